Background: an optimization exercise with open tools, aiming at a short achievable clock period and few clock cycles. Do not read the settings as production practice.
At most, simulation tests tie the RTL to the original design; equivalence was not proved.
Runs are listed by start time; runs that overlapped did not see each other's results, and the first one shown may already differ from the original design.
Not every run is shown, and edits may drop behaviour that the tests do not exercise.
No functional check of the RTL was part of run 1.
No activity file was given, so power comes from the tool's default toggle rates.

==> design/flow/design.v <==
`timescale 1ns/1ns
module MIPS(input clk, rst,
	output [31:0] imem_addr, input [31:0] imem_data,
	output [31:0] dmem_addr, output [31:0] dmem_wdata, output dmem_we, input [31:0] dmem_rdata);
	wire Is_SV, MemtoReg, Reg_Write, Mem_Read, Mem_Write ,  Branch, ALUsrc, ld;
	wire [1:0] regDst, writeDst, Jump;
	wire [2:0] ALUOp;
	wire [3:0] ALUOperation;
	wire [5:0] func, opcode;
	Data_path DP(clk , rst  , MemtoReg , Reg_Write , Mem_Read, Mem_Write , Branch , ALUsrc ,  ld , regDst ,   writeDst , Jump , ALUOperation, func, opcode,
		imem_addr, imem_data, dmem_addr, dmem_wdata, dmem_we, dmem_rdata);
	controller CU(opcode , MemtoReg , Reg_Write , Mem_Read ,Mem_Write ,  Branch , ALUsrc , ld , regDst ,  writeDst , Jump , ALUOp);
	ALU_control ALU_CU(func , ALUOp , ALUOperation);
endmodule
`timescale 1ns/1ns
module Data_path (input clk , reset , MemtoReg , Reg_Write , Mem_Read, Mem_Write  , Branch , ALUsrc ,  ld ,input [1:0] regDst ,   writeDst , Jump , input[3:0] ALUOperation, output [5:0]func, opcode,
  output [31:0] imem_addr, input [31:0] imem_data, output [31:0] dmem_addr, output [31:0] dmem_wdata, output dmem_we, input [31:0] dmem_rdata);
  wire [31:0] adrToPC, PC_out, PC_inc_out, Extend_data, instruction, WritetoReg_data,
  high_out, low_out, write_data, Read_data1, Read_data2, Operand_data2, branch_data
  , Mem_read_value , shifted_ext , adr_inc_out , concated;
  wire [63:0] ALU_result;
  wire Zero;
  wire [4:0] write_reg;
  wire [27:0] shifted_inst;
  PC CUT_PC(clk , reset, adrToPC , PC_out);
  PC_inc CUT_PCinc(PC_out, PC_inc_out);
  Sign_extend CUT_SE(instruction[15:0] , Extend_data);
  assign imem_addr = PC_out;
  assign instruction = imem_data;
  Mux4to1_32bit CUT_mux4_32( WritetoReg_data , PC_inc_out, high_out , low_out , writeDst , write_data);
  Mux3to1_5bit CUT_mux3_5( instruction[20:16] , instruction[15:11], 5'b11111, regDst , write_reg);
  Register_file CUT_RF(clk , reset ,  instruction[25:21] , instruction[20:16] , write_reg , write_data , Reg_Write , Read_data1 ,Read_data2);
  Mux2to1_32bit CUT_mux2_32( Read_data2 ,Extend_data , ALUsrc , Operand_data2);
  Shl2_32 CUT_shl2(Extend_data , shifted_ext);
  address_inc CUT_inc_adr( PC_inc_out, shifted_ext , adr_inc_out);
  assign can_branch = Zero & Branch;
  Mux2to1_32bit CUT3_mux2_32( PC_inc_out , adr_inc_out ,can_branch , branch_data);
  Shl2_26 CUT2_shl2( instruction[25:0] , shifted_inst);
  assign concated = {PC_inc_out[31:28], shifted_inst};
  Mux3to1_32bit CUT2_mux3_32( branch_data , concated, Read_data1 , Jump, adrToPC);
  ALU_32bit CUT_ALU(Read_data1, Operand_data2 , ALUOperation , ALU_result, Zero);
  REG32 High(reset, clk, ld, ALU_result[63:32], high_out);
  REG32 Low(reset, clk, ld, ALU_result[31:0], low_out);
  assign dmem_addr = ALU_result[31:0];
  assign dmem_wdata = Read_data2;
  assign dmem_we = Mem_Write;
  assign Mem_read_value = dmem_rdata;
  Mux2to1_32bit CUT2_mux2_32( ALU_result[31:0] , Mem_read_value ,MemtoReg , WritetoReg_data);
  assign func = instruction[5:0];
  assign opcode = instruction[31:26];
 endmodule
module controller (input [5:0] opcode , output reg MemtoReg , Reg_Write , Mem_Read , Mem_Write ,  Branch , ALUsrc , ld ,output reg [1:0] regDst ,  writeDst , Jump , output reg  [2:0] ALUOp);
	parameter [5:0] R_TYPE = 6'b000000;
	parameter [5:0] ADD_IMEDIATE = 6'b000001;  
	parameter [5:0] SLT_IMEDIATE = 6'b000010;  
	parameter [5:0] LOAD_WORD = 6'b000011;  
	parameter [5:0] SAVE_WORD = 6'b000100;  
	parameter [5:0] BRANCH_EQUAL = 6'b000101;  
	parameter [5:0] JUMP = 6'b000110;  
	parameter [5:0] JUMP_REG = 6'b000111;  
	parameter [5:0] JUMP_AND_LINK = 6'b001000;  
	always @ (*)
	begin 
		{MemtoReg , Reg_Write , Mem_Read , Branch , ALUsrc , ld, regDst , writeDst , Mem_Write ,  Jump , ALUOp} = 16'b0;
		Mem_Write = 1'b0;
		case (opcode)
		R_TYPE: begin  
			{regDst, Reg_Write, ALUsrc, MemtoReg, writeDst, Jump} = 9'b011000000;
			ALUOp = 3'b101;
		end
		ADD_IMEDIATE: begin  
			{regDst, Reg_Write, ALUsrc, MemtoReg, writeDst, Jump} = 9'b001100000;
			ALUOp = 3'b000;
		end
		SLT_IMEDIATE: begin  
			{regDst, Reg_Write, ALUsrc, MemtoReg, writeDst, Jump} = 9'b001100000;
			ALUOp = 3'b011;
		end	
		LOAD_WORD: begin  
			{regDst, MemtoReg, Reg_Write, Mem_Read, ALUsrc, writeDst, Jump} = 10'b0011110000;
			ALUOp = 3'b000;
			end	
		SAVE_WORD:begin  
			{ALUsrc, Mem_Write ,Jump} = 4'b1100;
			ALUOp = 3'b000;
			end
		BRANCH_EQUAL:begin  
			{Branch, Jump} = 3'b100;
			ALUOp = 3'b001;
		end
		JUMP:begin  
			{Jump} = 2'b01;
			end	
		JUMP_AND_LINK:begin  
			{Reg_Write, regDst, writeDst, Jump} = 7'b1100101;
			end
		JUMP_REG:begin  
			{Jump} = 2'b10;
			end		
		endcase
	end
endmodule 
module ALU_control(input [5:0] func , input [2:0] ALUop , output reg [3:0] ALUoperation);  
always @ (*)
	begin 
	  ALUoperation = 4'b0000;
	  case(ALUop)
	    0: ALUoperation = 4'b0000;  
	    1: ALUoperation = 4'b0111;  
	    2: ALUoperation = 4'b1000;  
	    3: ALUoperation = 4'b0110;  
	    4: ALUoperation = 4'b0010;  
	    5: case(func)
	         0: ALUoperation = 4'b0000;  
	         1: ALUoperation = 4'b0001;  
	         2: ALUoperation = 4'b0011;  
	         3: ALUoperation = 4'b0100;  
	         4: ALUoperation = 4'b0101;  
	         5: ALUoperation = 4'b0110;  
	         default: ALUoperation = 4'b0000;
	         endcase
	    default: ALUoperation = 4'b0000;
	     endcase
  end
endmodule
module ALU_32bit( input [31:0] In1 ,In2 , input [3:0] ALU_Sel ,output [63:0] Out, output Zero);
  reg [63:0] ALU_Result;
  reg temp_zero;
  always @(*)
  begin
      ALU_Result = 64'b0;
      temp_zero = 1'b0;
      case(ALU_Sel)
      4'b0000:  
       ALU_Result = In1 + In2; 
      4'b0001:  
       ALU_Result = In1 - In2;
      4'b0011:  
       ALU_Result = In1 & In2;
      4'b0100:  
       ALU_Result = In1 | In2;
      4'b0101:  
       ALU_Result = In1 ^ In2;
      4'b0110:  
       ALU_Result = ( In1 < In2 ) ? 32'd1 : 32'd0;
      4'b0111:  
       temp_zero = ( In1 == In2 ) ? 1'd1 : 1'd0  ;
      4'b1000:  
       temp_zero =  ( In1 == In2 ) ? 1'd0 : 1'd1;
        default: ALU_Result = 64'b0 ; 
      endcase
  end
  assign Out = ALU_Result;
  assign Zero = temp_zero;
endmodule
`timescale 1ns/1ns
module Register_file ( input clk, reset , input [4:0] Read_reg1 , Read_reg2 , write_reg ,  input [31:0] write_data , input reg_write ,output [31:0] Read_data1 ,Read_data2 );
	reg [31:0] Reg_data [0:31];
 	wire [31:0] test;
	assign test = Reg_data[9];
	integer i;
	assign Read_data1 = Reg_data[Read_reg1];
	assign Read_data2 = Reg_data[Read_reg2];
	always @ (posedge clk)
	begin 
		if ( reset )
			begin
				for ( i=0 ; i < 32 ; i = i+1)
					Reg_data [i] <= 0;
			end
		else 
			begin 
				if ( reg_write )
					if ( write_reg != 5'b0 )
						Reg_data[write_reg] <= write_data;
					else
					  Reg_data[write_reg] <= Reg_data[write_reg];
			end
	end
endmodule
`timescale 1ns/1ns
module REG32(input rst, clk, ld, input [31:0]data, output reg [31:0]out);
  always @(posedge clk) begin
      if(rst) out<=32'b0;
      else if(ld==1) out<=data;
      else out<=out;
  end
endmodule
`timescale 1ns/1ns
module PC(input clk , reset,  input [31:0] PC , 	output reg [31:0] PC_out);
	always @(posedge clk) begin
		if (reset)
			PC_out <=32'b0;
		else 
			PC_out <= PC;
	end
endmodule
module PC_inc ( input [31:0] PC , output [31:0] PC_inc_out);
	assign PC_inc_out = PC + 4;
endmodule
module address_inc( input [31:0] In1 , In2 , output [31:0] adr_inc_out);
	assign adr_inc_out = In1 + In2;
endmodule	
module Mux2to1_32bit( input [31:0] In1 , In2 ,input Sel , output [31:0]Out);
	assign Out = (Sel == 1'b0) ? In1 : 
	             (Sel == 1'b1) ? In2 : 32'bx;
endmodule
module Mux3to1_5bit( input [4:0] In1 , In2, In3 , input [1:0]Sel , output [4:0]Out);
	assign Out = (Sel == 2'b00) ? In1 : 
	             (Sel == 2'b01) ? In2 : 
	             (Sel == 2'b10) ? In3 : 5'bx;
endmodule
module Mux3to1_32bit( input [31:0] In1 , In2, In3 , input [1:0]Sel , output [31:0]Out);
	assign Out = (Sel == 2'b00) ? In1 : 
	             (Sel == 2'b01) ? In2 : 
	             (Sel == 2'b10) ? In3 : 32'bx;
endmodule
module Mux4to1_32bit( input [31:0] In1 , In2, In3 , In4 , input [1:0]Sel , output [31:0]Out);
	assign Out = (Sel == 2'b00) ? In1 : 
	             (Sel == 2'b01) ? In2 : 
	             (Sel == 2'b10) ? In3 : 
	             (Sel == 2'b11) ? In4 : 32'bx;
endmodule
module Sign_extend ( input [15:0] In , output reg [31:0] Out);
	integer i;
	always @ (*)
	begin 
		for ( i=16 ; i<32 ; i = i+1 )
		begin 
			Out [i] = In[15];
			Out [i-16] = In[i-16];
		end
	end
endmodule
module Shl2_32(input [31:0] In , 	output [31:0] Out);
    assign Out = {In[29:0], 2'b00};
endmodule
module Shl2_26(input [25:0] In , 	output [27:0] Out);
    assign Out = {In, 2'b00};
endmodule
==> design/flow/run.sh <==
#!/bin/bash
# synth_recipe.tcl (not shown) runs the flow's synth.tcl, then flattens the netlist and writes it again
# the make line also repeats each setting of config.mk as NAME=value (left out here)
make -C /OpenROAD-flow-scripts/flow DESIGN_CONFIG=/design/flow/config.mk WORK_HOME=/design/flow/orfs CLKGATE_MAP_FILE= SYNTH_SCRIPT=/design/flow/synth_recipe.tcl finish
==> design/flow/config.mk <==
export PLATFORM = sky130hd
export DESIGN_NAME = MIPS
export DESIGN_NICKNAME = MIPS
export VERILOG_FILES = /design/flow/design.v
export SDC_FILE = /design/flow/constraint.sdc
export NUM_CORES = 4
export LEC_CHECK = 0
export CAP_MARGIN = 20
export CORE_MARGIN = 2
export CORE_UTILIZATION = 40
export SLEW_MARGIN = 20
==> design/flow/constraint.sdc <==
create_clock -name core_clock -period 10.5 [get_ports {clk}]
set_input_delay 2.1000 -clock core_clock [delete_from_list [all_inputs] [get_ports {clk}]]
set_output_delay 2.1000 -clock core_clock [all_outputs]
set_load 0.01 [all_outputs]
==> results.sh, run 1 <==
export IMPL_setup_viol=0
export IMPL_grt_setup_unrepaired="no"
export IMPL_fmax_mhz=97.7
export IMPL_via_count=47234
export IMPL_gp_congestion=0.996
export IMPL_use_met1=0.409
export IMPL_start_util=0.403
export IMPL_die_area_sq_um=158000
export IMPL_grt_usage=0.321
export IMPL_synth_top_area_cell="edfxtp_1"
export IMPL_synthArstFlopShare=0
export IMPL_final_hold_violation_count=0
export IMPL_io_pins=163
export IMPL_worst_ep_required_time_ns=8.40
export IMPL_cts_tree="done"
export IMPL_ys_flop_type="edfxtp_1"
export IMPL_syn_avg_cell_area_sq_um=12.7
export IMPL_period_share=0.975
export IMPL_path_class="in -> out"
export IMPL_clock_sinks=1056
export IMPL_setup_tns_ns=0
export IMPL_power_leakage_nw=25.6
export IMPL_crit_path_start_kind="input port"
export IMPL_fin_nets=5243
export IMPL_swShare=0.338
export IMPL_ctsRootBufferMaster="clkbuf_16"
export IMPL_drt_wl_total_mm=256
export IMPL_min_from="DP.CUT_PC.PC_out[1]"
export IMPL_slew_violations=0
export IMPL_die_w_microns=398
export IMPL_power_frac_clock=0.317
export IMPL_num_rows=144
export IMPL_clock_latency_ns=0.75
export IMPL_ant_nets=0
export IMPL_grt_pass1_wl_mm=356
export IMPL_firstDrtPassIters=6
export IMPL_cap_violations=0
export IMPL_fillers=13831
export IMPL_clk_path_buf_depth=3
export IMPL_finalPower_mw=12.2
export IMPL_worst_setup_path_end_kind="primary output"
export IMPL_fin_crit_ns=10.24
export IMPL_synth_top_area_frac=0.496
export IMPL_drtIter0Drc=7387
export IMPL_slew_headroom=0.234
export IMPL_ys_seq_area_frac=0.507
export IMPL_p_comb_frac=0.286
export IMPL_avgViaCountPerCell=6.58
export IMPL_gr_max_usage_layer="met2"
export IMPL_numCtsBuffers=108
export IMPL_synth_warnings=8
export IMPL_dp_hpwl_mm=162
export IMPL_switching_power_mw=4.12
export IMPL_p_seq_frac=0.398
export IMPL_core_area_sq_um=154000
export IMPL_synth_cells=4894
export IMPL_internal_power_mw=8.07
export IMPL_syn_to_final_growth_pct=13.9
export IMPL_placed_cell_area_sq_um=67200
export IMPL_setup_slack_ns=0.263
export IMPL_design_area_sq_um=70600
export IMPL_io_buffer_count=162
export IMPL_grt_pass1_vias=46258
export IMPL_synth_edf_count=1024
export IMPL_skew_ns=0.0351
export IMPL_grt_overflow=0
export IMPL_cts_hold_buf=0
export IMPL_wl_per_cell_microns=35.7
export IMPL_met2_usage=0.500
export IMPL_die_h_microns=398
export IMPL_met3_usage=0.0855
export IMPL_reg2reg_depth=22
export IMPL_synth_seq_cells=1056
export IMPL_drc_errors=0
export IMPL_cts_max_level=3
export IMPL_drive_gt1_frac=0.236
export IMPL_synth_common_cells="nor2_1, edfxtp_1, mux4_2"
export IMPL_stdcell_count=7180
export IMPL_status="finished clean"
export IMPL_hp_class="reg -> reg"
export IMPL_netlist_area_sq_um=61900
export IMPL_antenna_found_initial=7
export IMPL_synth_cell_type_count=97
export IMPL_synthTopCellsByArea="edfxtp_1, mux4_2, nor2_1"
export IMPL_power_density_nw_per_um2=173
export IMPL_grt_max_degree=99
export IMPL_min_delay_path_depth=2
export IMPL_worstSetupStartpoint="imem_data[21]"
export IMPL_rr_startpoint="DP.CUT_RF.Reg_data[19][7]"
export IMPL_post_synth_top_count_cell="nor2_1"
export IMPL_post_place_ws_ns=0.217
export IMPL_peakVddDrop_uv=127
export IMPL_worstPathMaxFanout=43
export IMPL_worst_pin_slew_ns=1.14
export IMPL_placed_cells=6984
export IMPL_clk_pin_slew_ns=0.06
export IMPL_arrival_ns=8.14
-- routing by layer --
layer,vias up,wire length (microns)
met5,-,128
met1,23962,90200
met3,799,33700
met4,10,16200
li1,18857,-
met2,3606,116000
-- worst paths after layout --
kind                            slack, ns                         to
worst max register to register       3.65  DP.CUT_RF.Reg_data[5][27]
worst min-delay path                 0.57        DP.CUT_PC.PC_out[1]
worst max-delay path                 0.26              dmem_addr[17]
worst min register to register       0.57        DP.CUT_PC.PC_out[1]
-- logic make-up after synthesis --
group                      count (synthesis)  synth area share
and+or+nand+nor                         1632             0.111
DFF                                     1056             0.507
other                                      1         0.0000605
buffers and inverters                    549            0.0363
AOI/OAI and AO/OA                        702            0.0757
muxes                                    765             0.235
xor gates and xnor gates                  62           0.00877
adders and majority gates                127            0.0260
-- flip-flops by register name, indices dropped and copies added (netlist names) --
| name | cells |
|---|---|
| DP.CUT_PC.PC_out | 32 |
| DP.CUT_RF.Reg_data | 1024 |
-- power by group through the flow --
stage,registers (mW),logic [mW],clock network [mW]
6_report,4.85,3.48,3.86
5_1_grt,4.86,3.61,4.01
4_1_cts,4.85,3.39,3.87
3_5_place_dp,4.93,3.37,0
3_3_place_gp,4.92,3.38,0
2_1_floorplan,4.90,1.95,0
-- area by class of cell --
cell class	count	area (sq um)	area share
clock inverters	58	515	0.00730
flip-flops and latches	1056	31400	0.445
clock buffers	137	2880	0.0407
well taps	2044	2560	0.0362
inverters	121	454	0.00643
diodes	1	2.50	0.0000355
multi-input cells	3320	28800	0.408
repair buffers	443	4020	0.0570
-- critical path, stage by stage --
cell             delay (ns)
buf_8                  0.42
mux4_2                 0.56
mux4_2                 0.51
mux2i_1                0.61
buf_4                  0.25
inv_1                  0.06
ha_1                   0.41
nor2_1                 0.17
buf_4                  0.14
inv_1                  0.10
nor3_1                 0.21
nor2_1                 0.10
nor4_1                 0.37
a211oi_1               0.15
buf_4                  0.19
o221ai_1               0.25
buf_4                  0.17
a21oi_1                0.08
mux2_2                 0.28
o21ai_1                0.30
clkdlybuf4s50_1        0.61
-- through the flow --
stage	hold WS, ns	utilization
2_1_floorplan	0.543	-
3_3_place_gp	0.546	0.437
3_5_place_dp	0.557	0.437
4_1_cts	0.565	0.459
5_1_grt	0.652	0.459
6_report	0.572	0.459
-- placed cells by master (no fill, tap or decap), types with 12 or more instances in the layout --
cell type / count
xor2_1: 28
nand2b_2: 28
clkbuf_1: 26
nor3_1: 35
o21ai_0: 119
buf_4: 261
o21a_1: 17
a31oi_1: 16
clkbuf_16: 111
o211ai_1: 19
clkinv_2: 20
o21bai_1: 37
and3_1: 12
edfxtp_1: 1024
clkinv_1: 22
nand4_1: 19
a22oi_1: 96
a21o_1: 30
a221oi_1: 17
nand2b_1: 24
conb_1: 32
mux2i_1: 170
mux4_2: 548
nor2_1: 1137
xnor2_1: 34
ha_1: 124
nand2_1: 156
a21oi_1: 192
dfxtp_1: 32
nand3_1: 47
nor2_2: 24
nand2_2: 31
nor4_1: 16
buf_12: 23
inv_1: 121
mux2_2: 46
clkdlybuf4s50_1: 151
or2_2: 26
or3_1: 18
-- timing repair --
action / CTS / global route
endpoints found under the setup margin: 0 / 5
buffers inserted: 0 / 0
gates resized for setup: 0 / 3
==> inputs of run 2 (changes only) <==
==> design/flow/design.v (replaced) <==
`timescale 1ns/1ns
module MIPS(input clk, rst,
	output [31:0] imem_addr, input [31:0] imem_data,
	output [31:0] dmem_addr, output [31:0] dmem_wdata, output dmem_we, input [31:0] dmem_rdata);
	localparam [5:0] OP_R = 6'd0, OP_ADDI = 6'd1, OP_SLTI = 6'd2, OP_LW = 6'd3, OP_SW = 6'd4,
	                 OP_BEQ = 6'd5, OP_J = 6'd6, OP_JR = 6'd7, OP_JAL = 6'd8;
	reg  [31:0] pc;
	reg  [31:0] regs [1:31];
	reg         x_valid;
	reg  [5:0]  x_op, x_func;
	reg  [4:0]  x_dst;
	reg         x_we, x_lw, x_sw, x_beq, x_jr, x_jal, x_useimm, x_sub, x_slt;
	reg  [2:0]  x_logic;           
	reg  [15:0] x_imm;
	reg  [31:0] x_pc4, x_a, x_b;
	reg         x_fma, x_fmb, x_fwa, x_fwb;   
	reg         m_we, m_lw, m_sw;
	reg  [4:0]  m_dst;
	reg  [31:0] m_res, m_sdata;
	reg         w_we;
	reg  [4:0]  w_dst;
	reg  [31:0] w_data;
	wire [5:0]  f_op = imem_data[31:26];
	wire [4:0]  f_rs = imem_data[25:21];
	wire [4:0]  f_rt = imem_data[20:16];
	wire [4:0]  f_rd = imem_data[15:11];
	wire [5:0]  f_func = imem_data[5:0];
	wire [31:0] f_pc4 = pc + 32'd4;
	wire f_isR    = f_op == OP_R;
	wire f_uses_rs = f_isR | f_op == OP_ADDI | f_op == OP_SLTI | f_op == OP_LW | f_op == OP_SW | f_op == OP_BEQ | f_op == OP_JR;
	wire f_uses_rt = f_isR | f_op == OP_SW | f_op == OP_BEQ;
	wire f_jump   = f_op == OP_J | f_op == OP_JAL;
	wire [31:0] f_a = (f_rs == 5'd0) ? 32'd0 : regs[f_rs];
	wire [31:0] f_b = (f_rt == 5'd0) ? 32'd0 : regs[f_rt];
	reg  [4:0]  f_dst;
	reg         f_we;
	always @(*) begin
		f_dst = 5'd0; f_we = 1'b0;
		case (f_op)
			OP_R:                  begin f_dst = f_rd;  f_we = 1'b1; end
			OP_ADDI, OP_SLTI, OP_LW: begin f_dst = f_rt;  f_we = 1'b1; end
			OP_JAL:                begin f_dst = 5'd31; f_we = 1'b1; end
			default: ;
		endcase
		if (f_dst == 5'd0) f_we = 1'b0;
	end
	wire stall = x_valid & x_lw &
	             ((f_uses_rs & f_rs == x_dst) | (f_uses_rt & f_rt == x_dst));
	wire [31:0] xa = x_fma ? m_res : x_fwa ? w_data : x_a;
	wire [31:0] xb = x_fmb ? m_res : x_fwb ? w_data : x_b;
	wire [31:0] x_sext = {{16{x_imm[15]}}, x_imm};
	wire [31:0] opb = x_useimm ? x_sext : xb;
	wire [31:0] sum = xa + (x_sub ? ~opb : opb) + {31'd0, x_sub};
	wire        ltu = xa < opb;
	reg  [31:0] x_res;
	always @(*) begin
		if (x_jal)             x_res = x_pc4;
		else if (x_slt)        x_res = {31'd0, ltu};
		else if (x_logic[0])   x_res = xa & opb;
		else if (x_logic[1])   x_res = xa | opb;
		else if (x_logic[2])   x_res = xa ^ opb;
		else                   x_res = sum;
	end
	wire        x_eq = xa == xb;
	wire [31:0] x_btarget = x_pc4 + {x_sext[29:0], 2'b00};
	wire        redirect = x_valid & ((x_beq & x_eq) | x_jr);
	wire [31:0] redirect_pc = x_jr ? xa : x_btarget;
	wire [31:0] f_jtarget = {f_pc4[31:28], imem_data[25:0], 2'b00};
	always @(posedge clk) begin
		if (rst)           pc <= 32'd0;
		else if (redirect) pc <= redirect_pc;
		else if (stall)    pc <= pc;
		else if (f_jump)   pc <= f_jtarget;
		else               pc <= f_pc4;
	end
	always @(posedge clk) begin
		if (rst | redirect | stall) x_valid <= 1'b0;
		else                        x_valid <= 1'b1;
		x_op   <= f_op;
		x_func <= f_func;
		x_dst  <= f_dst;
		x_we   <= f_we & ~(rst | redirect | stall);
		x_lw   <= f_op == OP_LW;
		x_sw   <= f_op == OP_SW;
		x_beq  <= f_op == OP_BEQ;
		x_jr   <= f_op == OP_JR;
		x_jal  <= f_op == OP_JAL;
		x_useimm <= f_op == OP_ADDI | f_op == OP_SLTI | f_op == OP_LW | f_op == OP_SW;
		x_sub  <= f_isR & f_func == 6'd1;
		x_slt  <= (f_isR & f_func == 6'd5) | f_op == OP_SLTI;
		x_logic <= {f_isR & f_func == 6'd4, f_isR & f_func == 6'd3, f_isR & f_func == 6'd2};
		x_imm  <= imem_data[15:0];
		x_pc4  <= f_pc4;
		x_a    <= f_a;
		x_b    <= f_b;
		x_fma  <= x_we & f_rs == x_dst;
		x_fmb  <= x_we & f_rt == x_dst;
		x_fwa  <= m_we & f_rs == m_dst;
		x_fwb  <= m_we & f_rt == m_dst;
	end
	always @(posedge clk) begin
		m_we    <= x_we & x_valid & ~rst;
		m_lw    <= x_lw & x_valid;
		m_sw    <= x_sw & x_valid & ~rst;
		m_dst   <= x_dst;
		m_res   <= x_res;
		m_sdata <= xb;
	end
	assign imem_addr  = pc;
	assign dmem_addr  = m_res;
	assign dmem_wdata = m_sdata;
	assign dmem_we    = m_sw;
	wire [31:0] m_wdata = m_lw ? dmem_rdata : m_res;
	integer i;
	always @(posedge clk) begin
		if (rst) begin
			for (i = 1; i < 32; i = i + 1) regs[i] <= 32'd0;
		end else if (m_we) begin
			regs[m_dst] <= m_wdata;
		end
	end
	always @(posedge clk) begin
		w_we   <= m_we & ~rst;
		w_dst  <= m_dst;
		w_data <= m_wdata;
	end
endmodule
==> run 2 against run 1 <==
  * Clock-buffer cell count up 65
  * Register-to-register slack better by 1.3 ns
  * Final area grew 11%
  * Synthesized cell count is 7.0% higher
  * Critical endpoint is now m_res[28]
  * Largest cell class unchanged
  * Highest routed layer unchanged
==> results.sh, run 2 <==
export IMPL_synth_cell_type_count=84
export IMPL_worstSetupStartpoint="x_fwb"
export IMPL_fin_worst_hold_slack_ns=0.399
export IMPL_slowest_stage="dfxtp_2"
export IMPL_setup_slack_ns=5.00
export IMPL_min_delay_path_depth=0
export IMPL_path_class="reg -> reg"
export IMPL_fillers=15136
export IMPL_rr_endpoint="m_res[28]"
export IMPL_ys_seq_area_frac=0.525
export IMPL_min_from="pc[0]"
export IMPL_die_w_microns=419
export IMPL_synthTopCellsByArea="edfxtp_1, mux4_2, dfxtp_1"
export IMPL_min_to="x_pc4[0]"
export IMPL_synth_top_area_cell="edfxtp_1"
export IMPL_grt_overflow=0
export IMPL_start_util=0.402
export IMPL_die_h_microns=419
export IMPL_cts_setup_buffers=0
export IMPL_ctsRootBufferMaster="clkbuf_16"
export IMPL_die_area_sq_um=176000
export IMPL_worst_setup_path_end_kind="flip-flop"
export IMPL_core_area_sq_um=171000
export IMPL_drt_wl_total_mm=245
export IMPL_power_leakage_nw=28.9
export IMPL_dp_hpwl_mm=156
export IMPL_peakVddDrop_uv=145
export IMPL_stdcell_count=7670
export IMPL_fin_nets=5492
export IMPL_cts_max_level=4
export IMPL_cts_hold_buf=0
export IMPL_clk_pin_slew_ns=0.07
export IMPL_layout_common_cells="nor2_1, edfxtp_1, mux4_2, dfxtp_1, ha_1"
export IMPL_synth_top_area_frac=0.446
export IMPL_worst_pin_slew_ns=1.17
export IMPL_ys_flop_type="edfxtp_1"
export IMPL_worstPathMaxFanout=32
export IMPL_finalPower_mw=14.5
export IMPL_drc_errors=0
export IMPL_status="finished clean"
export IMPL_setup_tns_ns=0
export IMPL_synth_cells=5235
export IMPL_skew_ns=0.0405
export IMPL_antenna_found_initial=19
export IMPL_placed_cells=7380
export IMPL_drive_gt1_frac=0.215
export IMPL_fin_crit_ns=5.50
export IMPL_avgViaCountPerCell=6.15
export IMPL_clock_latency_ns=0.81
export IMPL_final_hold_violation_count=0
export IMPL_post_synth_top_count_cell="nor2_1"
export IMPL_rr_startpoint="x_fwb"
export IMPL_clk_path_buf_depth=3
export IMPL_crit_path_start_kind="flip-flop"
export IMPL_worst_ep_required_time_ns=11.18
export IMPL_crit_path_frequent_cell="o21ai_0"
export IMPL_grt_max_degree=149
export IMPL_drtIter0Drc=6386
export IMPL_cap_violations=0
export IMPL_cts_tree="done"
export IMPL_synth_edf_count=1024
export IMPL_slew_headroom=0.218
export IMPL_grt_pass1_wl_mm=344
export IMPL_mostFrequentLayoutCell="nor2_1"
export IMPL_placed_cell_area_sq_um=73300
export IMPL_grt_pass1_vias=45959
export IMPL_grt_setup_unrepaired="no"
export IMPL_setup_viol=0
export IMPL_max_stage_delay_ns=0.97
export IMPL_crit_chain="mux2i_1 -> o21ai_0 -> mux2i_1 -> xnor2_1 -> ha_1 -> o211ai_1 -> o21ai_0 -> a21oi_1 -> o31ai_1 -> buf_4 -> a31o_2 -> a221o_1 -> a311o_1 -> xnor2_1 -> o21ai_0 -> a21o_1"
export IMPL_power_density_nw_per_um2=186
export IMPL_synth_common_cells="nor2_1, edfxtp_1, mux4_2"
export IMPL_synth_warnings=1
export IMPL_largest_register_ffs=1024
export IMPL_ant_nets=0
export IMPL_design_area_sq_um=78300
export IMPL_fmax_mhz=182
export IMPL_utilization=0.457
export IMPL_regMostFlops="regs"
export IMPL_clock_sinks=1294
export IMPL_grt_usage=0.278
export IMPL_synthArstFlopShare=0
export IMPL_hp_class="reg -> reg"
export IMPL_netlist_area_sq_um=68900
export IMPL_io_buffer_count=162
export IMPL_cts_resized=0
export IMPL_firstDrtPassIters=6
export IMPL_io_pins=163
export IMPL_arrival_ns=6.18
export IMPL_via_count=47175
export IMPL_num_rows=152
export IMPL_numCtsBuffers=148
export IMPL_syn_avg_cell_area_sq_um=13.2
export IMPL_synth_seq_cells=1294
export IMPL_reg2reg_slack_ns=5.00
export IMPL_syn_to_final_growth_pct=13.7
export IMPL_gp_congestion=0.961
export IMPL_period_share=0.524
export IMPL_wl_per_cell_microns=32.0
export IMPL_post_place_ws_ns=4.65
export IMPL_slew_violations=0
export IMPL_reg2reg_depth=16
-- run 2: cell types whose count changed in the layout (fill, tap and decap cells not counted), moves of 67 or more --
cell	delta
dfxtp_1	+230
buf_4	-145
a22oi_1	-92
mux4_2	+92
a21oi_1	-68
ha_1	+67
-- run 2: kinds of logic after synthesis --
| logic type | after synthesis | synth area share |
|---|---|---|
| fa+ha+maj | 193 | 0.0353 |
| mux | 860 | 0.242 |
| buf+inv | 616 | 0.0350 |
| flops | 1294 | 0.525 |
| simple gates | 1641 | 0.0983 |
| xor+xnor | 154 | 0.0196 |
| compound gates | 477 | 0.0448 |
-- run 2: how the worst max path moves through the flow --
stage	endpoint	cells after the start
finish	m_res[28]	16
global route	m_res[21]	14
CTS	m_res[28]	16
detailed placement	x_b[6]	7
global placement	x_b[27]	7
floorplan	x_a[24]	7
-- run 2: power breakdown --
part,switching (mW),internal (mW)
clock network,2.23,2.89
registers,0.363,5.86
logic,2.03,1.16
total,4.63,9.91
-- run 2: layout make-up --
class | instances | area, sq um | area share
Sequential cell | 1294 | 36200 | 0.462
Multi-Input combinational cell | 3325 | 30900 | 0.395
Clock buffer | 202 | 4100 | 0.0523
Timing Repair Buffer | 298 | 2980 | 0.0380
Tap cell | 2310 | 2890 | 0.0369
Clock inverter | 73 | 647 | 0.00826
Inverter | 166 | 623 | 0.00795
Antenna cell | 2 | 5.00 | 0.0000639
-- run 2: routing by layer --
| metal | GRT usage | vias to the layer above | share of wire |
|---|---|---|---|
| met3 | 0.0737 | 525 | 0.12 |
| met5 | 0 | - | 0.00015 |
| li1 | - | 19527 | - |
| met2 | 0.428 | 2856 | 0.46 |
| met1 | 0.364 | 24261 | 0.37 |
| met4 | 0.137 | 6 | 0.054 |
-- run 2: critical path, delay by kind of cell, from the launching register on --
family | cells | cell delay [ns]
buf+inv | 1 | 0.18
fa+ha+maj | 1 | 0.39
mux | 2 | 0.55
flops | 1 | 0.97
compound gates | 10 | 2.87
xor+xnor | 2 | 0.41
Testbench counts for the RTL of run 2, summed over its fixed seeds: cycles 73,646.
==> inputs of run 3 (changes only) <==
==> design/flow/design.v (replaced) <==
`timescale 1ns/1ns
module ks_add #(parameter W = 32) (input [W-1:0] a, b, input cin, output [W-1:0] s, output cout);
	reg [W-1:0] g, p, ng, np, c;
	integer d, i;
	always @(*) begin
		g = a & b;
		p = a ^ b;
		for (d = 1; d < W; d = d * 2) begin
			ng = g; np = p;
			for (i = d; i < W; i = i + 1) begin
				ng[i] = g[i] | (p[i] & g[i-d]);
				np[i] = p[i] & p[i-d];
			end
			g = ng; p = np;
		end
		c[0] = cin;
		for (i = 1; i < W; i = i + 1) c[i] = g[i-1] | (p[i-1] & cin);
	end
	assign s = a ^ b ^ c;
	assign cout = g[W-1] | (p[W-1] & cin);
endmodule
module rf_read(input [991:0] r, input [31:1] oh, output reg [31:0] q);
	integer k;
	always @(*) begin
		q = 32'd0;
		for (k = 1; k < 32; k = k + 1)
			q = q | (r[32*(k-1) +: 32] & {32{oh[k]}});
	end
endmodule
module br_target(input [31:0] pc4, input [15:0] imm, output [31:0] t);
	wire [15:0] lo;
	wire        c;
	ks_add #(16) u_lo (.a(pc4[17:2]), .b(imm), .cin(1'b0), .s(lo), .cout(c));
	wire [13:0] hi   = pc4[31:18];
	wire [13:0] hi_p = hi + 14'd1;
	wire [13:0] hi_m = hi - 14'd1;
	wire        s0 = c == imm[15];
	wire        sp = c & ~imm[15];
	wire        sm = ~c & imm[15];
	assign t = {({14{s0}} & hi) | ({14{sp}} & hi_p) | ({14{sm}} & hi_m), lo, pc4[1:0]};
endmodule
module alu(input [31:0] a, b, link, input s_add, s_sub, s_and, s_or, s_xor, s_slt, s_link,
	output [31:0] res, output [31:0] sum);
	wire [31:0] dif;
	wire        c;
	ks_add #(32) u_add (.a(a), .b(b),  .cin(1'b0), .s(sum), .cout());
	ks_add #(32) u_sub (.a(a), .b(~b), .cin(1'b1), .s(dif), .cout(c));
	assign res = ({32{s_add}} & sum) | ({32{s_sub}} & dif) |
	             ({32{s_and}} & (a & b)) | ({32{s_or}} & (a | b)) |
	             ({32{s_xor}} & (a ^ b)) | {31'd0, s_slt & ~c} |
	             ({32{s_link}} & link);
endmodule
module MIPS(input clk, rst,
	output [31:0] imem_addr, input [31:0] imem_data,
	output [31:0] dmem_addr, output [31:0] dmem_wdata, output dmem_we, input [31:0] dmem_rdata);
	localparam [5:0] OP_R = 6'd0, OP_ADDI = 6'd1, OP_SLTI = 6'd2, OP_LW = 6'd3, OP_SW = 6'd4,
	                 OP_BEQ = 6'd5, OP_J = 6'd6, OP_JR = 6'd7, OP_JAL = 6'd8;
	reg  [31:0] pc;
	reg  [31:0] ras;               
	reg  [31:0] regs [1:31];
	reg         d_valid;
	reg  [31:0] d_ir, d_pc4, d_pred;
	reg  [31:1] d_rsoh, d_rtoh;    
	reg         x_valid;
	reg  [4:0]  x_dst;
	reg         x_we, x_lw, x_sw, x_beq, x_jr;
	reg  [15:0] x_imm;
	reg  [31:0] x_pc4, x_pred;
	reg  [31:0] x_a, x_b, x_o;     
	reg         x_rAdd, x_rSub, x_rAnd, x_rOr, x_rXor, x_rSlt, x_rLink;
	reg         m_we, m_lw;
	reg  [4:0]  m_dst;
	reg  [31:0] m_res;
	reg  [31:0] m_addr, m_sdata;   
	reg         m_sw;
	wire [31:0] r_add, x_res;
	alu u_alu (.a(x_a), .b(x_o), .link(x_pc4), .s_add(x_rAdd), .s_sub(x_rSub), .s_and(x_rAnd),
		.s_or(x_rOr), .s_xor(x_rXor), .s_slt(x_rSlt), .s_link(x_rLink), .res(x_res), .sum(r_add));
	wire        x_eq   = x_a == x_b;
	wire        x_jrok = x_a == x_pred;
	wire [31:0] x_btarget;
	ks_add #(30) u_xbt (.a(x_pc4[31:2]), .b({{14{x_imm[15]}}, x_imm}), .cin(1'b0), .s(x_btarget[31:2]), .cout());
	assign x_btarget[1:0] = x_pc4[1:0];
	wire        xr = x_valid & ((x_beq & x_eq) | (x_jr & ~x_jrok));
	wire [31:0] xr_pc = ({32{x_jr}} & x_a) | ({32{~x_jr}} & x_btarget);
	wire [31:0] m_wdata = ({32{m_lw}} & dmem_rdata) | ({32{~m_lw}} & m_res);
	wire [5:0]  d_op   = d_ir[31:26];
	wire [4:0]  d_rs   = d_ir[25:21];
	wire [4:0]  d_rt   = d_ir[20:16];
	wire [4:0]  d_rd   = d_ir[15:11];
	wire [5:0]  d_func = d_ir[5:0];
	wire [15:0] d_imm  = d_ir[15:0];
	wire d_isR    = d_op == OP_R;
	wire d_isBeq  = d_op == OP_BEQ;
	wire d_bsame  = d_isBeq & (d_rs == d_rt);       
	wire d_useimm = d_op == OP_ADDI | d_op == OP_SLTI | d_op == OP_LW | d_op == OP_SW;
	wire d_uses_rs = d_isR | d_useimm | (d_isBeq & ~d_bsame) | d_op == OP_JR;
	wire d_uses_rt = d_isR | d_op == OP_SW | (d_isBeq & ~d_bsame);
	wire d_isJal  = d_op == OP_JAL;
	reg  [4:0]  d_dst;
	reg         d_we;
	always @(*) begin
		d_dst = 5'd0; d_we = 1'b0;
		case (d_op)
			OP_R:                    begin d_dst = d_rd;  d_we = 1'b1; end
			OP_ADDI, OP_SLTI, OP_LW: begin d_dst = d_rt;  d_we = 1'b1; end
			OP_JAL:                  begin d_dst = 5'd31; d_we = 1'b1; end
			default: ;
		endcase
		if (d_dst == 5'd0) d_we = 1'b0;
	end
	wire [991:0] rflat;
	genvar gi;
	generate for (gi = 1; gi < 32; gi = gi + 1) begin : g_rf
		assign rflat[32*(gi-1) +: 32] = regs[gi];
	end endgenerate
	wire [31:0] d_a, d_b;
	rf_read u_rfa (.r(rflat), .oh(d_rsoh), .q(d_a));
	rf_read u_rfb (.r(rflat), .oh(d_rtoh), .q(d_b));
	wire xwe = x_we & x_valid;
	wire a_fx = xwe & d_rs == x_dst;
	wire a_fm = ~a_fx & m_we & d_rs == m_dst;
	wire a_fr = ~a_fx & ~a_fm;
	wire b_fx = xwe & d_rt == x_dst;
	wire b_fm = ~b_fx & m_we & d_rt == m_dst;
	wire b_fr = ~b_fx & ~b_fm;
	wire a_fl = a_fm & m_lw, a_fa = a_fm & ~m_lw;
	wire b_fl = b_fm & m_lw, b_fa = b_fm & ~m_lw;
	wire [31:0] d_av = ({32{a_fx}} & x_res) | ({32{a_fa}} & m_res) | ({32{a_fl}} & dmem_rdata) |
	                   ({32{a_fr}} & d_a);
	wire [31:0] d_bv = ({32{b_fx}} & x_res) | ({32{b_fa}} & m_res) | ({32{b_fl}} & dmem_rdata) |
	                   ({32{b_fr}} & d_b);
	wire [31:0] d_ov = ({32{~d_useimm & b_fx}} & x_res) | ({32{~d_useimm & b_fa}} & m_res) |
	                   ({32{~d_useimm & b_fl}} & dmem_rdata) | ({32{~d_useimm & b_fr}} & d_b) |
	                   ({32{d_useimm}} & {{16{d_imm[15]}}, d_imm});
	wire stall = d_valid & ~xr & xwe & x_lw &
	             ((d_uses_rs & d_rs == x_dst) | (d_uses_rt & d_rt == x_dst));
	wire dr = d_valid & ~xr & d_bsame;
	wire [31:0] dr_pc;
	br_target u_dbt (.pc4(d_pc4), .imm(d_imm), .t(dr_pc));
	wire [5:0]  f_op   = imem_data[31:26];
	wire        f_jump = f_op == OP_J | f_op == OP_JAL;
	wire        f_isJr = f_op == OP_JR;
	wire [31:0] f_pc4  = pc + 32'd4;
	wire [31:0] f_jtarget = {f_pc4[31:28], imem_data[25:0], 2'b00};
	wire        f_go = ~xr & ~dr & ~stall;
	wire [31:0] early_pc = xr ? xr_pc : dr ? dr_pc : pc;
	wire s_e = ~f_go;
	wire s_j = f_go & f_jump;
	wire s_r = f_go & f_isJr;
	wire s_n = f_go & ~f_jump & ~f_isJr;
	wire [31:0] f_next = ({32{s_e}} & early_pc) | ({32{s_j}} & f_jtarget) |
	                     ({32{s_r}} & ras) | ({32{s_n}} & f_pc4);
	always @(posedge clk) begin
		if (rst) pc <= 32'd0;
		else     pc <= f_next;
	end
	always @(posedge clk) begin
		if (rst)                    ras <= 32'd0;
		else if (d_valid & d_isJal) ras <= d_pc4;
	end
	integer k;
	always @(posedge clk) begin
		if (rst | xr | dr) d_valid <= 1'b0;
		else if (~stall)   d_valid <= 1'b1;
		if (~stall) begin
			d_ir   <= imem_data;
			d_pc4  <= f_pc4;
			d_pred <= ras;
			for (k = 1; k < 32; k = k + 1) begin
				d_rsoh[k] <= imem_data[25:21] == k[4:0];
				d_rtoh[k] <= imem_data[20:16] == k[4:0];
			end
		end
	end
	always @(posedge clk) begin
		x_valid <= d_valid & ~rst & ~xr & ~stall;
		x_dst  <= d_dst;
		x_we   <= d_we;
		x_lw   <= d_op == OP_LW;
		x_sw   <= d_op == OP_SW;
		x_beq  <= d_isBeq & ~d_bsame;
		x_jr   <= d_op == OP_JR;
		x_imm  <= d_imm;
		x_pc4  <= d_pc4;
		x_pred <= d_pred;
		x_a    <= d_av;
		x_b    <= d_bv;
		x_o    <= d_ov;
		x_rSub <= d_isR & d_func == 6'd1;
		x_rAnd <= d_isR & d_func == 6'd2;
		x_rOr  <= d_isR & d_func == 6'd3;
		x_rXor <= d_isR & d_func == 6'd4;
		x_rSlt <= (d_isR & d_func == 6'd5) | d_op == OP_SLTI;
		x_rLink <= d_isJal;
		x_rAdd <= ~((d_isR & (d_func == 6'd1 | d_func == 6'd2 | d_func == 6'd3 | d_func == 6'd4 |
		                      d_func == 6'd5)) | d_op == OP_SLTI | d_isJal);
	end
	always @(posedge clk) begin
		m_we    <= xwe & ~rst;
		m_lw    <= x_lw;
		m_dst   <= x_dst;
		m_res   <= x_res;
		m_sw    <= x_sw & x_valid & ~rst;
		m_addr  <= r_add;
		m_sdata <= x_b;
	end
	assign imem_addr  = pc;
	assign dmem_addr  = m_addr;
	assign dmem_wdata = m_sdata;
	assign dmem_we    = m_sw;
	reg rst_q;
	always @(posedge clk) rst_q <= rst;
	integer i;
	always @(posedge clk) begin
		if (rst_q) begin
			for (i = 1; i < 32; i = i + 1) regs[i] <= 32'd0;
		end else if (m_we) begin
			regs[m_dst] <= m_wdata;
		end
	end
endmodule
==> design/flow/flow/run.sh (new file) <==
#!/bin/bash
# Layout flow: the standard flow (its synthesis unchanged), with
# repair_timing aiming for setup slack beyond the design's clock period and
# the port buffers made from buf cells that the resizer can size.
set -o pipefail
bash standard.sh SETUP_SLACK_MARGIN=7.3 "BUFFER_PORTS_ARGS=-buffer_cell sky130_fd_sc_hd__buf_8" finish > standard.log 2>&1
==> design/flow/standard.sh (new file) <==
#!/bin/bash
# synth_recipe.tcl (not shown) runs the flow's synth.tcl, then flattens the netlist and writes it again
# the make line also repeats each setting of config.mk as NAME=value (left out here)
make -C /OpenROAD-flow-scripts/flow DESIGN_CONFIG=/design/flow/config.mk WORK_HOME=/design/flow/orfs CLKGATE_MAP_FILE= SYNTH_SCRIPT=/design/flow/synth_recipe.tcl "${@:-finish}"
--- a/design/flow/config.mk
+++ b/design/flow/config.mk
@@ -7,5 +7,7 @@
 export LEC_CHECK = 0
+export ABC_CLOCK_PERIOD_IN_PS = 1000
 export CAP_MARGIN = 20
 export CORE_MARGIN = 2
-export CORE_UTILIZATION = 40
+export CORE_UTILIZATION = 30
 export SLEW_MARGIN = 20
+export SYNTH_HIERARCHICAL = 1
removed: design/flow/run.sh
==> run 3 against run 2 <==
  * Largest cell class unchanged
  * Clock power rose by 9.8%
  * Register-to-register slack improved by 2.1 ns
  * Largest power group unchanged
  * Still clean
  * Highest routed layer unchanged
  * Clock skew fell by 0.0011 ns
  * Sequential share of layout area rose by 1.6 points
  * Total power rose by 14%
  * Critical endpoint is now dmem_wdata[31]
  * Maximum frequency rose by 58%
==> results.sh, run 3 <==
export IMPL_finalPower_mw=16.6
export IMPL_layout_common_cells="edfxtp_1, nor2_1, a22oi_1, nand2_1, buf_4"
export IMPL_setup_viol=0
export IMPL_grt_usage=0.246
export IMPL_arrival_ns=1.38
export IMPL_skew_ns=0.0394
export IMPL_period_share=0.331
export IMPL_die_h_microns=498
export IMPL_drt_wl_total_mm=323
export IMPL_crit_family="flip-flops"
export IMPL_grt_pass1_wl_mm=440
export IMPL_max_stage_delay_ns=0.43
export IMPL_clock_latency_ns=0.83
export IMPL_fmax_mhz=288
export IMPL_cts_tree="done"
export IMPL_fin_crit_ns=3.48
export IMPL_fin_nets=7032
export IMPL_numCtsBuffers=156
export IMPL_slew_violations=0
export IMPL_power_leakage_nw=32.4
export IMPL_grt_pass1_vias=57446
export IMPL_die_w_microns=498
export IMPL_path_class="reg -> out"
export IMPL_antenna_found_initial=48
export IMPL_setup_tns_ns=0
export IMPL_reg2reg_depth=7
export IMPL_crit_path_start_kind="flip-flop"
export IMPL_syn_to_final_growth_pct=20.4
export IMPL_mostFrequentLayoutCell="edfxtp_1"
export IMPL_grt_setup_unrepaired="yes"
export IMPL_regMostFlops="regs"
export IMPL_syn_avg_cell_area_sq_um=11.1
export IMPL_via_count=61481
export IMPL_slew_headroom=0.256
export IMPL_power_density_nw_per_um2=188
export IMPL_crit_cells=1
export IMPL_clk_pin_slew_ns=0.07
export IMPL_grt_overflow=0
export IMPL_wl_per_cell_microns=31.9
export IMPL_drc_errors=0
export IMPL_peakVddDrop_uv=191
export IMPL_avgViaCountPerCell=6.07
export IMPL_multi_input_area_sq_um=30900
export IMPL_min_delay_path_depth=0
export IMPL_start_util=0.302
export IMPL_die_area_sq_um=248000
export IMPL_firstDrtPassIters=8
export IMPL_dp_hpwl_mm=203
export IMPL_num_rows=181
export IMPL_hp_class="reg -> reg"
export IMPL_io_pins=163
export IMPL_gp_congestion=0.943
export IMPL_clk_path_buf_depth=3
export IMPL_largest_register_ffs=992
export IMPL_io_buffer_count=162
export IMPL_slowest_stage="dfxtp_4"
export IMPL_worstPathMaxFanout=1
export IMPL_placed_cells=9648
export IMPL_ctsRootBufferMaster="clkbuf_16"
export IMPL_worst_ep_required_time_ns=8.40
export IMPL_ff_latch_area_sq_um=42200
export IMPL_ant_nets=0
export IMPL_worst_setup_path_end_kind="primary output"
export IMPL_grt_max_degree=70
export IMPL_drive_gt1_frac=0.196
export IMPL_synth_cells=6636
export IMPL_cap_violations=0
export IMPL_stdcell_count=10127
export IMPL_drtIter0Drc=10895
export IMPL_crit_chain="buf_8"
export IMPL_cts_hold_buf=0
export IMPL_clock_sinks=1514
export IMPL_synth_warnings=11
export IMPL_cts_max_level=4
export IMPL_netlist_area_sq_um=73400
export IMPL_status="finished clean"
export IMPL_fillers=23587
export IMPL_worst_pin_slew_ns=1.11
export IMPL_core_area_sq_um=243000
export IMPL_path_buf_inv=1
export IMPL_final_hold_violation_count=0
run 3: what timing repair did:
action / in CTS / in global routing
gates resized for setup: 353 / 233
setup endpoints to repair: 830 / 566
pin swaps: 48 / 105
setup buffers: 100 / 58
cloned: 8 / 13
run 3: layer usage:
layer  global-route usage  vias up  part of all wire
met3               0.0841      875              0.14
met2                0.363     4725              0.42
met5             0.000965        -            0.0014
met1                0.313    30429              0.37
li1                     -    25414                 -
met4                0.141       38             0.068
run 3: stage by stage:
| step | setup WS [ns] | hold WS (ns) | util | area, sq um |
|---|---|---|---|---|
| 2_1_floorplan | 6.86 | 0.323 | - | 73500 |
| 3_3_place_gp | 5.84 | 0.325 | 0.326 | 79300 |
| 3_5_place_dp | 5.78 | 0.330 | 0.326 | 79300 |
| 4_1_cts | 6.98 | 0.348 | 0.356 | 86500 |
| 5_1_grt | 7.01 | 0.359 | 0.363 | 88300 |
| 6_report | 7.02 | 0.351 | 0.363 | 88300 |
run 3: final cells by class:
class | instances | share of cell area
Clock inverter | 78 | 0.00931
Sequential cell | 1514 | 0.478
Timing Repair Buffer | 513 | 0.0641
Antenna cell | 20 | 0.000567
Inverter | 140 | 0.00615
Clock buffer | 202 | 0.0472
Tap cell | 3202 | 0.0454
Multi-Input combinational cell | 4458 | 0.349
run 3: path summary, 6_finish.rpt:
path | start | slack (ns) | end
worst min register to register | d_pred[20] | 0.35 | x_pred[20]
worst max-delay path | m_sdata[31] | 7.02 | dmem_wdata[31]
worst max register to register | d_rsoh[7] | 7.12 | x_a[31]
worst min-delay path | d_pred[20] | 0.35 | x_pred[20]
run 3: power by group:
group	switching, mW	leakage, nW	total [mW]	internal (mW)
logic	2.57	14.8	3.80	1.23
clock network	2.50	2.43	5.62	3.12
registers	0.375	15.2	7.18	6.80
total	5.45	32.4	16.6	11.1
Testbench counts for the RTL of run 3, summed over its fixed seeds: cycles 73,030.
==> inputs of run 4 (changes only) <==
--- a/design/flow/design.v
+++ b/design/flow/design.v
@@ -60,3 +60,11 @@
 	reg  [31:0] regs [1:31];
+	reg  [3:0]  bt_v;
+	reg  [7:0]  bt_tag [0:3];
+	reg  [31:0] bt_tgt [0:3];
+	reg  [1:0]  bt_ctr [0:3];
 	reg         d_valid;
+	reg         d_bp;              
+	reg  [31:0] d_bpt;
+	reg  [1:0]  d_bidx;
+	reg  [7:0]  d_btag;
 	reg  [31:0] d_ir, d_pc4, d_pred;
@@ -70,2 +78,7 @@
 	reg         x_rAdd, x_rSub, x_rAnd, x_rOr, x_rXor, x_rSlt, x_rLink;
+	reg         x_bany, x_bsame;   
+	reg         x_bp;
+	reg  [31:0] x_bpt, x_btarget;
+	reg  [1:0]  x_bidx;
+	reg  [7:0]  x_btag;
 	reg         m_we, m_lw;
@@ -80,7 +93,8 @@
 	wire        x_jrok = x_a == x_pred;
-	wire [31:0] x_btarget;
-	ks_add #(30) u_xbt (.a(x_pc4[31:2]), .b({{14{x_imm[15]}}, x_imm}), .cin(1'b0), .s(x_btarget[31:2]), .cout());
-	assign x_btarget[1:0] = x_pc4[1:0];
-	wire        xr = x_valid & ((x_beq & x_eq) | (x_jr & ~x_jrok));
-	wire [31:0] xr_pc = ({32{x_jr}} & x_a) | ({32{~x_jr}} & x_btarget);
+	wire        x_taken = x_bany & (x_bsame | x_eq);
+	wire        x_bpok  = x_taken & (x_bpt == x_btarget);
+	wire        xr = x_valid & ((x_bp & ~x_bpok) | (~x_bp & x_beq & x_eq) | (x_jr & ~x_jrok));
+	wire        xr_seq = x_bp & ~x_taken;
+	wire [31:0] xr_pc = ({32{x_jr}} & x_a) | ({32{~x_jr & xr_seq}} & x_pc4) |
+	                    ({32{~x_jr & ~xr_seq}} & x_btarget);
 	wire [31:0] m_wdata = ({32{m_lw}} & dmem_rdata) | ({32{~m_lw}} & m_res);
@@ -137,3 +151,3 @@
 	             ((d_uses_rs & d_rs == x_dst) | (d_uses_rt & d_rt == x_dst));
-	wire dr = d_valid & ~xr & d_bsame;
+	wire dr = d_valid & ~xr & d_bsame & ~d_bp;
 	wire [31:0] dr_pc;
@@ -147,8 +161,13 @@
 	wire [31:0] early_pc = xr ? xr_pc : dr ? dr_pc : pc;
+	wire [1:0]  f_bidx = pc[3:2];
+	wire [7:0]  f_btag = pc[11:4];
+	wire        f_bhit = bt_v[f_bidx] & bt_tag[f_bidx] == f_btag & bt_ctr[f_bidx][1];
+	wire [31:0] f_bt   = bt_tgt[f_bidx];
 	wire s_e = ~f_go;
 	wire s_j = f_go & f_jump;
-	wire s_r = f_go & f_isJr;
-	wire s_n = f_go & ~f_jump & ~f_isJr;
+	wire s_r = f_go & ~f_jump & f_isJr;
+	wire s_b = f_go & ~f_jump & ~f_isJr & f_bhit;
+	wire s_n = f_go & ~f_jump & ~f_isJr & ~f_bhit;
 	wire [31:0] f_next = ({32{s_e}} & early_pc) | ({32{s_j}} & f_jtarget) |
-	                     ({32{s_r}} & ras) | ({32{s_n}} & f_pc4);
+	                     ({32{s_r}} & ras) | ({32{s_b}} & f_bt) | ({32{s_n}} & f_pc4);
 	always @(posedge clk) begin
@@ -169,2 +188,6 @@
 			d_pred <= ras;
+			d_bp   <= ~f_jump & ~f_isJr & f_bhit;
+			d_bpt  <= f_bt;
+			d_bidx <= f_bidx;
+			d_btag <= f_btag;
 			for (k = 1; k < 32; k = k + 1) begin
@@ -195,2 +218,9 @@
 		x_rLink <= d_isJal;
+		x_bany <= d_isBeq;
+		x_bsame <= d_bsame;
+		x_bp   <= d_bp;
+		x_bpt  <= d_bpt;
+		x_btarget <= dr_pc;
+		x_bidx <= d_bidx;
+		x_btag <= d_btag;
 		x_rAdd <= ~((d_isR & (d_func == 6'd1 | d_func == 6'd2 | d_func == 6'd3 | d_func == 6'd4 |
@@ -207,2 +237,21 @@
 	end
+	wire x_bmatch = bt_v[x_bidx] & bt_tag[x_bidx] == x_btag;
+	integer e;
+	always @(posedge clk) begin
+		if (rst) begin
+			bt_v <= 4'd0;
+		end else if (x_valid & x_bany) begin
+			if (x_taken) begin
+				bt_v[x_bidx]   <= 1'b1;
+				bt_tag[x_bidx] <= x_btag;
+				bt_tgt[x_bidx] <= x_btarget;
+				if (x_bmatch & (bt_tgt[x_bidx] == x_btarget))
+					bt_ctr[x_bidx] <= (bt_ctr[x_bidx] == 2'd3) ? 2'd3 : bt_ctr[x_bidx] + 2'd1;
+				else
+					bt_ctr[x_bidx] <= 2'd2;
+			end else if (x_bmatch) begin
+				bt_ctr[x_bidx] <= (bt_ctr[x_bidx] == 2'd0) ? 2'd0 : bt_ctr[x_bidx] - 2'd1;
+			end
+		end
+	end
 	assign imem_addr  = pc;
==> run 4 against run 3 <==
  * Still clean on timing, DRC and antenna
  * Sequential cell count grew 276
  * Sequential share of layout area is 1.3 points higher
  * Die area up 13%
  * Area after synthesis is 13% higher
  * Synthesized cell count rose by 6.2%
  * Non-clock buffer count is 119 higher
  * Critical path depth grew 1
  * Total power grew 18%
  * First-iteration DRC count rose by 13%
  * Global-route usage rose by 0.52 points
  * Hold slack worse by 0.011 ns
  * Largest cell class unchanged
  * Largest power group unchanged
  * Highest routed layer unchanged
==> results.sh, run 4 <==
export IMPL_status="finished clean"
export IMPL_path_buf_inv=2
export IMPL_post_place_ws_ns=5.18
export IMPL_layout_common_cells="edfxtp_1, nor2_1, a22oi_1, buf_4, nand2_1"
export IMPL_power_leakage_nw=37.0
export IMPL_multi_input_area_sq_um=33800
export IMPL_die_w_microns=529
export IMPL_netlist_area_sq_um=82700
export IMPL_clock_sinks=1790
export IMPL_grt_overflow=0
export IMPL_crit_path_start_kind="flip-flop"
export IMPL_drt_wl_total_mm=369
export IMPL_internal_power_mw=13.3
export IMPL_io_buffer_count=162
export IMPL_stdcell_count=11092
export IMPL_crit_family="flip-flops"
export IMPL_worst_setup_path_end_kind="primary output"
export IMPL_mostFrequentLayoutCell="edfxtp_1"
export IMPL_fillers=26237
export IMPL_grt_usage=0.252
export IMPL_drive_gt1_frac=0.234
export IMPL_via_count=67798
export IMPL_worst_pin_slew_ns=1.09
export IMPL_synth_cells=7045
export IMPL_swShare=0.319
export IMPL_final_hold_violation_count=0
export IMPL_max_stage_delay_ns=0.38
export IMPL_wl_per_cell_microns=33.3
export IMPL_cts_hold_buf=0
export IMPL_start_util=0.302
export IMPL_core_area_sq_um=274000
export IMPL_clk_pin_slew_ns=0.06
export IMPL_gp_congestion=0.995
export IMPL_slew_violations=0
export IMPL_dp_hpwl_mm=235
export IMPL_setup_tns_ns=0
export IMPL_die_h_microns=529
export IMPL_path_class="reg -> out"
export IMPL_power_frac_clock=0.341
export IMPL_fin_worst_hold_slack_ns=0.339
export IMPL_placed_cell_area_sq_um=89300
export IMPL_io_pins=163
export IMPL_arrival_ns=1.52
export IMPL_drtIter0Drc=12337
export IMPL_utilization=0.371
export IMPL_placed_cells=10417
export IMPL_grt_setup_unrepaired="yes"
export IMPL_slew_headroom=0.273
export IMPL_largestRegisters="regs (992), bt_tgt (128)"
export IMPL_crit_chain="buf_12 -> buf_8"
export IMPL_design_area_sq_um=102000
export IMPL_hp_class="reg -> reg"
export IMPL_p_comb_frac=0.225
export IMPL_regMostFlops="regs"
export IMPL_drc_errors=0
export IMPL_largest_register_ffs=992
export IMPL_clk_path_buf_depth=4
export IMPL_clock_latency_ns=0.89
export IMPL_ant_nets=0
export IMPL_grt_pass1_wl_mm=499
export IMPL_peakVddDrop_uv=134
export IMPL_cts_tree="done"
export IMPL_period_share=0.345
export IMPL_cts_max_level=4
export IMPL_worstPathMaxFanout=3
export IMPL_p_seq_frac=0.435
export IMPL_ctsRootBufferMaster="clkbuf_16"
export IMPL_die_area_sq_um=280000
export IMPL_grt_pass1_vias=62347
export IMPL_firstDrtPassIters=12
export IMPL_syn_avg_cell_area_sq_um=11.7
export IMPL_power_density_nw_per_um2=192
export IMPL_syn_to_final_growth_pct=22.8
export IMPL_ff_latch_area_sq_um=49900
export IMPL_antenna_found_initial=58
export IMPL_fmax_mhz=276
export IMPL_fin_nets=7542
export IMPL_fin_crit_ns=3.62
export IMPL_finalPower_mw=19.5
export IMPL_cap_violations=0
export IMPL_setup_slack_ns=6.88
export IMPL_synth_warnings=10
export IMPL_numCtsBuffers=192
export IMPL_num_rows=192
export IMPL_grt_max_degree=65
export IMPL_skew_ns=0.0850
export IMPL_worst_ep_required_time_ns=8.40
export IMPL_switching_power_mw=6.22
export IMPL_avgViaCountPerCell=6.11
export IMPL_slowest_stage="dfxtp_4"
export IMPL_setup_viol=0
## run 4: worst paths after layout
| path | start | end | slack, ns | depth (start not counted) |
|---|---|---|---|---|
| hold / removal | d_bidx[0] | x_bidx[0] | 0.34 | 0 |
| setup / recovery | pc[2] | imem_addr[2] | 6.88 | 2 |
| setup reg to reg | x_o[0] | x_o[30] | 6.96 | 14 |
| hold reg to reg | d_bidx[0] | x_bidx[0] | 0.34 | 0 |
## run 4: layout make-up
cell class                      count  share of cell area
Inverter                          135             0.00530
Clock buffer                      240              0.0509
Clock inverter                     99             0.00743
Multi-Input combinational cell   4573               0.333
Tap cell                         3589              0.0442
Timing Repair Buffer              632              0.0671
Sequential cell                  1790               0.491
Antenna cell                       34            0.000838
## run 4: power by group through the flow
stage | logic [mW] | registers (mW) | clock network, mW
after floorplan | 1.74 | 8.39 | 0
after global placement | 3.42 | 8.59 | 0
after detailed placement | 3.42 | 8.60 | 0
after CTS | 3.86 | 8.47 | 6.66
after global routing | 4.47 | 8.51 | 6.94
final | 4.39 | 8.49 | 6.65
## run 4: worst register-to-register path, stage by stage (launching register included)
cell and delay [ns]:
dfxtp_4 0.39, inv_4 0.05, ha_4 0.21, a211o_4 0.36
a2111o_1 0.45, a21boi_4 0.32, o2111ai_2 0.20, a31oi_2 0.26
o21ai_2 0.09, xor2_1 0.18, a22oi_1 0.24, nand3_2 0.22
nand2_2 0.13, o21ai_4 0.09, mux2_4 0.29
## run 4: layer usage
| metal | global-route usage | part of all wire | up-vias |
|---|---|---|---|
| met5 | 0 | 0.00050 | - |
| met4 | 0.151 | 0.071 | 24 |
| met3 | 0.0832 | 0.13 | 1034 |
| met2 | 0.380 | 0.44 | 5383 |
| met1 | 0.311 | 0.36 | 33940 |
| li1 | - | - | 27417 |
## run 4: repair_timing
item	in CTS	in global routing
pin swaps	130	132
resized for setup	598	349
endpoints found under the setup margin	926	730
gates cloned	15	4
setup buffers	184	97
Testbench counts for the RTL of run 4, summed over its fixed seeds: cycles 70,701.
==> inputs of run 5 (changes only) <==
--- a/design/flow/config.mk
+++ b/design/flow/config.mk
@@ -10,3 +10,3 @@
 export CORE_MARGIN = 2
-export CORE_UTILIZATION = 30
+export CORE_UTILIZATION = 40
 export SLEW_MARGIN = 20
==> run 5 against run 4 <==
  * First-iteration DRC count down 1.3%
  * Register-to-register slack gained 0.09 ns
  * Sequential power hardly changed
  * Wire length down 2.2%
  * Via count fell by 0.64%
  * Die area fell by 25%
  * Worst setup slack improved by 0.043 ns
  * Hold slack lost 0.043 ns
  * Clock skew fell by 0.0068 ns
  * Clock power up 2%
  * Critical endpoint unchanged
==> results.sh, run 5 <==
export IMPL_status="finished clean"
export IMPL_path_buf_inv=2
export IMPL_cts_hold_buf=0
export IMPL_rr_startpoint="x_o[0]"
export IMPL_num_rows=166
export IMPL_finalPower_mw=19.6
export IMPL_worstPathMaxFanout=3
export IMPL_antenna_found_initial=81
export IMPL_crit_family="flip-flops"
export IMPL_ff_latch_area_sq_um=49900
export IMPL_wl_per_cell_microns=35.4
export IMPL_clk_pin_slew_ns=0.06
export IMPL_drc_errors=0
export IMPL_crit_chain="buf_16 -> buf_8"
export IMPL_min_delay_path_depth=0
export IMPL_die_w_microns=459
export IMPL_worst_setup_path_end_kind="primary output"
export IMPL_grt_usage=0.331
export IMPL_grt_pass1_vias=62323
export IMPL_clock_sinks=1790
export IMPL_via_count=67363
export IMPL_io_buffer_count=162
export IMPL_syn_to_final_growth_pct=21.1
export IMPL_ctsRootBufferMaster="clkbuf_16"
export IMPL_reg2reg_slack_ns=7.05
export IMPL_io_pins=163
export IMPL_drt_wl_total_mm=361
export IMPL_grt_pass1_wl_mm=492
export IMPL_start_util=0.404
export IMPL_clock_latency_ns=0.88
export IMPL_grt_max_degree=66
export IMPL_netlist_area_sq_um=82700
export IMPL_max_stage_delay_ns=0.38
export IMPL_grt_setup_unrepaired="yes"
export IMPL_rr_endpoint="x_o[30]"
export IMPL_core_area_sq_um=205000
export IMPL_worst_ep_required_time_ns=8.40
export IMPL_dp_hpwl_mm=227
export IMPL_min_from="d_bpt[27]"
export IMPL_worst_pin_slew_ns=1.15
export IMPL_peakVddDrop_uv=179
export IMPL_numCtsBuffers=189
export IMPL_multi_input_area_sq_um=33400
export IMPL_skew_ns=0.0782
export IMPL_crit_cells=2
export IMPL_fmax_mhz=280
export IMPL_mostFrequentLayoutCell="edfxtp_1"
export IMPL_cap_violations=0
export IMPL_slew_violations=0
export IMPL_layout_common_cells="edfxtp_1, nor2_1, a22oi_1, nand2_1, buf_4"
export IMPL_setup_tns_ns=0
export IMPL_slew_headroom=0.226
export IMPL_period_share=0.341
export IMPL_arrival_ns=1.48
export IMPL_fillers=17950
export IMPL_min_to="x_bpt[27]"
export IMPL_reg2reg_depth=15
export IMPL_path_class="reg -> out"
export IMPL_synth_cells=7045
export IMPL_regMostFlops="regs"
export IMPL_fin_crit_ns=3.58
export IMPL_synth_warnings=10
export IMPL_largestRegisters="regs (992), bt_tgt (128)"
export IMPL_gp_congestion=1.04
export IMPL_final_hold_violation_count=0
export IMPL_crit_path_start_kind="flip-flop"
export IMPL_setup_viol=0
export IMPL_largest_register_ffs=992
export IMPL_grt_overflow=0
export IMPL_drive_gt1_frac=0.227
export IMPL_drtIter0Drc=12176
export IMPL_fin_nets=7527
export IMPL_hp_class="reg -> reg"
export IMPL_die_area_sq_um=210000
export IMPL_avgViaCountPerCell=6.61
export IMPL_clk_path_buf_depth=3
export IMPL_power_leakage_nw=36.7
export IMPL_syn_avg_cell_area_sq_um=11.7
export IMPL_power_density_nw_per_um2=195
export IMPL_cts_tree="done"
export IMPL_cts_max_level=4
export IMPL_ant_nets=0
export IMPL_die_h_microns=459
export IMPL_slowest_stage="dfxtp_4"
export IMPL_firstDrtPassIters=10
[run 5: worst max-delay path by stage]
stage / startpoint / end / slack (ns)
detailed placement: x_a[22] / d_rsoh[29] / 5.43
CTS: pc[2] / imem_addr[2] / 6.88
floorplan: rst / bt_tag[0][0] / 6.45
global route: pc[2] / imem_addr[2] / 6.90
global placement: x_a[22] / pc[18] / 5.28
finish: pc[2] / imem_addr[2] / 6.92
[run 5: repair_timing]
action,in CTS,in global routing
setup endpoints to repair,1114,465
resized for setup,546,282
setup buffers,163,109
pin swaps,135,138
gates cloned,16,1
[run 5: report_power, final]
part | internal [mW] | total (mW) | leakage [nW] | switching [mW]
sequential | 8.03 | 8.46 | 17.8 | 0.432
clock | 3.84 | 6.81 | 3.06 | 2.97
combinational | 1.56 | 4.29 | 15.9 | 2.73
total | 13.4 | 19.6 | 36.7 | 6.12
[run 5: final cells by class]
type,instances,area share
inverters,135,0.00551
well taps,2688,0.0336
clock buffers,253,0.0526
clock inverters,99,0.00967
flip-flops and latches,1790,0.498
repair buffers,620,0.0667
multi-input cells,4573,0.334
diodes,28,0.000699
[run 5: routing by layer]
layer / share of wire / wire [microns] / vias up / global-route usage
li1: - / - / 27372 / -
met1: 0.36 / 129000 / 33260 / 0.420
met3: 0.14 / 49900 / 1229 / 0.107
met2: 0.42 / 153000 / 5432 / 0.486
met4: 0.080 / 28900 / 70 / 0.215
met5: 0.0015 / 553 / - / 0.00344
[run 5: per-stage QoR]
step | hold WS [ns] | instance area [sq um] | util | worst slack, ns | std cells
after floorplan | 0.323 | 83000 | - | 6.45 | 7052
after global routing | 0.314 | 100000 | 0.488 | 6.90 | 10169
after detailed placement | 0.326 | 88200 | 0.430 | 5.43 | 9516
final | 0.297 | 100000 | 0.489 | 6.92 | 10186
after CTS | 0.304 | 97900 | 0.478 | 6.88 | 10047
after global placement | 0.325 | 88100 | 0.430 | 5.28 | 9513
==> inputs of run 6 (changes only) <==
--- a/design/flow/design.v
+++ b/design/flow/design.v
@@ -60,11 +60,3 @@
 	reg  [31:0] regs [1:31];
-	reg  [3:0]  bt_v;
-	reg  [7:0]  bt_tag [0:3];
-	reg  [31:0] bt_tgt [0:3];
-	reg  [1:0]  bt_ctr [0:3];
 	reg         d_valid;
-	reg         d_bp;              
-	reg  [31:0] d_bpt;
-	reg  [1:0]  d_bidx;
-	reg  [7:0]  d_btag;
 	reg  [31:0] d_ir, d_pc4, d_pred;
@@ -78,7 +70,2 @@
 	reg         x_rAdd, x_rSub, x_rAnd, x_rOr, x_rXor, x_rSlt, x_rLink;
-	reg         x_bany, x_bsame;   
-	reg         x_bp;
-	reg  [31:0] x_bpt, x_btarget;
-	reg  [1:0]  x_bidx;
-	reg  [7:0]  x_btag;
 	reg         m_we, m_lw;
@@ -93,8 +80,7 @@
 	wire        x_jrok = x_a == x_pred;
-	wire        x_taken = x_bany & (x_bsame | x_eq);
-	wire        x_bpok  = x_taken & (x_bpt == x_btarget);
-	wire        xr = x_valid & ((x_bp & ~x_bpok) | (~x_bp & x_beq & x_eq) | (x_jr & ~x_jrok));
-	wire        xr_seq = x_bp & ~x_taken;
-	wire [31:0] xr_pc = ({32{x_jr}} & x_a) | ({32{~x_jr & xr_seq}} & x_pc4) |
-	                    ({32{~x_jr & ~xr_seq}} & x_btarget);
+	wire [31:0] x_btarget;
+	ks_add #(30) u_xbt (.a(x_pc4[31:2]), .b({{14{x_imm[15]}}, x_imm}), .cin(1'b0), .s(x_btarget[31:2]), .cout());
+	assign x_btarget[1:0] = x_pc4[1:0];
+	wire        xr = x_valid & ((x_beq & x_eq) | (x_jr & ~x_jrok));
+	wire [31:0] xr_pc = ({32{x_jr}} & x_a) | ({32{~x_jr}} & x_btarget);
 	wire [31:0] m_wdata = ({32{m_lw}} & dmem_rdata) | ({32{~m_lw}} & m_res);
@@ -151,3 +137,3 @@
 	             ((d_uses_rs & d_rs == x_dst) | (d_uses_rt & d_rt == x_dst));
-	wire dr = d_valid & ~xr & d_bsame & ~d_bp;
+	wire dr = d_valid & ~xr & d_bsame;
 	wire [31:0] dr_pc;
@@ -161,13 +147,8 @@
 	wire [31:0] early_pc = xr ? xr_pc : dr ? dr_pc : pc;
-	wire [1:0]  f_bidx = pc[3:2];
-	wire [7:0]  f_btag = pc[11:4];
-	wire        f_bhit = bt_v[f_bidx] & bt_tag[f_bidx] == f_btag & bt_ctr[f_bidx][1];
-	wire [31:0] f_bt   = bt_tgt[f_bidx];
 	wire s_e = ~f_go;
 	wire s_j = f_go & f_jump;
-	wire s_r = f_go & ~f_jump & f_isJr;
-	wire s_b = f_go & ~f_jump & ~f_isJr & f_bhit;
-	wire s_n = f_go & ~f_jump & ~f_isJr & ~f_bhit;
+	wire s_r = f_go & f_isJr;
+	wire s_n = f_go & ~f_jump & ~f_isJr;
 	wire [31:0] f_next = ({32{s_e}} & early_pc) | ({32{s_j}} & f_jtarget) |
-	                     ({32{s_r}} & ras) | ({32{s_b}} & f_bt) | ({32{s_n}} & f_pc4);
+	                     ({32{s_r}} & ras) | ({32{s_n}} & f_pc4);
 	always @(posedge clk) begin
@@ -188,10 +169,6 @@
 			d_pred <= ras;
-			d_bp   <= ~f_jump & ~f_isJr & f_bhit;
-			d_bpt  <= f_bt;
-			d_bidx <= f_bidx;
-			d_btag <= f_btag;
-			for (k = 1; k < 32; k = k + 1) begin
-				d_rsoh[k] <= imem_data[25:21] == k[4:0];
-				d_rtoh[k] <= imem_data[20:16] == k[4:0];
-			end
+		end
+		for (k = 1; k < 32; k = k + 1) begin
+			d_rsoh[k] <= (stall ? d_rs : imem_data[25:21]) == k[4:0];
+			d_rtoh[k] <= (stall ? d_rt : imem_data[20:16]) == k[4:0];
 		end
@@ -218,9 +195,2 @@
 		x_rLink <= d_isJal;
-		x_bany <= d_isBeq;
-		x_bsame <= d_bsame;
-		x_bp   <= d_bp;
-		x_bpt  <= d_bpt;
-		x_btarget <= dr_pc;
-		x_bidx <= d_bidx;
-		x_btag <= d_btag;
 		x_rAdd <= ~((d_isR & (d_func == 6'd1 | d_func == 6'd2 | d_func == 6'd3 | d_func == 6'd4 |
@@ -237,21 +207,2 @@
 	end
-	wire x_bmatch = bt_v[x_bidx] & bt_tag[x_bidx] == x_btag;
-	integer e;
-	always @(posedge clk) begin
-		if (rst) begin
-			bt_v <= 4'd0;
-		end else if (x_valid & x_bany) begin
-			if (x_taken) begin
-				bt_v[x_bidx]   <= 1'b1;
-				bt_tag[x_bidx] <= x_btag;
-				bt_tgt[x_bidx] <= x_btarget;
-				if (x_bmatch & (bt_tgt[x_bidx] == x_btarget))
-					bt_ctr[x_bidx] <= (bt_ctr[x_bidx] == 2'd3) ? 2'd3 : bt_ctr[x_bidx] + 2'd1;
-				else
-					bt_ctr[x_bidx] <= 2'd2;
-			end else if (x_bmatch) begin
-				bt_ctr[x_bidx] <= (bt_ctr[x_bidx] == 2'd0) ? 2'd0 : bt_ctr[x_bidx] - 2'd1;
-			end
-		end
-	end
 	assign imem_addr  = pc;
==> run 6 against run 5 <==
  * Still clean on timing, DRC and antenna
  * Maximum frequency rose by 4.0%
  * Sequential power fell by 16%
  * Critical path depth fell by 1
  * Non-clock buffer count fell by 120
  * Global-route usage fell by 0.069 points
  * Combinational power fell by 9.8%
==> results.sh, run 6 <==
export IMPL_drive_gt1_frac=0.196
export IMPL_grt_usage=0.331
export IMPL_gp_congestion=1.02
export IMPL_drc_errors=0
export IMPL_synth_warnings=11
export IMPL_num_rows=157
export IMPL_p_comb_frac=0.232
export IMPL_cts_hold_buf=0
export IMPL_fin_crit_ns=3.44
export IMPL_slowest_stage="dfxtp_4"
export IMPL_die_h_microns=434
export IMPL_skew_ns=0.0372
export IMPL_slew_violations=0
export IMPL_period_share=0.328
export IMPL_io_pins=163
export IMPL_path_class="reg -> out"
export IMPL_syn_avg_cell_area_sq_um=10.8
export IMPL_fin_nets=7222
export IMPL_dp_hpwl_mm=204
export IMPL_setup_viol=0
export IMPL_internal_power_mw=11.3
export IMPL_via_count=62008
export IMPL_hp_class="reg -> reg"
export IMPL_dr_max_layer_used="met5"
export IMPL_worst_setup_path_end_kind="primary output"
export IMPL_peakVddDrop_uv=145
export IMPL_p_seq_frac=0.427
export IMPL_ant_nets=0
export IMPL_die_area_sq_um=189000
export IMPL_drtIter0Drc=10337
export IMPL_numCtsBuffers=162
export IMPL_core_area_sq_um=183000
export IMPL_reg2reg_slack_ns=7.07
export IMPL_grt_pass1_wl_mm=440
export IMPL_largest_register_ffs=992
export IMPL_wl_met2_mm=135
export IMPL_grt_max_degree=65
export IMPL_die_w_microns=434
export IMPL_swShare=0.326
export IMPL_clk_path_buf_depth=3
export IMPL_slew_headroom=0.311
export IMPL_clock_latency_ns=0.85
export IMPL_crit_family="flip-flops"
export IMPL_power_density_nw_per_um2=190
export IMPL_max_stage_delay_ns=0.39
export IMPL_grt_overflow=0
export IMPL_start_util=0.403
export IMPL_cts_max_level=4
export IMPL_netlist_area_sq_um=74000
export IMPL_grt_pass1_vias=57604
export IMPL_io_buffer_count=162
export IMPL_cts_tree="done"
export IMPL_min_to="x_pred[20]"
export IMPL_path_buf_inv=1
export IMPL_clock_sinks=1514
export IMPL_crit_path_start_kind="flip-flop"
export IMPL_rr_endpoint="x_o[0]"
export IMPL_syn_to_final_growth_pct=18.8
export IMPL_reg2reg_depth=9
export IMPL_clk_pin_slew_ns=0.06
export IMPL_status="finished clean"
export IMPL_fmax_mhz=291
export IMPL_worstPathMaxFanout=2
export IMPL_rr_startpoint="d_rtoh[2]"
export IMPL_power_leakage_nw=32.9
export IMPL_mostFrequentLayoutCell="nor2_1"
export IMPL_met1_length_mm=118
export IMPL_worst_ep_required_time_ns=8.40
export IMPL_switching_power_mw=5.45
export IMPL_cap_violations=0
export IMPL_min_delay_path_depth=0
export IMPL_crit_chain="buf_8"
export IMPL_power_frac_clock=0.341
export IMPL_avgViaCountPerCell=6.47
export IMPL_wl_per_cell_microns=33.6
export IMPL_firstDrtPassIters=9
export IMPL_worst_pin_slew_ns=1.03
export IMPL_final_hold_violation_count=0
export IMPL_ctsRootBufferMaster="clkbuf_16"
export IMPL_synth_cells=6868
export IMPL_arrival_ns=1.34
export IMPL_drt_wl_total_mm=322
export IMPL_min_from="d_pred[20]"
export IMPL_layout_common_cells="nor2_1, edfxtp_1, a22oi_1, nand2_1, buf_4"
export IMPL_grt_setup_unrepaired="yes"
export IMPL_regMostFlops="regs"
export IMPL_fin_worst_hold_slack_ns=0.338
export IMPL_finalPower_mw=16.7
export IMPL_antenna_found_initial=46
export IMPL_setup_tns_ns=0
export IMPL_wl_met3_mm=45.8
[run 6: stage by stage]
stage          worst slack (ns)  area, sq um  utilization  std cells
2_1_floorplan              6.83        74200            -       6875
3_3_place_gp               5.54        78800        0.430       9104
3_5_place_dp               5.43        78900        0.430       9105
4_1_cts                    7.02        86800        0.473       9523
5_1_grt                    6.99        87900        0.479       9569
6_report                   7.06        88000        0.479       9586
[run 6: area by class of cell]
cell class	count	area [sq um]
antenna	17	42.5
clock buffer	211	4420
clock inverter	85	761
fill	16497	95500
inverter	154	588
multi-input combinational	4641	32100
sequential	1514	41600
tap	2464	3080
timing repair buffer	500	5340
[run 6: metal layers]
metal | vias up | global-route usage
met4 | 50 | 0.200
met2 | 4393 | 0.470
met5 | - | 0
met3 | 869 | 0.122
li1 | 26002 | -
met1 | 30694 | 0.426
[run 6: worst max path at each step]
stage / startpoint / end / cells past startpoint
floorplan: imem_data[27] / pc[19] / 7
global placement: x_a[0] / d_ir[27] / 7
detailed placement: x_a[8] / d_ir[26] / 7
CTS: pc[1] / imem_addr[1] / 1
global route: x_o[0] / x_o[30] / 15
finish: pc[1] / imem_addr[1] / 1
[run 6: repair_timing]
action | 4_1_cts | 5_1_grt
hold endpoints to repair | 0 | 0
cloned | 3 | 3
setup buffers | 119 | 43
endpoints found under the setup margin | 935 | 462
pin swaps | 89 | 65
gates resized for setup | 453 | 171
[run 6: power groups by stage]
stage	combinational, mW	clock (mW)	sequential (mW)
final	3.87	5.71	7.13
after CTS	3.60	5.72	7.12
after global routing	3.98	5.96	7.16
after floorplan	1.67	0	7.07
after global placement	3.22	0	7.21
after detailed placement	3.24	0	7.22
Testbench counts for the RTL of run 6, summed over its fixed seeds: cycles 73,030.
==> inputs of run 7 (changes only) <==
--- a/design/flow/design.v
+++ b/design/flow/design.v
@@ -60,3 +60,11 @@
 	reg  [31:0] regs [1:31];
+	reg  [3:0]  bt_v;
+	reg  [9:0]  bt_tag [0:3];
+	reg  [31:0] bt_tgt [0:3];
+	reg  [1:0]  bt_ctr [0:3];
+	reg  [1:0]  bt_rr;
 	reg         d_valid;
+	reg         d_bp;              
+	reg  [31:0] d_bpt;
+	reg  [9:0]  d_btag;
 	reg  [31:0] d_ir, d_pc4, d_pred;
@@ -70,2 +78,6 @@
 	reg         x_rAdd, x_rSub, x_rAnd, x_rOr, x_rXor, x_rSlt, x_rLink;
+	reg         x_bany, x_bsame;   
+	reg         x_bp;
+	reg  [31:0] x_bpt, x_btarget;
+	reg  [9:0]  x_btag;
 	reg         m_we, m_lw;
@@ -80,7 +92,8 @@
 	wire        x_jrok = x_a == x_pred;
-	wire [31:0] x_btarget;
-	ks_add #(30) u_xbt (.a(x_pc4[31:2]), .b({{14{x_imm[15]}}, x_imm}), .cin(1'b0), .s(x_btarget[31:2]), .cout());
-	assign x_btarget[1:0] = x_pc4[1:0];
-	wire        xr = x_valid & ((x_beq & x_eq) | (x_jr & ~x_jrok));
-	wire [31:0] xr_pc = ({32{x_jr}} & x_a) | ({32{~x_jr}} & x_btarget);
+	wire        x_taken = x_bany & (x_bsame | x_eq);
+	wire        x_bpok  = x_taken & (x_bpt == x_btarget);
+	wire        xr = x_valid & ((x_bp & ~x_bpok) | (~x_bp & x_beq & x_eq) | (x_jr & ~x_jrok));
+	wire        xr_seq = x_bp & ~x_taken;
+	wire [31:0] xr_pc = ({32{x_jr}} & x_a) | ({32{~x_jr & xr_seq}} & x_pc4) |
+	                    ({32{~x_jr & ~xr_seq}} & x_btarget);
 	wire [31:0] m_wdata = ({32{m_lw}} & dmem_rdata) | ({32{~m_lw}} & m_res);
@@ -137,3 +150,3 @@
 	             ((d_uses_rs & d_rs == x_dst) | (d_uses_rt & d_rt == x_dst));
-	wire dr = d_valid & ~xr & d_bsame;
+	wire dr = d_valid & ~xr & d_bsame & ~d_bp;
 	wire [31:0] dr_pc;
@@ -147,8 +160,21 @@
 	wire [31:0] early_pc = xr ? xr_pc : dr ? dr_pc : pc;
+	wire [9:0]  f_btag = pc[11:2];
+	reg  [3:0]  f_bpv;
+	reg  [31:0] f_bt;
+	integer j;
+	always @(*) begin
+		f_bt = 32'd0;
+		for (j = 0; j < 4; j = j + 1) begin
+			f_bpv[j] = bt_v[j] & bt_tag[j] == f_btag & bt_ctr[j][1];
+			f_bt = f_bt | ({32{f_bpv[j]}} & bt_tgt[j]);
+		end
+	end
+	wire        f_bhit = |f_bpv;
 	wire s_e = ~f_go;
 	wire s_j = f_go & f_jump;
-	wire s_r = f_go & f_isJr;
-	wire s_n = f_go & ~f_jump & ~f_isJr;
+	wire s_r = f_go & ~f_jump & f_isJr;
+	wire s_b = f_go & ~f_jump & ~f_isJr & f_bhit;
+	wire s_n = f_go & ~f_jump & ~f_isJr & ~f_bhit;
 	wire [31:0] f_next = ({32{s_e}} & early_pc) | ({32{s_j}} & f_jtarget) |
-	                     ({32{s_r}} & ras) | ({32{s_n}} & f_pc4);
+	                     ({32{s_r}} & ras) | ({32{s_b}} & f_bt) | ({32{s_n}} & f_pc4);
 	always @(posedge clk) begin
@@ -169,2 +195,5 @@
 			d_pred <= ras;
+			d_bp   <= ~f_jump & ~f_isJr & f_bhit;
+			d_bpt  <= f_bt;
+			d_btag <= f_btag;
 		end
@@ -195,2 +224,8 @@
 		x_rLink <= d_isJal;
+		x_bany <= d_isBeq;
+		x_bsame <= d_bsame;
+		x_bp   <= d_bp;
+		x_bpt  <= d_bpt;
+		x_btarget <= dr_pc;
+		x_btag <= d_btag;
 		x_rAdd <= ~((d_isR & (d_func == 6'd1 | d_func == 6'd2 | d_func == 6'd3 | d_func == 6'd4 |
@@ -207,2 +242,27 @@
 	end
+	reg  [3:0] x_bm;
+	integer e;
+	always @(*) for (e = 0; e < 4; e = e + 1) x_bm[e] = bt_v[e] & bt_tag[e] == x_btag;
+	always @(posedge clk) begin
+		if (rst) begin
+			bt_v  <= 4'd0;
+			bt_rr <= 2'd0;
+		end else if (x_valid & x_bany) begin
+			if (x_bm == 4'd0) begin
+				if (x_taken) begin
+					bt_v[bt_rr]   <= 1'b1;
+					bt_tag[bt_rr] <= x_btag;
+					bt_tgt[bt_rr] <= x_btarget;
+					bt_ctr[bt_rr] <= 2'd2;
+					bt_rr <= bt_rr + 2'd1;
+				end
+			end else begin
+				for (e = 0; e < 4; e = e + 1) if (x_bm[e]) begin
+					bt_tgt[e] <= x_btarget;
+					if (x_taken) bt_ctr[e] <= (bt_ctr[e] == 2'd3) ? 2'd3 : bt_ctr[e] + 2'd1;
+					else         bt_ctr[e] <= (bt_ctr[e] == 2'd0) ? 2'd0 : bt_ctr[e] - 2'd1;
+				end
+			end
+		end
+	end
 	assign imem_addr  = pc;
==> run 7 against run 6 <==
  * Cell count up 8.1%
  * Maximum frequency decreased by 7.6%
  * Combinational power shrank 2%
  * Hold slack worse by 0.016 ns
  * Critical endpoint is now pc[10]
  * Largest power group unchanged
  * Highest routed layer unchanged
==> results.sh, run 7 <==
export IMPL_status="finished clean"
export IMPL_cts_hold_buf=0
export IMPL_peakVddDrop_uv=169
export IMPL_worst_pin_slew_ns=1.20
export IMPL_fin_nets=7716
export IMPL_clk_path_buf_depth=3
export IMPL_syn_avg_cell_area_sq_um=11.4
export IMPL_path_class="in -> reg"
export IMPL_mostFrequentLayoutCell="edfxtp_1"
export IMPL_ctsRootBufferMaster="clkbuf_16"
export IMPL_grt_max_degree=66
export IMPL_grt_pass1_wl_mm=479
export IMPL_netlist_area_sq_um=83100
export IMPL_placed_cells=9784
export IMPL_avgViaCountPerCell=6.54
export IMPL_worstPathMaxFanout=5
export IMPL_regMostFlops="regs"
export IMPL_drc_errors=0
export IMPL_largestRegisters="regs (992), bt_tgt (128), bt_tag (40)"
export IMPL_start_util=0.402
export IMPL_fillers=18370
export IMPL_firstDrtPassIters=10
export IMPL_slew_violations=0
export IMPL_skew_ns=0.0948
export IMPL_worst_ep_required_time_ns=11.25
export IMPL_numCtsBuffers=190
export IMPL_switching_power_mw=5.75
export IMPL_setup_viol=0
export IMPL_grt_setup_unrepaired="yes"
export IMPL_core_area_sq_um=207000
export IMPL_grt_pass1_vias=62181
export IMPL_power_leakage_nw=37.1
export IMPL_via_count=67795
export IMPL_grt_overflow=0
export IMPL_ant_nets=0
export IMPL_cts_max_level=4
export IMPL_die_area_sq_um=211000
export IMPL_synth_warnings=10
export IMPL_grt_usage=0.317
export IMPL_internal_power_mw=13.0
export IMPL_power_density_nw_per_um2=190
export IMPL_synth_cells=7320
export IMPL_io_buffer_count=162
export IMPL_die_w_microns=460
export IMPL_io_pins=163
export IMPL_drive_gt1_frac=0.192
export IMPL_period_share=0.355
export IMPL_fin_worst_hold_slack_ns=0.322
export IMPL_gp_congestion=0.983
export IMPL_fin_crit_ns=3.72
export IMPL_clock_latency_ns=0.88
export IMPL_setup_tns_ns=0
export IMPL_clock_sinks=1800
export IMPL_final_hold_violation_count=0
export IMPL_fmax_mhz=269
export IMPL_die_h_microns=460
export IMPL_layout_common_cells="edfxtp_1, nor2_1, a22oi_1, nand2_1, dfxtp_1"
export IMPL_swShare=0.307
export IMPL_arrival_ns=4.47
export IMPL_p_comb_frac=0.203
export IMPL_wl_per_cell_microns=33.7
export IMPL_crit_path_start_kind="input port"
export IMPL_p_seq_frac=0.449
export IMPL_drtIter0Drc=12350
export IMPL_utilization=0.477
export IMPL_cts_tree="done"
export IMPL_largest_register_ffs=992
export IMPL_cap_violations=0
export IMPL_stdcell_count=10361
export IMPL_worst_setup_path_end_kind="flip-flop"
export IMPL_syn_to_final_growth_pct=18.6
export IMPL_dp_hpwl_mm=223
export IMPL_slew_headroom=0.200
export IMPL_power_frac_clock=0.348
export IMPL_antenna_found_initial=42
export IMPL_num_rows=167
export IMPL_hp_class="reg -> reg"
export IMPL_drt_wl_total_mm=350
export IMPL_clk_pin_slew_ns=0.06
-- run 7: worst max-delay path, cell delays in order --
cell and delay, ns:
buf_8 0.10, or3b_4 0.39, a2111oi_4 0.28, buf_4 0.20, buf_12 0.11, nor2_4 0.04, o41ai_4 0.08, bufinv_8 0.24
buf_12 0.12, buf_12 0.13, a222oi_1 0.28, nand3_1 0.12, a32o_1 0.27
-- run 7: final cells by class --
class | count | area [sq um] | share of cell area
multi-input cells | 4797 | 33300 | 0.337
flip-flops and latches | 1800 | 49500 | 0.502
well taps | 2704 | 3380 | 0.0343
repair buffers | 559 | 5960 | 0.0605
inverters | 144 | 566 | 0.00574
diodes | 15 | 37.5 | 0.000381
clock buffers | 273 | 5300 | 0.0537
repair inverters | 1 | 16.3 | 0.000165
clock inverters | 68 | 589 | 0.00598
-- run 7: path summary, 6_finish.rpt --
path | slack (ns) | end | startpoint | depth (start not counted)
hold / removal | 0.32 | x_bpt[15] | d_bpt[15] | 0
hold reg to reg | 0.32 | x_bpt[15] | d_bpt[15] | 0
setup / recovery | 6.78 | pc[10] | imem_data[28] | 13
setup reg to reg | 7.06 | pc[29] | d_pc4[5] | 15
-- run 7: routing by layer --
| metal | global-route usage | up-vias | part of all wire |
|---|---|---|---|
| met5 | 0 | - | 0.00062 |
| met4 | 0.157 | 32 | 0.061 |
| met3 | 0.0915 | 1018 | 0.13 |
| met2 | 0.476 | 5317 | 0.43 |
| met1 | 0.419 | 33547 | 0.37 |
| li1 | - | 27881 | - |
-- run 7: power groups by stage --
stage	clock network (mW)	logic [mW]	registers, mW
after global placement	0	3.04	8.50
final	6.52	3.81	8.40
after detailed placement	0	3.06	8.52
after CTS	6.54	3.39	8.39
after floorplan	0	1.65	8.35
after global routing	6.81	3.91	8.43
-- run 7: what timing repair did --
item | in CTS | in global routing
setup buffers | 135 | 71
pin swaps | 117 | 122
cloned | 8 | 1
gates resized for setup | 427 | 172
endpoints found under the setup margin | 822 | 583
-- run 7: per-stage QoR --
step                power (mW)  worst slack (ns)  area [sq um]
global route              19.1              6.74         98500
detailed placement        11.6              5.47         88400
finish                    18.7              6.78         98600
CTS                       18.3              6.82         97000
floorplan                 10.0              6.45         83300
global placement          11.5              5.47         88300
Testbench counts for the RTL of run 7, summed over its fixed seeds: cycles 70,391.
==> inputs of run 8 (changes only) <==
--- a/design/flow/design.v
+++ b/design/flow/design.v
@@ -51,2 +51,13 @@
 	             ({32{s_link}} & link);
+endmodule
+module f_sel(input [5:0] op, input go, output sj, sr, so, plain);
+	wire jump = op == 6'd6 | op == 6'd8;
+	wire jr   = op == 6'd7;
+	assign sj = go & jump;
+	assign sr = go & ~jump & jr;
+	assign so = ~(sj | sr);
+	assign plain = ~jump & ~jr;
+endmodule
+module pc_mux(input sj, sr, so, input [31:0] jt, ras, base, output [31:0] q);
+	assign q = ({32{sj}} & jt) | ({32{sr}} & ras) | ({32{so}} & base);
 endmodule
@@ -154,4 +165,2 @@
 	wire [5:0]  f_op   = imem_data[31:26];
-	wire        f_jump = f_op == OP_J | f_op == OP_JAL;
-	wire        f_isJr = f_op == OP_JR;
 	wire [31:0] f_pc4  = pc + 32'd4;
@@ -172,9 +181,8 @@
 	wire        f_bhit = |f_bpv;
-	wire s_e = ~f_go;
-	wire s_j = f_go & f_jump;
-	wire s_r = f_go & ~f_jump & f_isJr;
-	wire s_b = f_go & ~f_jump & ~f_isJr & f_bhit;
-	wire s_n = f_go & ~f_jump & ~f_isJr & ~f_bhit;
-	wire [31:0] f_next = ({32{s_e}} & early_pc) | ({32{s_j}} & f_jtarget) |
-	                     ({32{s_r}} & ras) | ({32{s_b}} & f_bt) | ({32{s_n}} & f_pc4);
+	wire [31:0] f_seq  = ({32{f_bhit}} & f_bt) | ({32{~f_bhit}} & f_pc4);
+	wire [31:0] f_base = ({32{f_go}} & f_seq) | ({32{~f_go}} & early_pc);
+	wire        s_j, s_r, s_o, f_plain;
+	f_sel  u_fsel (.op(f_op), .go(f_go), .sj(s_j), .sr(s_r), .so(s_o), .plain(f_plain));
+	wire [31:0] f_next;
+	pc_mux u_pcm (.sj(s_j), .sr(s_r), .so(s_o), .jt(f_jtarget), .ras(ras), .base(f_base), .q(f_next));
 	always @(posedge clk) begin
@@ -195,3 +203,3 @@
 			d_pred <= ras;
-			d_bp   <= ~f_jump & ~f_isJr & f_bhit;
+			d_bp   <= f_plain & f_bhit;
 			d_bpt  <= f_bt;
--- a/design/flow/config.mk
+++ b/design/flow/config.mk
@@ -10,3 +10,3 @@
 export CORE_MARGIN = 2
-export CORE_UTILIZATION = 40
+export CORE_UTILIZATION = 30
 export SLEW_MARGIN = 20
==> run 8 against run 7 <==
  * Clock-buffer cell count decreased by 13
  * Critical path type is now reg -> reg
  * Largest cell class unchanged
  * Wire length rose by 2.8%
  * Sequential share of layout area down 1.3 points
  * Register-to-register slack got worse by 0.22 ns
  * Synthesized cell count decreased by 1.0%
  * Core utilization shrank 11 points
  * Worst setup slack better by 0.058 ns
  * Clock power increased by 5.2%
  * Via count is 1.1% lower
  * Still clean
  * Critical endpoint is now pc[16]
  * Area after synthesis down 0.35%
==> results.sh, run 8 <==
export IMPL_layout_common_cells="edfxtp_1, nor2_1, a22oi_1, nand2_1, buf_4"
export IMPL_crit_chain="xnor2_2 -> nand4_1 -> nor4_4 -> buf_4 -> a31oi_4 -> o41a_1 -> o21a_4 -> nor2_4 -> nor3b_4 -> buf_6 -> o21ai_4 -> buf_12 -> buf_16 -> a222oi_1 -> inv_1 -> nor2b_1"
export IMPL_clock_sinks=1800
export IMPL_avgViaCountPerCell=5.91
export IMPL_gp_congestion=1.01
export IMPL_met1_length_mm=133
export IMPL_drt_wl_total_mm=359
export IMPL_synth_warnings=10
export IMPL_clock_latency_ns=0.92
export IMPL_core_area_sq_um=274000
export IMPL_finalPower_mw=19.5
export IMPL_slew_headroom=0.223
export IMPL_grt_pass1_wl_mm=490
export IMPL_fmax_mhz=273
export IMPL_slew_violations=0
export IMPL_max_stage_delay_ns=0.48
export IMPL_crit_path_start_kind="flip-flop"
export IMPL_worst_setup_path_end_kind="flip-flop"
export IMPL_fin_crit_ns=3.66
export IMPL_via_count=67069
export IMPL_syn_to_final_growth_pct=22.4
export IMPL_largestRegisters="regs (992), bt_tgt (128), bt_tag (40)"
export IMPL_setup_slack_ns=6.84
export IMPL_power_leakage_nw=37.5
export IMPL_grt_max_degree=75
export IMPL_crit_family="compound AO/OA/AOI/OAI gates"
export IMPL_die_h_microns=529
export IMPL_io_pins=163
export IMPL_power_density_nw_per_um2=192
export IMPL_drive_gt1_frac=0.218
export IMPL_ant_nets=0
export IMPL_fin_nets=7724
export IMPL_dr_max_layer_used="met5"
export IMPL_firstDrtPassIters=11
export IMPL_antenna_found_initial=44
export IMPL_num_rows=192
export IMPL_arrival_ns=4.39
export IMPL_dp_hpwl_mm=231
export IMPL_worst_ep_required_time_ns=11.22
export IMPL_die_area_sq_um=280000
export IMPL_fillers=26272
export IMPL_largest_register_ffs=992
export IMPL_status="finished clean"
export IMPL_cts_tree="done"
export IMPL_start_util=0.302
export IMPL_cap_violations=0
export IMPL_drtIter0Drc=11607
export IMPL_clk_path_buf_depth=4
export IMPL_design_area_sq_um=101000
export IMPL_worst_pin_slew_ns=1.17
export IMPL_cts_max_level=4
export IMPL_wl_met3_mm=44.4
export IMPL_period_share=0.349
export IMPL_final_hold_violation_count=0
export IMPL_grt_pass1_vias=62654
export IMPL_mostFrequentLayoutCell="edfxtp_1"
export IMPL_skew_ns=0.113
export IMPL_grt_overflow=0
export IMPL_synth_cells=7247
export IMPL_wl_per_cell_microns=31.7
export IMPL_worstPathMaxFanout=8
export IMPL_post_place_ws_ns=5.62
export IMPL_grt_usage=0.244
export IMPL_hp_class="reg -> reg"
export IMPL_slowest_stage="o41a_1"
export IMPL_path_class="reg -> reg"
export IMPL_cts_hold_buf=0
export IMPL_utilization=0.370
export IMPL_setup_tns_ns=0
export IMPL_die_w_microns=529
export IMPL_placed_cell_area_sq_um=89300
export IMPL_wl_met2_mm=154
export IMPL_peakVddDrop_uv=144
export IMPL_grt_setup_unrepaired="yes"
export IMPL_netlist_area_sq_um=82800
export IMPL_setup_viol=0
export IMPL_numCtsBuffers=197
export IMPL_path_buf_inv=5
export IMPL_ctsRootBufferMaster="clkbuf_16"
export IMPL_syn_avg_cell_area_sq_um=11.4
export IMPL_regMostFlops="regs"
export IMPL_drc_errors=0
export IMPL_io_buffer_count=162
export IMPL_clk_pin_slew_ns=0.07
[run 8: cell types whose count changed in the layout (fill, tap and decap cells not counted), sizes merged, moves of 28 or more]
cell / previous run / this run
or2: 46 / 6
inv: 148 / 190
buf: 556 / 617
xnor2: 143 / 188
mux2i: 124 / 86
o21ai: 187 / 155
a21oi: 141 / 169
nand2: 523 / 400
o22ai: 7 / 68
xor2: 161 / 116
[run 8: layout make-up]
| class | count | area, sq um | area share |
|---|---|---|---|
| clock inverter | 86 | 801 | 0.00790 |
| clock buffer | 260 | 5360 | 0.0529 |
| multi-input combinational | 4696 | 33600 | 0.332 |
| antenna | 14 | 35.0 | 0.000346 |
| sequential | 1800 | 49600 | 0.489 |
| timing repair buffer | 622 | 6600 | 0.0652 |
| timing repair inverter | 3 | 38.8 | 0.000383 |
| tap | 3686 | 4610 | 0.0455 |
| inverter | 181 | 723 | 0.00714 |
[run 8: metrics by stage]
stage / hold WS (ns) / instances
final: 0.303 / 11348
after global routing: 0.311 / 11335
after CTS: 0.296 / 11213
after detailed placement: 0.327 / 10686
after global placement: 0.323 / 10686
after floorplan: 0.323 / 7254
[run 8: power breakdown]
part           leakage, nW  internal, mW  total (mW)  switching, mW
clock network         3.01          3.88        6.86           2.98
registers             17.6          8.01        8.43          0.421
logic                 16.9          1.44        4.19           2.74
total                 37.5          13.3        19.5           6.14
[run 8: routing by layer]
| metal | vias up | global-route usage |
|---|---|---|
| met4 | 40 | 0.160 |
| met2 | 4795 | 0.363 |
| li1 | 27817 | - |
| met3 | 933 | 0.0631 |
| met5 | - | 0 |
| met1 | 33484 | 0.313 |
[run 8: path summary, 6_finish.rpt]
| kind | startpoint | to | slack (ns) | depth (start not counted) |
|---|---|---|---|---|
| setup / recovery | x_b[23] | pc[16] | 6.84 | 16 |
| hold reg to reg | x_b[11] | m_sdata[11] | 0.30 | 0 |
| hold / removal | x_b[11] | m_sdata[11] | 0.30 | 0 |
| setup reg to reg | x_b[23] | pc[16] | 6.84 | 16 |
[run 8: repair_timing]
item	in CTS	in global routing
endpoints found under the setup margin	784	909
buffers inserted	172	110
gates resized for setup	578	254
cloned	9	10
pin swaps	147	127
Testbench counts for the RTL of run 8, summed over its fixed seeds: cycles 70,391.
==> inputs of run 9 (changes only) <==
--- a/design/flow/config.mk
+++ b/design/flow/config.mk
@@ -10,3 +10,3 @@
 export CORE_MARGIN = 2
-export CORE_UTILIZATION = 30
+export CORE_UTILIZATION = 40
 export SLEW_MARGIN = 20
==> run 9 against run 8 <==
  * Sequential power about the same
  * Clock-buffer cell count increased by 17
  * Register-to-register slack got worse by 0.11 ns
  * Via count increased by 1.7%
  * First-iteration DRC count increased by 7.9%
  * Core utilization increased by 12 points
  * Clock skew decreased by 0.040 ns
  * Synthesized cell count unchanged
  * Combinational power about the same
  * Total power about the same
  * Hold slack improved by 0.020 ns
  * Largest power group unchanged
==> results.sh, run 9 <==
export IMPL_status="finished clean"
export IMPL_clock_latency_ns=0.91
export IMPL_use_met1=0.437
export IMPL_grt_overflow=0
export IMPL_skew_ns=0.0727
export IMPL_avgViaCountPerCell=6.55
export IMPL_mostFrequentLayoutCell="edfxtp_1"
export IMPL_grt_max_degree=86
export IMPL_gp_congestion=0.999
export IMPL_final_hold_violation_count=0
export IMPL_switching_power_mw=6.15
export IMPL_wl_per_cell_microns=35.3
export IMPL_cts_hold_buf=0
export IMPL_grt_pass1_wl_mm=498
export IMPL_layout_common_cells="edfxtp_1, nor2_1, a22oi_1, nand2_1, buf_4"
export IMPL_largestRegisters="regs (992), bt_tgt (128), bt_tag (40)"
export IMPL_num_rows=167
export IMPL_ctsRootBufferMaster="clkbuf_16"
export IMPL_fin_nets=7772
export IMPL_die_area_sq_um=211000
export IMPL_die_h_microns=459
export IMPL_core_area_sq_um=206000
export IMPL_io_buffer_count=162
export IMPL_largest_register_ffs=992
export IMPL_dp_hpwl_mm=231
export IMPL_via_count=68234
export IMPL_power_density_nw_per_um2=191
export IMPL_arrival_ns=4.37
export IMPL_fillers=18023
export IMPL_syn_to_final_growth_pct=22.9
export IMPL_clk_pin_slew_ns=0.06
export IMPL_drive_gt1_frac=0.226
export IMPL_die_w_microns=459
export IMPL_firstDrtPassIters=9
export IMPL_path_class="reg -> reg"
export IMPL_internal_power_mw=13.3
export IMPL_period_share=0.360
export IMPL_fmax_mhz=265
export IMPL_regMostFlops="regs"
export IMPL_clk_path_buf_depth=3
export IMPL_synth_warnings=10
export IMPL_grt_setup_unrepaired="yes"
export IMPL_crit_path_start_kind="flip-flop"
export IMPL_fin_crit_ns=3.78
export IMPL_start_util=0.401
export IMPL_drtIter0Drc=12523
export IMPL_worstPathMaxFanout=14
export IMPL_slew_violations=0
export IMPL_setup_tns_ns=0
export IMPL_slew_headroom=0.213
export IMPL_netlist_area_sq_um=82800
export IMPL_syn_avg_cell_area_sq_um=11.4
export IMPL_numCtsBuffers=189
export IMPL_cts_tree="done"
export IMPL_clock_sinks=1800
export IMPL_utilization=0.493
export IMPL_power_leakage_nw=38.0
export IMPL_io_pins=163
export IMPL_antenna_found_initial=60
export IMPL_setup_viol=0
export IMPL_drc_errors=0
export IMPL_peakVddDrop_uv=174
export IMPL_grt_usage=0.334
export IMPL_p_seq_frac=0.434
export IMPL_swShare=0.316
export IMPL_ant_nets=0
export IMPL_worst_ep_required_time_ns=11.10
export IMPL_cts_max_level=4
export IMPL_worst_pin_slew_ns=1.18
export IMPL_met3_usage=0.101
export IMPL_hp_class="reg -> reg"
export IMPL_finalPower_mw=19.5
export IMPL_worst_setup_path_end_kind="flip-flop"
export IMPL_power_frac_clock=0.349
export IMPL_synth_cells=7247
export IMPL_cap_violations=0
export IMPL_gr_max_usage_layer="met2"
export IMPL_p_comb_frac=0.217
export IMPL_grt_pass1_vias=63169
export IMPL_drt_wl_total_mm=368
export IMPL_met2_usage=0.480
## run 9: changes by cell type in the layout (fill, tap and decap cells not counted), moves of 10 or more
cell      before  now
buf_12        18   48
o22ai_1       35   12
buf_6         60   76
o22ai_4       10   22
clkbuf_1      47   58
ha_4          36   47
mux2i_1       54   43
o22ai_2       23   34
dfxtp_1      321  331
ha_2          18    8
## run 9: critical path: stages, from the launching register on
cell       delay, ns
dfxtp_2         0.34
xnor2_2         0.17
nand4_1         0.22
nor4_4          0.42
a31oi_4         0.21
o41a_1          0.54
o21a_4          0.30
buf_6           0.13
buf_6           0.10
buf_6           0.10
buf_6           0.11
buf_6           0.12
nor2_4          0.12
buf_12          0.14
buf_12          0.13
clkinv_16       0.09
clkbuf_16       0.21
## run 9: final timing paths
check,cells after the start,from,slack (ns),endpoint
worst min register to register,0,d_bpt[1],0.32,x_bpt[1]
worst min-delay path,0,d_bpt[1],0.32,x_bpt[1]
worst max-delay path,16,x_b[8],6.72,d_ir[22]
worst max register to register,16,x_b[8],6.72,d_ir[22]
## run 9: what timing repair did
item	4_1_cts	5_1_grt
pin swaps	146	137
endpoints found under the setup margin	1175	793
buffers inserted	207	100
gates cloned	18	23
resized for setup	610	331
hold endpoints to repair	0	0
## run 9: layer usage
layer / vias up / part of all wire
li1: 27946 / -
met1: 33858 / 0.37
met2: 5333 / 0.42
met3: 1033 / 0.14
met4: 64 / 0.077
met5: - / 0.0011
## run 9: cell type report
type | instances | area (sq um) | share of cell area
clock buffer | 277 | 5410 | 0.0532
multi-input combinational | 4700 | 34100 | 0.335
tap | 2704 | 3380 | 0.0333
inverter | 181 | 732 | 0.00720
clock inverter | 75 | 813 | 0.00800
timing repair buffer | 668 | 7540 | 0.0742
timing repair inverter | 9 | 190 | 0.00187
antenna | 10 | 25.0 | 0.000246
sequential | 1800 | 49500 | 0.487
## run 9: power groups by stage
stage                     registers, mW  clock network, mW  logic, mW
after floorplan                    8.35                  0       1.67
after global placement             8.54                  0       3.28
after detailed placement           8.56                  0       3.29
after CTS                          8.42               6.80       3.74
after global routing               8.46               7.07       4.28
final                              8.44               6.80       4.22
## run 9: per-stage QoR
| step | worst slack, ns | cell area, sq um | instances | hold WS [ns] |
|---|---|---|---|---|
| 2_1_floorplan | 6.91 | 83100 | 7254 | 0.323 |
| 3_3_place_gp | 5.59 | 88100 | 9714 | 0.324 |
| 3_5_place_dp | 5.55 | 88100 | 9714 | 0.327 |
| 4_1_cts | 6.87 | 98800 | 10291 | 0.315 |
| 5_1_grt | 6.67 | 102000 | 10417 | 0.322 |
| 6_report | 6.72 | 102000 | 10424 | 0.323 |
==> inputs of run 10 (changes only) <==
--- a/design/flow/design.v
+++ b/design/flow/design.v
@@ -91,3 +91,4 @@
 	reg         x_bp;
-	reg  [31:0] x_bpt, x_btarget;
+	reg  [31:0] x_btarget;
+	reg         x_tgtok;           
 	reg  [9:0]  x_btag;
@@ -104,3 +105,3 @@
 	wire        x_taken = x_bany & (x_bsame | x_eq);
-	wire        x_bpok  = x_taken & (x_bpt == x_btarget);
+	wire        x_bpok  = x_taken & x_tgtok;
 	wire        xr = x_valid & ((x_bp & ~x_bpok) | (~x_bp & x_beq & x_eq) | (x_jr & ~x_jrok));
@@ -235,3 +236,3 @@
 		x_bp   <= d_bp;
-		x_bpt  <= d_bpt;
+		x_tgtok <= d_bpt == dr_pc;
 		x_btarget <= dr_pc;
==> run 10 against run 9 <==
  * Combinational power is 4% lower
  * First-iteration DRC count shrank 3.1%
  * Sequential share of layout area up 0.41 points
  * Synthesized cell count is 0.75% higher
  * Largest power group unchanged
  * Hold slack improved by 0.017 ns
  * Via count shrank 1.2%
  * Final area shrank 2.1%
  * Still clean
  * Die area shrank 0.21%
  * Core utilization decreased by 0.70 points
  * Total power fell by 1.5%
  * Sequential cell count shrank 31
==> results.sh, run 10 <==
export IMPL_setup_tns_ns=0
export IMPL_power_density_nw_per_um2=192
export IMPL_slew_violations=0
export IMPL_crit_family="compound AO/OA/AOI/OAI gates"
export IMPL_clock_sinks=1769
export IMPL_crit_path_start_kind="flip-flop"
export IMPL_power_leakage_nw=37.1
export IMPL_dp_hpwl_mm=225
export IMPL_drc_errors=0
export IMPL_netlist_area_sq_um=82600
export IMPL_grt_setup_unrepaired="yes"
export IMPL_worst_setup_path_end_kind="flip-flop"
export IMPL_clk_pin_slew_ns=0.07
export IMPL_regMostFlops="regs"
export IMPL_setup_viol=0
export IMPL_cts_max_level=4
export IMPL_fillers=18033
export IMPL_period_share=0.347
export IMPL_path_class="reg -> reg"
export IMPL_utilization=0.486
export IMPL_ant_nets=0
export IMPL_fin_nets=7737
export IMPL_drive_gt1_frac=0.209
export IMPL_io_buffer_count=162
export IMPL_ff_latch_area_sq_um=48900
export IMPL_final_hold_violation_count=0
export IMPL_largestRegisters="regs (992), bt_tgt (128), bt_tag (40)"
export IMPL_grt_usage=0.320
export IMPL_worstSetupStartpoint="d_pc4[3]"
export IMPL_worstPathMaxFanout=6
export IMPL_start_util=0.403
export IMPL_via_count=67415
export IMPL_largest_register_ffs=992
export IMPL_syn_to_final_growth_pct=20.5
export IMPL_fmax_mhz=274
export IMPL_fin_worst_hold_slack_ns=0.340
export IMPL_min_from="d_btag[0]"
export IMPL_drtIter0Drc=12137
export IMPL_core_area_sq_um=205000
export IMPL_multi_input_area_sq_um=33900
export IMPL_slowest_stage="edfxtp_1"
export IMPL_fin_crit_ns=3.65
export IMPL_synth_cells=7301
export IMPL_cts_tree="done"
export IMPL_layout_common_cells="edfxtp_1, nor2_1, a22oi_1, nand2_1, buf_4"
export IMPL_max_stage_delay_ns=0.44
export IMPL_grt_overflow=0
export IMPL_io_pins=163
export IMPL_num_rows=166
export IMPL_firstDrtPassIters=10
export IMPL_skew_ns=0.0786
export IMPL_worst_pin_slew_ns=1.17
export IMPL_syn_avg_cell_area_sq_um=11.3
export IMPL_placed_cells=9740
export IMPL_die_h_microns=458
export IMPL_status="finished clean"
export IMPL_synth_warnings=10
export IMPL_grt_pass1_wl_mm=481
export IMPL_numCtsBuffers=187
export IMPL_stdcell_count=10371
export IMPL_arrival_ns=4.38
export IMPL_cap_violations=0
export IMPL_gp_congestion=1.00
export IMPL_peakVddDrop_uv=183
export IMPL_path_buf_inv=3
export IMPL_antenna_found_initial=33
export IMPL_slew_headroom=0.218
export IMPL_drt_wl_total_mm=350
export IMPL_ctsRootBufferMaster="clkbuf_16"
export IMPL_rr_startpoint="d_pc4[3]"
export IMPL_crit_chain="ha_4 -> o211ai_4 -> o21ai_2 -> a31oi_4 -> o31ai_4 -> o22a_4 -> inv_4 -> ha_4 -> inv_4 -> nand2_2 -> o211ai_1 -> o311ai_4 -> mux2i_1 -> mux2i_1 -> a21o_1 -> a222oi_1 -> inv_1 -> nor2b_1"
export IMPL_grt_max_degree=76
export IMPL_finalPower_mw=19.2
export IMPL_grt_pass1_vias=63036
export IMPL_die_w_microns=458
export IMPL_cts_hold_buf=0
export IMPL_die_area_sq_um=210000
export IMPL_mostFrequentLayoutCell="edfxtp_1"
export IMPL_avgViaCountPerCell=6.50
export IMPL_hp_class="reg -> reg"
export IMPL_wl_per_cell_microns=33.8
export IMPL_clk_path_buf_depth=3
export IMPL_worst_ep_required_time_ns=11.23
export IMPL_clock_latency_ns=0.90
[run 10: area by class of cell]
| class | instances | area share |
|---|---|---|
| flip-flops and latches | 1769 | 0.491 |
| multi-input cells | 4742 | 0.340 |
| repair buffers | 607 | 0.0638 |
| clock buffers | 256 | 0.0515 |
| well taps | 2688 | 0.0338 |
| clock inverters | 88 | 0.0111 |
| inverters | 206 | 0.00795 |
| diodes | 14 | 0.000352 |
| repair inverters | 1 | 0.0000754 |
[run 10: through the flow]
| stage | area [sq um] | setup slack (ns) |
|---|---|---|
| finish | 99600 | 6.85 |
| global route | 99500 | 6.72 |
| CTS | 97800 | 6.90 |
| detailed placement | 87700 | 6.06 |
| global placement | 87700 | 6.16 |
| floorplan | 82900 | 6.99 |
[run 10: timing repair]
item                       4_1_cts  5_1_grt
gates resized for setup        654      231
pin swaps                      162      141
setup endpoints to repair     1187      620
buffers inserted               185       74
cloned                          10        4
[run 10: path summary, 6_finish.rpt]
| path | slack, ns | cells past startpoint | to |
|---|---|---|---|
| min | 0.34 | 0 | x_btag[0] |
| max | 6.85 | 18 | pc[29] |
| max reg2reg | 6.85 | 18 | pc[29] |
| min reg2reg | 0.34 | 0 | x_btag[0] |
[run 10: metal layers]
| metal | track usage | up-vias | share of wire |
|---|---|---|---|
| met3 | 0.0974 | 936 | 0.13 |
| li1 | - | 27849 | - |
| met5 | 0.00413 | - | 0.00095 |
| met4 | 0.187 | 32 | 0.070 |
| met1 | 0.406 | 33636 | 0.36 |
| met2 | 0.483 | 4962 | 0.44 |
[run 10: report_power, final]
| part | internal, mW | switching, mW | total (mW) |
|---|---|---|---|
| logic | 1.43 | 2.62 | 4.05 |
| registers | 7.89 | 0.419 | 8.31 |
| clock network | 3.80 | 3.01 | 6.81 |
| total | 13.1 | 6.04 | 19.2 |
Testbench counts for the RTL of run 10, summed over its fixed seeds: cycles 70,391.

==> separate check: timing with driven ports <==
The flow's constraints put no driver on any port. The routed layouts listed below were extracted and timed again, unchanged, in two steps.
Step 1 assumes that a clkbuf_16 drives the clock port and a buf_2 every other input.
Step 2 also shifts input and output timing later by t, the mid clock arrival at the registers, as if the neighbouring blocks saw the same clock.
Slacks: ideal / step 1 / step 2; pairs: ideal / step 1.
run	shift t [ns]	setup slack, ns	worst setup path after step 2	worst register clock-pin slew, ns
run 1	0.818	0.263 / 0.216 / 0.216	input to output	0.07 / 0.07
run 2	0.870	4.999 / 4.999 / 4.683	input to register	0.07 / 0.07
run 3	0.899	7.023 / 6.936 / 6.409	input to register	0.07 / 0.07
run 4	0.948	6.880 / 6.778 / 6.355	input to register	0.07 / 0.07
run 5	0.930	6.923 / 6.830 / 6.395	input to register	0.07 / 0.07
run 6	0.913	7.060 / 6.979 / 6.426	input to register	0.07 / 0.07
run 7	0.915	6.777 / 6.819 / 5.903	input to register	0.07 / 0.07
run 8	0.967	6.835 / 6.813 / 6.443	input to register	0.07 / 0.07
run 9	0.966	6.725 / 6.725 / 6.426	input to register	0.07 / 0.07
run 10	0.944	6.853 / 6.834 / 6.447	input to register	0.07 / 0.07
After both steps every run listed still meets setup and hold. The setup slack of run 7, which loses most, moves by +0.042 ns with the drivers and by -0.874 ns with both steps.
